This is an optimization exercise on Yosys and OpenROAD, whose aim is small area, not a production implementation.
Only simulation tests tie the RTL to the original design; equivalence was not proved.
The runs stand in the order in which they began. Some may have run side by side, so a run need not build on the results above it, and the first need not be the original design.
Not every run is shown, and edits may drop behaviour that the tests do not exercise.
The clock cells of runs 7 to 15 come from the design's own scripts or RTL, not from TritonCTS.
The clock port is modelled as an ideal driver, which makes a skipped or thinned clock tree look cheaper than it is; a real chip needs a root buffer or a tree.

===== design/flow/config.mk =====
export PLATFORM = sky130hd
export DESIGN_NAME = uart
export DESIGN_NICKNAME = uart
export VERILOG_FILES = /design/flow/design.v
export SDC_FILE = /design/flow/constraint.sdc
export NUM_CORES = 4
export LEC_CHECK = 0
export CAP_MARGIN = 20
export CORE_MARGIN = 2
export CORE_UTILIZATION = 40
export SLEW_MARGIN = 20

===== design/flow/constraint.sdc =====
create_clock -name core_clock -period 20.0 [get_ports {clock}]
set_input_delay 4.0000 -clock core_clock [delete_from_list [all_inputs] [get_ports {clock}]]
set_output_delay 4.0000 -clock core_clock [all_outputs]
set_load 0.01 [all_outputs]

===== design/flow/design.v =====
module frequencyDivider #(
	parameter frequencyClock=50000000,
	parameter baudRate=115200
)(
	input clock,
	input reset,
	output txenable1,					 
	output rxenable1					 
);
localparam integer txCountMax=(frequencyClock/baudRate);
localparam integer rxCountMax=(txCountMax/8);
reg txDividedClock;		 
reg rxDividedClock;		 
assign txenable1=txDividedClock;
assign rxenable1=rxDividedClock;
integer txCount;
integer rxCount;
always @ (posedge clock) begin
	if(reset) begin
		txCount=0;
		rxCount=0;
		txDividedClock<=1'b0;
		rxDividedClock<=1'b0;
	end
	else begin
		if(txCount<=(txCountMax/2)) begin
			txDividedClock<=1'b1;
		end
		else if(txCount>(txCountMax/2)) begin
			txDividedClock<=1'b0;
		end
		txCount=txCount+1;
		if(txCount==txCountMax) begin
			txCount=0;
		end
		if(rxCount<=(rxCountMax/2)) begin
			rxDividedClock<=1'b1;
		end
		else if(rxCount>(rxCountMax/2)) begin
			rxDividedClock<=1'b0;
		end
		rxCount=rxCount+1;
		if(rxCount==rxCountMax) begin
			rxCount=0;
		end
	end
end
endmodule
module transmitter(
	input clock,
	input reset,
	input enable,
	input transmit, 			 
	input [7:0] txDataIn,	 
	output reg txDataOut,    
	output txOut				 
);
reg start;
integer count;
reg prevEnable;
assign txOut=txDataOut;
always @ (posedge clock) begin
	if(reset==1'b1) begin
		txDataOut<=1'b1;			 
		start=1'b0;
		count=0;
		prevEnable=1'b0;
	end
	else begin
		if(enable==1'b1 && prevEnable==1'b0) begin
			if(transmit==1'b1 && start==1'b0) begin
				txDataOut<=1'b0;		 
				count=0;
				start=1;	
			end	
			else if(start==1'b1 && count<8) begin
				txDataOut<=txDataIn[count];
				count=count+1;
			end
			else if(start==1'b1) begin
				txDataOut<=1'b1;
				start=1'b0;
				count=0;
			end
		end
		prevEnable=enable;
	end
end	
endmodule
module receiver(
	input clock,
	input reset,
	input enable,
	input rxDataIn,						 
	output reg [7:0] rxDataOut			 
);
integer count;
integer enableCount;
reg start;
reg startBit;
reg prevEnable;
always @ (posedge clock) begin
	if(reset==1'b1) begin
		start=1'b0;
		startBit=1'b0;
		count=0;
		enableCount=0;
		rxDataOut<=8'b00000000;
		prevEnable=1'b0;
	end
	else begin
		if(enable==1'b1 && prevEnable==1'b0) begin
			enableCount=enableCount+1;
			if(rxDataIn==1'b0 && start==1'b0) begin
				start=1'b1;
				enableCount=1;
			end
			else if(startBit==1'b0 && start==1'b1) begin
				if(enableCount==8) begin
					startBit=1'b1;
					enableCount=0;
				end
			end
			else if(start==1'b1 && startBit==1'b1) begin
				if(enableCount==4) begin
					if(count==8) begin
						start=1'b0;
						startBit=1'b0;
						count=0;
					end
					else begin
						rxDataOut[count]<=rxDataIn;
						count=count+1;
					end
				end
			end
			if(enableCount==8) begin
				enableCount=0;
			end
		end
		prevEnable=enable;
	end
end
endmodule
module uart # (
	parameter baudRate=115200,
	parameter clockFrequency=50000000
)(
	input clock,             
	input reset,             
	input transmit,			 
	input [7:0] dataIn,      
	output  txenable,			 
	output  rxenable,        
	output [7:0] dataOut,	 
	output txOutData         
);
wire txDataOut;
wire rxDataIn;
assign rxDataIn=txDataOut;
frequencyDivider #(
	.baudRate(baudRate),
	.frequencyClock(clockFrequency)
	)frequencyDivider1 (
	.clock(clock),
	.reset(reset),
	.txenable1(txenable),
	.rxenable1(rxenable)
	);
transmitter tx(
	.clock(clock),
	.enable(txenable),
	.reset(reset),
	.transmit(transmit),
	.txDataIn(dataIn),
	.txDataOut(txDataOut),
	.txOut(txOutData)
);
receiver rx(
	.clock(clock),
	.enable(rxenable),
	.reset(reset),
	.rxDataIn(rxDataIn),
	.rxDataOut(dataOut)
);
endmodule

===== design/flow/run.sh =====
#!/bin/bash
# synth_recipe.tcl (not shown) runs the flow's synth.tcl, then flattens the netlist and writes it again
# the make line also repeats each setting of config.mk as NAME=value (left out here)
make -C /OpenROAD-flow-scripts/flow DESIGN_CONFIG=/design/flow/config.mk WORK_HOME=/design/flow/orfs CLKGATE_MAP_FILE= SYNTH_SCRIPT=/design/flow/synth_recipe.tcl finish

==> metrics.cfg, run 1 <==
[run_status]
status = no timing/DRC/antenna violations

[setup_path]
worstPathRequired_ns = 20.34
end_kind = register
crit_chain = buf_4, buf_4, inv_1, o21ai_1, buf_4, nor3_1
criticalPathCategory = in -> reg
rr_endpoint = rx.count[21]
worstPathArrival_ns = 6.21
critPathSlowestCell = buf_4
cp_top_family = buffers and inverters
cp-start-kind = input pin
reg2reg_setup_slack_ns = 15.35
r2r_start = rx.enableCount[0]
crit_path_frequent_cell = buf_4
slowest_delay_ns = 0.67
crit_fanout = 79
reg2regPathDepth = 10
path_buf_inv = 4

[sta]
finalSetupTns_ns = 0
hold_ws_ns = 0.470
tightest_slew_ns = 0.977
clock_skew_ns = 0.0176
rsz0062_at_grt = no
max_freq_mhz = 170
setup_viol = 0
min_period_ns = 5.87
relSlewSlack_pct = 34.3
hold_viol = 0
drv_slew = 0
period_share_pct = 29.4

[global_routing]
antenna_found_initial = 1
grt_usage_pct = 19.0
overflow = 0
grt_max_degree = 80
first_global_vias = 9351
grt_pass1_wl_um = 46600

[hold_path]
min_to = tx.count[31]
min_path_type = reg -> reg
holdPathStages = 1
worstHoldStart = tx.count[31]

[drt]
wl_per_cell_um = 15.0
drcViolationCount = 0
antenna_left = 0
drt_wl_total_um = 27500
drt-pass1-iter-count = 5
via_per_inst = 5.69
num_vias = 10400
drtIter0Drc = 839

[synth]
syn_inst = 1498
ys_seq_area_share_pct = 31.5
ys_types = 83
synth_area_leader_cell = dfxtp_1
syn_area_um2 = 11200
yosys-top-cells-area = dfxtp_1 32%, nor2_1 6.9%, xnor2_1 4.3%
async_reset_ff_share_pct = 0
synth_top_area_share_pct = 31.5
synth.most_common_cell = nor2_1
ys_top_cells_by_count = 207 x nor2_1, 176 x dfxtp_1, 116 x nand2_1, 91 x nand3_1, 81 x clkbuf_1
synth-seq-cells = 176
synth_top_flop_cell = dfxtp_1
synth-edff-count = 0
syn_avg_cell_area_um2 = 7.46
ys_warn_count = 3
synth_fp_nets = 1518

[clocking]
cts_setup_buffers = 0
clk_latency_ns = 0.44
cts_hold_buf = 0
cts_root_buf = clkbuf_16
cts_max_level = 4
clk_pin_slew_ns = 0.09
clock-sinks = 176
clockBufferDepth = 2
cts_tree = built
ctsResizeCount = 0
numCtsBuffers = 17

[floorplanning]
coreArea_um2 = 27600
start_util_pct = 40.5
die_height_um = 171
io_pins = 22
die-area_um2 = 29300
row_count = 61
die_w_um = 171

[placement]
hpwl_um = 19000
place_congestion = 0.854
io_buffers = 21

[layout]
area_growth_pct = 8.75
layout-drive-gt1-share_pct = 5.51
diodes = 0
final_util_pct = 44.0
nets = 1459
nFillCells = 2797

[job]
drv_cap = 0

[cells in the final DEF (no fill, tap or decap), types with 6 or more instances in the layout]
cell type and n:
or4_1 16, clkdlybuf4s50_1 20, dfxtp_1 176, or2_2 10
nand2b_1 8, a31oi_1 18, xnor2_1 55, nor3_1 42
ha_1 9, o22ai_1 6, nor4_1 57, and4_1 15
a21oi_1 79, a22oi_1 10, o21ai_0 77, o31ai_1 17
nand3_1 91, nor2b_1 13, buf_4 10, mux2i_1 12
nand2_1 116, a22o_1 7, and3_1 31, nand4b_1 8
nand4_1 53, or3_1 36, clkinv_8 6, xor2_1 55
o31a_1 6, and2_1 8, inv_1 37, a211o_1 9
nor2_1 207, nor3b_1 7, clkbuf_16 17
[sequential cells by signal, summed over array words and instances (netlist names), 8 cells and up]
signal and cells:
rx.rxDataOut 8, tx.count 32, frequencyDivider1.txCount 32, frequencyDivider1.rxCount 32, rx.count 32, rx.enableCount 32
[logic make-up (layout without fill, tap and decap cells)]
group | Yosys count | after routing | share of synthesized area, %
buf+inv | 146 | 100 | 5.31
simple gates | 742 | 742 | 34.6
fa+ha+maj | 9 | 9 | 1.01
compound gates | 296 | 296 | 17.0
mux | 19 | 19 | 1.98
xor+xnor | 110 | 110 | 8.62
flops | 176 | 176 | 31.5
[cell type report]
cell class	instances	area [um^2]	share of cell area, %
timing repair buffer	31	290	2.39
clock buffer	17	425	3.50
inverter	37	139	1.14
clock inverter	15	213	1.75
multi-input combinational	1176	7100	58.4
sequential	176	3520	29.0
tap	378	473	3.89
[routing by layer]
layer / part of all wire [%] / vias up / GRT usage [%]
met2: 45 / 167 / 30.6
met1: 50 / 4882 / 27.2
met4: 0.76 / 0 / 3.46
met5: 0 / - / 0
li1: - / 5338 / -
met3: 3.5 / 18 / 2.85
[stage by stage]
| stage | cells | instance area (um^2) | worst slack (ns) |
|---|---|---|---|
| finish | 1830 | 12200 | 14.13 |
| global route | 1830 | 12200 | 13.86 |
| CTS | 1829 | 12100 | 14.04 |
| detailed placement | 1797 | 11500 | 13.59 |
| global placement | 1796 | 11500 | 13.47 |
| floorplan | 1498 | 11200 | 14.61 |
[how the worst max path moves through the flow]
stage / startpoint / to / slack (ns) / depth (start not counted)
finish: reset / tx.count[22] / 14.13 / 6
global route: reset / tx.count[22] / 13.86 / 6
CTS: reset / tx.count[22] / 14.04 / 6
detailed placement: reset / tx.count[22] / 13.59 / 6
global placement: reset / rx.count[7] / 13.47 / 5
floorplan: transmit / tx.count[19] / 14.61 / 8
Power of run 1 is not shown: the default activity estimate is doubtful for this run.
==> inputs of run 2 (changes only) <==
==> design/flow/design.v (replaced) <==
module frequencyDivider (
	input clock,
	input reset,
	output reg txenable1,
	output reg rxenable1,
	output txtick,
	output rxtick
);
reg [7:0] txCount;
reg [4:0] rxCount;
wire txWrap = &txCount;
wire rxWrap = &rxCount;
assign txtick = txenable1 & ~txCount[7] & ~txCount[6] & ~txCount[4] & ~txCount[3] & ~txCount[0];
assign rxtick = rxenable1 & ~rxCount[4] & ~rxCount[3] & ~rxCount[1] & ~rxCount[0];
always @(posedge clock) begin
	if (reset) begin
		txCount <= 8'hff;
		rxCount <= 5'h1f;
		txenable1 <= 1'b0;
		rxenable1 <= 1'b0;
	end else begin
		txenable1 <= txenable1 ^ txWrap;
		rxenable1 <= rxenable1 ^ rxWrap;
		txCount <= (txCount + 8'd1) | {2'b00, txWrap, 1'b0, txWrap & txenable1, txWrap & ~txenable1, txWrap & ~txenable1, 1'b0};
		rxCount <= (rxCount + 5'd1) | {2'b00, rxWrap, rxWrap & rxenable1, 1'b0};
	end
end
endmodule
module transmitter (
	input clock,
	input reset,
	input tick,
	input transmit,
	input [7:0] txDataIn,
	output reg txDataOut
);
reg [3:0] state;
wire idle = state[3] & state[0];
wire last = state[3] & ~state[0];
always @(posedge clock) begin
	if (reset) begin
		state <= 4'hf;
		txDataOut <= 1'b1;
	end else if (tick) begin
		if (idle) begin
			if (transmit) begin
				state <= 4'h0;
				txDataOut <= 1'b0;
			end
		end else if (last) begin
			state <= 4'hf;
			txDataOut <= 1'b1;
		end else begin
			state <= state + 4'd1;
			txDataOut <= txDataIn[state[2:0]];
		end
	end
end
endmodule
module receiver (
	input clock,
	input reset,
	input tick,
	input rxDataIn,
	output reg [7:0] rxDataOut
);
reg [6:0] q;
wire idle = ~q[6] & ~q[5];
wire [6:0] qn = q + 7'd1;
wire sample = qn[6] & ~qn[2] & ~qn[1] & ~qn[0];
always @(posedge clock) begin
	if (reset) begin
		q <= 7'd0;
		rxDataOut <= 8'd0;
	end else if (tick) begin
		if (idle) begin
			if (~rxDataIn)
				q <= 7'd53;
		end else begin
			q <= qn;
			if (sample)
				rxDataOut[qn[5:3]] <= rxDataIn;
		end
	end
end
endmodule
module uart (
	input clock,             
	input reset,             
	input transmit,          
	input [7:0] dataIn,      
	output txenable,         
	output rxenable,         
	output [7:0] dataOut,    
	output txOutData         
);
wire txtick, rxtick;
frequencyDivider frequencyDivider1 (
	.clock(clock),
	.reset(reset),
	.txenable1(txenable),
	.rxenable1(rxenable),
	.txtick(txtick),
	.rxtick(rxtick)
);
transmitter tx (
	.clock(clock),
	.reset(reset),
	.tick(txtick),
	.transmit(transmit),
	.txDataIn(dataIn),
	.txDataOut(txOutData)
);
receiver rx (
	.clock(clock),
	.reset(reset),
	.tick(rxtick),
	.rxDataIn(txOutData),
	.rxDataOut(dataOut)
);
endmodule
==> run 2 against run 1 <==
- worst hold slack got worse by 0.030 ns
- register-to-register slack improved by 2.1 ns
- global-route usage decreased by 3.7 points
- maximum frequency increased by 9.8%
- design area decreased by 82%
- routed wire length decreased by 87%
- critical path depth decreased by 5
- utilization increased by 5.3 points
- worst setup slack improved by 0.52 ns
==> metrics.cfg, run 2 <==
[sta]
min_period_ns = 5.35  ; -0.524 ns
fin_ws_ns = 14.65  ; +0.524 ns
period_share_pct = 26.7  ; -2.6 points
rsz0062_at_grt = no
max_freq_mhz = 187  ; +9.8%
hold_viol = 0  ; unchanged
setup_viol = 0  ; unchanged
tightest_slew_ns = 0.557  ; -0.421 ns
drv_slew = 0  ; unchanged
clock_skew_ns = 0.00634  ; -0.0113 ns
relSlewSlack_pct = 62.9  ; +29 points
finalSetupTns_ns = 0  ; unchanged

[layout]
final-seq-area_um2 = 701  ; -80%
nFillCells = 434  ; -84%
nets = 238  ; -84%
diodes = 0  ; unchanged
multi_input_area_um2 = 1080  ; -85%
layout-drive-gt1-share_pct = 9.22  ; +3.7 points
top_regs = frequencyDivider1.txCount: 8 flops, rx.rxDataOut: 8 flops, rx.q: 7 flops
layout_common_cells = 35 x dfxtp_1, 20 x clkdlybuf4s50_1, 14 x nand2_1
mostFrequentLayoutCell = dfxtp_1
area_growth_pct = 18.1
final_util_pct = 49.3  ; +5.3 points

[global_routing]
antenna_found_initial = 0  ; -1
first_global_vias = 1466  ; -84%
grt_pass1_wl_um = 6280  ; -87%
overflow = 0  ; unchanged
grt_usage_pct = 15.3  ; -3.7 points
grt_max_degree = 37  ; -54%

[synth]
syn_avg_cell_area_um2 = 9.48  ; +27%
ys_seq_area_share_pct = 38.3  ; +6.8 points
synth_fp_nets = 215  ; -86%
synth-edff-count = 0  ; unchanged
synth_top_flop_cell = dfxtp_1
synth_compound_area_share_pct = 16.3  ; -0.66 points
synth_mux_area_share_pct = 5.26  ; +3.3 points
ys_warn_count = 3  ; unchanged
synth_top_area_share_pct = 38.3  ; +6.8 points
synthSimpleGateAreaFrac_pct = 23.0  ; -12 points
synthXorXnorAreaFrac_pct = 6.70  ; -1.9 points
ys_types = 48  ; -42%
ys_top_cells_by_count = 35 x dfxtp_1, 14 x nand2_1, 12 x nor2_1, 11 x ha_1, 10 x nand2b_1
syn_area_um2 = 1830  ; -84%
synthAdderAreaFrac_pct = 7.52  ; +6.5 points
synth_area_leader_cell = dfxtp_1
async_reset_ff_share_pct = 0  ; unchanged
synth-seq-cells = 35  ; -80%
synth.most_common_cell = dfxtp_1
syn_inst = 193  ; -87%
synth_top_family_by_area = simple AND/OR/NAND/NOR gates
yosys-top-cells-area = dfxtp_1 38%, ha_1 7.5%, xor2_1 3.8%

[placement]
place_congestion = 0.808  ; -5.4%
hpwl_um = 2570  ; -87%
pre_cts_ws_ns = 13.95  ; +0.366 ns
io_buffers = 21  ; unchanged

[setup_path]
reg2reg_setup_slack_ns = 17.42  ; +2.07 ns
worstPathRequired_ns = 16.00  ; -4.34 ns
criticalPathCategory = reg -> out
rr_endpoint = rx.rxDataOut[2]
startpoint = tx.txDataOut
end_kind = output port
worstPathArrival_ns = 1.35  ; -4.86 ns
path_depth = 1  ; -5
reg2regPathDepth = 9  ; -1
critPathSlowestCell = clkdlybuf4s50_1
r2r_start = rx.q[0]
crit_chain = clkdlybuf4s50_1
path_buf_inv = 1  ; -3
cp_top_family = buffers and inverters
cp-start-kind = register
crit_fanout = 5  ; -94%
crit_end = txOutData
slowest_delay_ns = 0.59  ; -0.08 ns

[floorplanning]
die-area_um2 = 5130  ; -82%
row_count = 24  ; -61%
io_pins = 22  ; unchanged
die_w_um = 71.7  ; -58%
coreArea_um2 = 4380  ; -84%
start_util_pct = 41.8  ; +1.3 points
die_height_um = 71.7  ; -58%

[clocking]
ctsResizeCount = 0  ; unchanged
numCtsBuffers = 5  ; -12
clockBufferDepth = 2  ; unchanged
cts_setup_buffers = 0  ; unchanged
cts_hold_buf = 0  ; unchanged
clock-sinks = 35  ; -80%
clk_latency_ns = 0.28  ; -0.16 ns
cts_root_buf = clkbuf_8
cts_tree = built
cts_max_level = 2  ; -2
clk_pin_slew_ns = 0.07  ; -0.02 ns

[job]
drv_cap = 0  ; unchanged

[drt]
drtIter0Drc = 25  ; -97%
antenna_left = 0  ; unchanged
drt_wl_total_um = 3560  ; -87%
wl_per_cell_um = 13.2  ; -12%
via_per_inst = 5.43  ; -4.5%
num_vias = 1460  ; -86%
drt-pass1-iter-count = 4  ; -1
drcViolationCount = 0  ; unchanged

[run_status]
status = no timing/DRC/antenna violations

[hold_path]
worstHoldStart = frequencyDivider1.rxCount[0]
min_path_type = reg -> reg

==> run 2: cells by family after synthesis <==
logic type | after synthesis
adders and majority gates | 11
xor gates and xnor gates | 14
muxes | 7
buffers and inverters | 14
and+or+nand+nor | 74
DFF | 35
AOI/OAI and AO/OA | 38
==> run 2: layer usage <==
layer,share of wire [%],track usage [%],vias up
li1,-,-,747
met1,45,17.5,690
met2,50,27.1,17
met3,3.1,4.64,6
met4,1.4,5.03,0
met5,0,0,-
==> run 2: worst min-delay path by stage <==
stage,end,slack [ns],depth (start not counted)
6_report,frequencyDivider1.rxCount[0],0.44,1
5_1_grt,frequencyDivider1.rxCount[0],0.46,1
4_1_cts,frequencyDivider1.txCount[0],0.44,1
3_5_place_dp,frequencyDivider1.rxCount[0],0.43,1
3_3_place_gp,frequencyDivider1.txCount[0],0.41,1
2_1_floorplan,frequencyDivider1.txCount[0],0.40,1
==> run 2: final cells by class <==
type | instances | area share, %
Clock buffer | 7 | 3.53
Clock inverter | 1 | 0.231
Inverter | 9 | 1.56
Multi-Input combinational cell | 144 | 49.8
Sequential cell | 35 | 32.4
Tap cell | 52 | 3.01
Timing Repair Buffer | 21 | 9.49
==> run 2: through the flow <==
| stage | cell area, um^2 | hold slack [ns] | cells |
|---|---|---|---|
| after floorplan | 1830 | 0.396 | 193 |
| after global placement | 2090 | 0.413 | 261 |
| after detailed placement | 2090 | 0.428 | 261 |
| after CTS | 2170 | 0.443 | 269 |
| after global routing | 2160 | 0.464 | 269 |
| final | 2160 | 0.440 | 269 |
Power of run 2 is not shown: the default activity estimate is doubtful for this run.
==> inputs of run 3 (changes only) <==
--- a/design/flow/config.mk
+++ b/design/flow/config.mk
@@ -10,2 +10,3 @@
 export CORE_UTILIZATION = 40
+export CTS_BUF_LIST = sky130_fd_sc_hd__clkbuf_4
 export SLEW_MARGIN = 20
==> run 3 against run 2 <==
- clock skew is 0.0053 ns higher
- highest routed layer unchanged
- clock-buffer cell count stayed put
- worst hold slack better by 0.0063 ns
- routed wire length is 0.20% lower
- still clean on timing, DRC and antenna
- synthesized cell count stayed put
- non-clock buffer count stayed put
==> metrics.cfg, run 3 <==
[clocking]
cts_setup_buffers = 0  ; unchanged
cts_hold_buf = 0  ; unchanged
cts_root_buf = clkbuf_4
cts_max_level = 2  ; unchanged
numCtsBuffers = 5  ; unchanged
clock-sinks = 35  ; unchanged
cts_tree = built
clk_latency_ns = 0.35  ; +0.07 ns
clockBufferDepth = 2  ; unchanged
clk_pin_slew_ns = 0.10  ; +0.03 ns
ctsResizeCount = 0  ; unchanged

[global_routing]
first_global_vias = 1486  ; +1.4%
grt_usage_pct = 15.3  ; +0.029 points
antenna_found_initial = 0  ; unchanged
overflow = 0  ; unchanged
grt_max_degree = 37  ; unchanged
grt_pass1_wl_um = 6280  ; unchanged

[floorplanning]
die_height_um = 71.7  ; unchanged
row_count = 24  ; unchanged
start_util_pct = 41.8  ; unchanged
coreArea_um2 = 4380  ; unchanged
die-area_um2 = 5130  ; unchanged
die_w_um = 71.7  ; unchanged
io_pins = 22  ; unchanged

[sta]
setup_viol = 0  ; unchanged
max_freq_mhz = 185  ; -1.2%
min_period_ns = 5.42  ; +0.0664 ns
rsz0062_at_grt = no
clock_skew_ns = 0.0117  ; +0.00533 ns
drv_slew = 0  ; unchanged
finalSetupTns_ns = 0  ; unchanged
tightest_slew_ns = 0.549  ; -0.00786 ns
period_share_pct = 27.1  ; +0.33 points
relSlewSlack_pct = 63.4  ; +0.52 points
fin_ws_ns = 14.58  ; -0.0664 ns
hold_viol = 0  ; unchanged

[placement]
io_buffers = 21  ; unchanged
hpwl_um = 2570  ; unchanged
place_congestion = 0.808  ; unchanged
pre_cts_ws_ns = 13.95  ; unchanged

[synth]
synth.most_common_cell = dfxtp_1
ys_types = 48  ; unchanged
synth_fp_nets = 215  ; unchanged
synth_top_area_share_pct = 38.3  ; unchanged
async_reset_ff_share_pct = 0  ; unchanged
synth-edff-count = 0  ; unchanged
syn_inst = 193  ; unchanged
ys_seq_area_share_pct = 38.3  ; unchanged
syn_avg_cell_area_um2 = 9.48  ; unchanged
syn_area_um2 = 1830  ; unchanged
ys_top_cells_by_count = 35 x dfxtp_1, 14 x nand2_1, 12 x nor2_1, 11 x ha_1, 10 x nand2b_1
synth_area_leader_cell = dfxtp_1
ys_warn_count = 3  ; unchanged
yosys-top-cells-area = dfxtp_1 38%, ha_1 7.5%, xor2_1 3.8%
synth-seq-cells = 35  ; unchanged
synth_top_flop_cell = dfxtp_1

[layout]
area_growth_pct = 16.8
top_regs = frequencyDivider1.txCount: 8 flops, rx.rxDataOut: 8 flops, rx.q: 7 flops
layout_common_cells = 35 x dfxtp_1, 20 x clkdlybuf4s50_1, 14 x nand2_1
layout-drive-gt1-share_pct = 10.1  ; +0.92 points
nets = 238  ; unchanged
mostFrequentLayoutCell = dfxtp_1
diodes = 0  ; unchanged
nFillCells = 442  ; +1.8%

[setup_path]
path_buf_inv = 1  ; unchanged
criticalPathCategory = reg -> out
cp_top_family = buffers and inverters
cp-start-kind = register
end_kind = output port
worstPathRequired_ns = 16.00  ; about the same
slowest_delay_ns = 0.59  ; about the same
crit_fanout = 5  ; unchanged
crit_chain = clkdlybuf4s50_1
worstPathArrival_ns = 1.42  ; +0.07 ns
critPathSlowestCell = clkdlybuf4s50_1

[drt]
num_vias = 1461  ; +0.068%
drcViolationCount = 0  ; unchanged
via_per_inst = 5.43  ; about the same
wl_per_cell_um = 13.2  ; -0.20%
drt_wl_total_um = 3550  ; -0.20%
drt-pass1-iter-count = 6  ; +2
antenna_left = 0  ; unchanged
drtIter0Drc = 32  ; +28%

[run_status]
status = no timing/DRC/antenna violations

[hold_path]
min_path_type = reg -> reg

[job]
drv_cap = 0  ; unchanged

-- run 3: cell types whose count changed in the layout (fill, tap and decap cells not counted) --
cell / before / now
clkbuf_1: 2 / 0
clkbuf_8: 5 / 0
clkbuf_4: 0 / 7
-- run 3: layout make-up --
class | count | area, um^2 | share of cell area, %
tap | 52 | 65.1 | 3.04
clock buffer | 7 | 52.6 | 2.46
clock inverter | 1 | 5.00 | 0.234
inverter | 9 | 33.8 | 1.58
sequential | 35 | 701 | 32.8
timing repair buffer | 21 | 205 | 9.60
multi-input combinational | 144 | 1080 | 50.3
-- run 3: worst register-to-register path, delay by kind of cell (launching register included) --
family / cells / cell delay (ns)
XOR/XNOR: 3 / 0.71
adder cells (fa/ha/maj): 2 / 0.54
buffers and inverters: 1 / 0.12
flip-flops: 1 / 0.45
multiplexers: 1 / 0.21
AND/OR/NAND/NOR: 2 / 0.51
-- run 3: path summary, 6_finish.rpt --
kind | cells past startpoint | slack, ns | end | startpoint
setup reg to reg | 9 | 17.41 | rx.rxDataOut[4] | rx.q[0]
hold / removal | 1 | 0.45 | frequencyDivider1.rxCount[0] | frequencyDivider1.rxCount[0]
setup / recovery | 1 | 14.58 | txOutData | tx.txDataOut
hold reg to reg | 1 | 0.45 | frequencyDivider1.rxCount[0] | frequencyDivider1.rxCount[0]
-- run 3: kinds of logic after synthesis --
| family | count (synthesis) | share of synthesized area [%] |
|---|---|---|
| simple gates | 74 | 23.0 |
| compound gates | 38 | 16.3 |
| flops | 35 | 38.3 |
| xor+xnor | 14 | 6.70 |
| buf+inv | 14 | 2.94 |
| fa+ha+maj | 11 | 7.52 |
| mux | 7 | 5.26 |
-- run 3: through the flow --
| stage | hold slack, ns | cell area, um^2 | instances | util (%) |
|---|---|---|---|---|
| after CTS | 0.452 | 2140 | 269 | 48.9 |
| after floorplan | 0.396 | 1830 | 193 | - |
| after global routing | 0.474 | 2140 | 269 | 48.8 |
| after global placement | 0.413 | 2090 | 261 | 47.6 |
| after detailed placement | 0.428 | 2090 | 261 | 47.6 |
| final | 0.447 | 2140 | 269 | 48.8 |
-- run 3: metal layers --
layer  vias up  global-route usage (%)  part of all wire (%)  routed length [um]
li1        748                       -                     -                   -
met1       690                    17.2                    45                1610
met2        16                    27.2                    50                1760
met3         7                    3.38                   3.3                 118
met4         0                    7.55                   1.6                  58
met5         -                       0                     0                   0
Power of run 3 is not shown: the default activity estimate is doubtful for this run.
==> inputs of run 4 (changes only) <==
--- a/design/flow/design.v
+++ b/design/flow/design.v
@@ -8,7 +8,10 @@
 );
-reg [7:0] txCount;
+reg txMod2;
+reg [2:0] txMod7;
+reg [4:0] txMod31;
 reg [4:0] rxCount;
-wire txWrap = &txCount;
 wire rxWrap = &rxCount;
-assign txtick = txenable1 & ~txCount[7] & ~txCount[6] & ~txCount[4] & ~txCount[3] & ~txCount[0];
+wire txZero = ~txMod2 & ~|txMod7 & ~|txMod31;
+wire txOne = txMod7 == 3'b001 && txMod31 == 5'b00001;	 
+assign txtick = txMod2 & txOne;
 assign rxtick = rxenable1 & ~rxCount[4] & ~rxCount[3] & ~rxCount[1] & ~rxCount[0];
@@ -16,3 +19,5 @@
 	if (reset) begin
-		txCount <= 8'hff;
+		txMod2 <= 1'b0;
+		txMod7 <= 3'd0;
+		txMod31 <= 5'd0;
 		rxCount <= 5'h1f;
@@ -21,5 +26,7 @@
 	end else begin
-		txenable1 <= txenable1 ^ txWrap;
+		txMod2 <= ~txMod2;
+		txMod7 <= {txMod7[1:0], ~(txMod7[2] ^ txMod7[1])};
+		txMod31 <= {txMod31[3:0], ~(txMod31[4] ^ txMod31[2])};
+		txenable1 <= txZero | (txenable1 & ~(~txMod2 & txOne));
 		rxenable1 <= rxenable1 ^ rxWrap;
-		txCount <= (txCount + 8'd1) | {2'b00, txWrap, 1'b0, txWrap & txenable1, txWrap & ~txenable1, txWrap & ~txenable1, 1'b0};
 		rxCount <= (rxCount + 5'd1) | {2'b00, rxWrap, rxWrap & rxenable1, 1'b0};
==> design/flow/flow/run.sh (new file) <==
#!/bin/bash
# Own layout flow: the standard synthesis, then its combinational logic
# re-mapped for area by ABC (registers untouched), then the standard ORFS
# layout of that netlist with 1x port buffers.
set -euo pipefail
W=$PWD
F=$W/flow
bash standard.sh synth > $W/std_synth.log 2>&1
STD=$W/orfs/results/$FLOW_PLATFORM/uart/base/1_2_yosys.v
cp $STD $W/std_netlist.v
export LIBFILE=$FLOW_HOME/platforms/sky130hd/lib/sky130_fd_sc_hd__tt_025C_1v80.lib
export DONT_USE_CELLS="$(make -s -C $FLOW_HOME DESIGN_CONFIG=$W/config.mk print-DONT_USE_CELLS 2>/dev/null | sed -n 's/^DONT_USE_CELLS: //p')"
export STD_NETLIST=$W/std_netlist.v OUT_NETLIST=$W/resyn.v ABC_SCRIPT=$F/area.abc
yosys -c $F/resyn.tcl > $W/resyn.log 2>&1
rm -rf $W/orfs
export SYNTH_NETLIST_FILES=$W/resyn.v
export BUFFER_PORTS_ARGS="-buffer_cell sky130_fd_sc_hd__buf_1"
bash standard.sh > $W/layout.log 2>&1
==> design/flow/flow/area.abc (new file) <==
strash
dch -f
map -a
strash
dch -f
map -a
==> design/flow/flow/resyn.tcl (new file) <==
# Re-map the combinational logic of the standard synthesis netlist for area.
# The flip-flops are kept as they are (same instances, names and cell types).
yosys -import
set lib $::env(LIBFILE)
read_liberty -ignore_miss_func $lib
read_verilog -defer $::env(STD_NETLIST)
hierarchy -top $::env(FLOW_TOP)
foreach m [split [string trim [tee -q -s result.string select -list-mod =sky130_fd_sc_hd__*df* =sky130_fd_sc_hd__*dl*]] "\n"] {
  setattr -mod -set keep_hierarchy 1 $m
}
flatten
opt -purge
techmap
opt -fast
set du {}
foreach c $::env(DONT_USE_CELLS) { lappend du -dont_use $c }
abc -liberty $lib {*}$du -script $::env(ABC_SCRIPT)
opt_clean -purge
hilomap -singleton -hicell sky130_fd_sc_hd__conb_1 HI -locell sky130_fd_sc_hd__conb_1 LO
select $::env(FLOW_TOP)
tee -o resyn_stat.txt stat -liberty $lib
write_verilog -noattr -noexpr -nohex -nodec -selected $::env(OUT_NETLIST)
==> design/flow/standard.sh (new file) <==
#!/bin/bash
# synth_recipe.tcl (not shown) runs the flow's synth.tcl, then flattens the netlist and writes it again
# the make line also repeats each setting of config.mk as NAME=value (left out here)
make -C /OpenROAD-flow-scripts/flow DESIGN_CONFIG=/design/flow/config.mk WORK_HOME=/design/flow/orfs CLKGATE_MAP_FILE= SYNTH_SCRIPT=/design/flow/synth_recipe.tcl "${@:-finish}"
--- a/design/flow/config.mk
+++ b/design/flow/config.mk
@@ -10,3 +10,2 @@
 export CORE_UTILIZATION = 40
-export CTS_BUF_LIST = sky130_fd_sc_hd__clkbuf_4
 export SLEW_MARGIN = 20
removed: design/flow/run.sh
==> run 4 against run 3 <==
- non-clock buffer count unchanged
- critical endpoint is now rx.rxDataOut[1]
- flip-flop and latch count increased by 1
- clock skew decreased by 0.0073 ns
- register-to-register slack improved by 0.56 ns
- maximum frequency decreased by 2.5%
==> metrics.cfg, run 4 <==
[drt]
wl_per_cell_um = 10.3  ; -22%
drt-pass1-iter-count = 4  ; -2
drt_wl_total_um = 2850  ; -20%
antenna_left = 0  ; unchanged
drtIter0Drc = 68  ; +110%
via_per_inst = 4.72  ; -13%
drcViolationCount = 0  ; unchanged
num_vias = 1302  ; -11%

[sta]
finalSetupTns_ns = 0  ; unchanged
max_freq_mhz = 180  ; -2.5%
min_period_ns = 5.55  ; +0.139 ns
tightest_slew_ns = 0.742  ; +0.193 ns
drv_slew = 0  ; unchanged
clock_skew_ns = 0.00435  ; -0.00732 ns
hold_viol = 0  ; unchanged
relSlewSlack_pct = 50.5  ; -13 points
fin_ws_ns = 14.45  ; -0.139 ns
rsz0062_at_grt = no
setup_viol = 0  ; unchanged
period_share_pct = 27.8  ; +0.69 points

[layout]
final_util_pct = 47.2  ; -1.6 points
largest_reg_flops = 8
design_area_um2 = 1700  ; -20%
mostFrequentLayoutCell = dfxtp_1
nets = 238  ; unchanged
final-seq-area_um2 = 721  ; +2.9%
top_regs = rx.rxDataOut: 8 flops, rx.q: 7 flops
nFillCells = 367  ; -17%
diodes = 0  ; unchanged
area_growth_pct = 15.8
layout_common_cells = 36 x dfxtp_1, 35 x nor2_1, 32 x clkinv_1
multi_input_area_um2 = 628  ; -42%
layout-drive-gt1-share_pct = 5.70  ; -4.4 points
top_register = rx.rxDataOut

[floorplanning]
coreArea_um2 = 3610  ; -18%
die_w_um = 64.6  ; -9.8%
start_util_pct = 40.7  ; -1.0 points
io_pins = 22  ; unchanged
die_height_um = 64.6  ; -9.8%
die-area_um2 = 4170  ; -19%
row_count = 22  ; -8.3%

[setup_path]
end_kind = register
criticalPathCategory = in -> reg
cp-start-kind = input pin
slowest_delay_ns = 0.64  ; +0.05 ns
critPathSlowestCell = clkinv_1
worstPathArrival_ns = 5.73  ; +4.31 ns
crit_chain = buf_1, clkinv_1, nand2_1, o21ai_0
crit_fanout = 19  ; +14
worstPathRequired_ns = 20.17  ; +4.17 ns

[clocking]
clock-sinks = 36  ; +2.9%
clk_latency_ns = 0.29  ; -0.06 ns
cts_tree = built
cts_hold_buf = 0  ; unchanged
clk_pin_slew_ns = 0.08  ; -0.02 ns
cts_setup_buffers = 0  ; unchanged
cts_root_buf = clkbuf_8
ctsResizeCount = 0  ; unchanged
cts_max_level = 2  ; unchanged
numCtsBuffers = 5  ; unchanged
clockBufferDepth = 2  ; unchanged

[run_status]
status = no timing/DRC/antenna violations

[global_routing]
grt_usage_pct = 15.3  ; about the same
overflow = 0  ; unchanged
grt_max_degree = 20  ; -46%
antenna_found_initial = 0  ; unchanged
first_global_vias = 1164  ; -22%
grt_pass1_wl_um = 4860  ; -23%

[placement]
io_buffers = 21  ; unchanged
hpwl_um = 2060  ; -20%
post_dp_cell_area_um2 = 1610  ; -23%
pre_cts_ws_ns = 14.04  ; +0.0901 ns
place_congestion = 0.815  ; +0.89%

[synth]
syn_inst = 199  ; +3.1%
synth_fp_nets = 210  ; -2.3%
ys_warn_count = 0  ; -3
syn_avg_cell_area_um2 = 7.38  ; -22%
syn_area_um2 = 1470  ; -20%

[hold_path]
min_path_type = reg -> reg

[job]
drv_cap = 0  ; unchanged

==> run 4: layout make-up <==
class / instances / share of cell area (%)
Sequential cell: 36 / 42.4
Tap cell: 48 / 3.53
Timing Repair Buffer: 21 / 4.64
Multi-Input combinational cell: 131 / 36.9
Clock buffer: 5 / 4.05
Inverter: 32 / 7.06
Clock inverter: 3 / 1.40
==> run 4: critical path, delay by kind of cell <==
family | cells | cell delay, ns
AOI/OAI and AO/OA | 1 | 0.13
buffers and inverters | 2 | 1.19
and+or+nand+nor | 1 | 0.40
==> run 4: through the flow <==
stage / instances / hold slack, ns
floorplan: 199 / 0.375
global placement: 268 / 0.392
detailed placement: 268 / 0.392
CTS: 276 / 0.412
global route: 276 / 0.428
finish: 276 / 0.408
==> run 4: path summary, 6_finish.rpt <==
path / start / end / slack, ns / depth (start not counted)
setup / recovery: reset / rx.rxDataOut[1] / 14.45 / 4
hold / removal: frequencyDivider1.rxCount[0] / frequencyDivider1.rxCount[0] / 0.41 / 1
setup reg to reg: frequencyDivider1.txMod7[1] / tx.state[2] / 17.97 / 7
hold reg to reg: frequencyDivider1.rxCount[0] / frequencyDivider1.rxCount[0] / 0.41 / 1
==> run 4: per-layer routing <==
metal,vias up,global-route usage [%],routed length [um]
met3,9,4.86,130
li1,715,-,-
met1,550,18.5,1420
met2,28,23.2,1220
met4,0,10.4,85
met5,-,0,0
Power of run 4 is not shown: the default activity estimate is doubtful for this run.
==> inputs of run 5 (changes only) <==
--- a/design/flow/flow/run.sh
+++ b/design/flow/flow/run.sh
@@ -17,2 +17,3 @@
 export BUFFER_PORTS_ARGS="-buffer_cell sky130_fd_sc_hd__buf_1"
+if [[ -f $F/cts_args.txt ]]; then export CTS_ARGS="$(cat $F/cts_args.txt)"; fi
 bash standard.sh > $W/layout.log 2>&1
==> design/flow/flow/area.abc (replaced) <==
strash
&get -n
&deepsyn -I 4 -J 50
&put
dc2
dch -f
map -a
strash
dc2
dch -f
map -a
==> design/flow/flow/cts_args.txt (new file) <==
-buf_list sky130_fd_sc_hd__clkbuf_16 -root_buf sky130_fd_sc_hd__clkbuf_16 -dont_use_dummy_load -repair_clock_nets
==> run 5 against run 4 <==
- synthesized cell count is 15% lower
- final cell count decreased by 12%
- worst setup slack better by 0.75 ns
- critical path type unchanged
- critical endpoint is now tx.state[2]
- largest cell class unchanged
- highest routed layer unchanged
==> metrics.cfg, run 5 <==
[setup_path]
worstPathArrival_ns = 5.00  ; -0.73 ns
end_kind = register
worstPathRequired_ns = 20.20  ; +0.03 ns
reg2regPathDepth = 8  ; +1
crit_fanout = 25  ; +6
cp-start-kind = input pin
criticalPathCategory = in -> reg

[clocking]
clock-sinks = 36  ; unchanged
clk_pin_slew_ns = 0.05  ; -0.03 ns
cts_setup_buffers = 0  ; unchanged
clk_latency_ns = 0.27  ; -0.02 ns
cts_max_level = 2  ; unchanged
cts_root_buf = clkbuf_16
clockBufferDepth = 2  ; unchanged
cts_hold_buf = 0  ; unchanged
numCtsBuffers = 5  ; unchanged
ctsResizeCount = 0  ; unchanged
cts_tree = built

[drt]
wirelength_met1_um = 1280  ; -9.5%
drt-pass1-iter-count = 4  ; unchanged
wl_met2_um = 1220  ; +0.49%
wl_per_cell_um = 11.0  ; +6.1%
routed.top_layer = met4
antenna_left = 0  ; unchanged
drcViolationCount = 0  ; unchanged
num_vias = 1198  ; -8.0%
drt_wl_total_um = 2650  ; -7.0%
via_per_inst = 4.95  ; +4.9%
drtIter0Drc = 62  ; -8.8%
dr_wl_met3_um = 91  ; -30%

[sta]
setup_viol = 0  ; unchanged
max_freq_mhz = 208  ; +16%
min_period_ns = 4.80  ; -0.751 ns
rsz0062_at_grt = no
relSlewSlack_pct = 68.3  ; +18 points
clock_skew_ns = 0.0115  ; +0.00717 ns
drv_slew = 0  ; unchanged
hold_viol = 0  ; unchanged
tightest_slew_ns = 0.471  ; -0.271 ns
period_share_pct = 24.0  ; -3.8 points
finalSetupTns_ns = 0  ; unchanged

[global_routing]
grt_usage_pct = 14.9  ; -0.43 points
overflow = 0  ; unchanged
first_global_vias = 1133  ; -2.7%
grt_pass1_wl_um = 4630  ; -4.8%
grt_max_degree = 26  ; +30%
antenna_found_initial = 0  ; unchanged

[synth]
syn_inst = 169  ; -15%
syn_area_um2 = 1370  ; -6.8%
synth_fp_nets = 180  ; -14%
syn_avg_cell_area_um2 = 8.10  ; +9.7%
ys_warn_count = 0  ; unchanged

[floorplanning]
io_pins = 22  ; unchanged
die_height_um = 62.5  ; -3.3%
row_count = 21  ; -4.5%
start_util_pct = 41.3  ; +0.61 points
die_w_um = 62.5  ; -3.3%
die-area_um2 = 3910  ; -6.4%
coreArea_um2 = 3310  ; -8.2%

[layout]
top_register = rx.rxDataOut
largest_reg_flops = 8  ; unchanged
area_growth_pct = 19.7
layout_common_cells = 36 x dfxtp_1, 32 x nor2_1, 24 x clkinv_1
nFillCells = 326  ; -11%
top_regs = rx.rxDataOut: 8 flops, rx.q: 7 flops
layout-drive-gt1-share_pct = 5.61  ; -0.090 points
mostFrequentLayoutCell = dfxtp_1
diodes = 0  ; unchanged
nets = 209  ; -12%

[placement]
hpwl_um = 1980  ; -3.7%
io_buffers = 21  ; unchanged
place_congestion = 0.740  ; -9.1%

[hold_path]
min_path_type = reg -> reg
holdPathStages = 1  ; unchanged

[job]
drv_cap = 0  ; unchanged

[run_status]
status = no timing/DRC/antenna violations

[run 5: per-stage QoR]
step	cell area (um^2)	util (%)	hold WS, ns	std cells	setup slack, ns
2_1_floorplan	1370	-	0.375	169	15.38
3_3_place_gp	1510	45.7	0.390	237	15.01
3_5_place_dp	1510	45.7	0.394	237	14.92
4_1_cts	1640	49.5	0.407	242	15.19
5_1_grt	1640	49.5	0.422	242	15.04
6_report	1640	49.5	0.403	242	15.20
[run 5: final timing paths]
check                               start                            to  slack [ns]
max                                 reset                   tx.state[2]       15.20
max reg2reg  frequencyDivider1.txMod31[2]                   tx.state[2]       17.82
min          frequencyDivider1.rxCount[0]  frequencyDivider1.rxCount[0]        0.40
min reg2reg  frequencyDivider1.rxCount[0]  frequencyDivider1.rxCount[0]        0.40
[run 5: layout make-up]
cell class | instances | area (um^2) | share of cell area [%]
tap | 46 | 57.6 | 3.51
clock buffer | 5 | 125 | 7.64
sequential | 36 | 721 | 44.0
multi-input combinational | 109 | 558 | 34.1
inverter | 24 | 90.1 | 5.50
timing repair buffer | 22 | 86.3 | 5.27
[run 5: layer usage]
layer	up-vias	track usage (%)
met1	528	17.3
met2	23	25.1
met4	0	8.33
li1	642	-
met3	5	3.42
met5	-	0
[run 5: worst max-delay path, cell delays in order]
cell and delay, ns:
buf_1 0.07, buf_4 0.26, nor2_1 0.12, o21ai_0 0.31, o21ai_0 0.14, o21ai_0 0.08
Power of run 5 is not shown: the default activity estimate is doubtful for this run.
==> inputs of run 6 (changes only) <==
==> design/flow/flow/cts_args.txt (replaced) <==
-buf_list sky130_fd_sc_hd__clkbuf_8 -root_buf sky130_fd_sc_hd__clkbuf_8 -sink_clustering_enable -sink_clustering_size 40 -sink_clustering_max_diameter 500 -dont_use_dummy_load -repair_clock_nets
==> run 6 against run 5 <==
- still clean on timing, DRC and antenna
- flip-flop and latch count did not move
- design area fell by 3.4%
- clock skew rose by 0.0034 ns
- critical endpoint is now txOutData
- largest cell class unchanged
- highest routed layer unchanged
==> metrics.cfg, run 6 <==
[clocking]
ctsResizeCount = 0  ; unchanged
clk_latency_ns = 0.28  ; about the same
cts_hold_buf = 0  ; unchanged
cts_root_buf = clkbuf_8
clock-sinks = 36  ; unchanged
cts_setup_buffers = 0  ; unchanged
cts_max_level = 2  ; unchanged
numCtsBuffers = 5  ; unchanged
clk_pin_slew_ns = 0.06  ; about the same
clockBufferDepth = 2  ; unchanged
cts_tree = built

[setup_path]
worstPathArrival_ns = 0.81  ; -4.19 ns
worstPathRequired_ns = 16.00  ; -4.20 ns
cp-start-kind = register
crit_chain = buf_1
slowest_delay_ns = 0.37  ; +0.06 ns
criticalPathCategory = reg -> out
reg2regPathDepth = 8  ; unchanged
cp_top_family = flip-flops
critPathSlowestCell = dfxtp_1
r2r_start = frequencyDivider1.txMod31[2]
reg2reg_setup_slack_ns = 17.82  ; about the same
rr_endpoint = tx.state[2]
crit_fanout = 3  ; -88%
path_buf_inv = 1  ; -1
end_kind = output port

[floorplanning]
die-area_um2 = 3910  ; unchanged
io_pins = 22  ; unchanged
die_height_um = 62.5  ; unchanged
die_w_um = 62.5  ; unchanged
start_util_pct = 41.3  ; unchanged
coreArea_um2 = 3310  ; unchanged
row_count = 21  ; unchanged

[placement]
hpwl_um = 1980  ; unchanged
place_congestion = 0.740  ; unchanged
place_inst = 237  ; unchanged
io_buffers = 21  ; unchanged

[global_routing]
busiest_layer = met2
use_met1_pct = 17.3  ; unchanged
antenna_found_initial = 0  ; unchanged
first_global_vias = 1122  ; -0.97%
use_met2_pct = 24.9  ; -0.27 points
overflow = 0  ; unchanged
grt_pass1_wl_um = 4620  ; -0.28%
grt_usage_pct = 14.8  ; -0.077 points
grt_max_degree = 26  ; unchanged
grt_use_met3_pct = 3.42  ; unchanged

[drt]
num_vias = 1200  ; +0.17%
wl_per_cell_um = 11.1  ; +1.3%
drt_wl_total_um = 2690  ; +1.3%
drcViolationCount = 0  ; unchanged
drtIter0Drc = 66  ; +6.5%
drt-pass1-iter-count = 4  ; unchanged
via_per_inst = 4.96  ; +0.17%
antenna_left = 0  ; unchanged

[hold_path]
holdPathStages = 1  ; unchanged
min_path_type = reg -> reg
worstHoldStart = frequencyDivider1.rxCount[0]
min_to = frequencyDivider1.rxCount[0]

[layout]
layout-drive-gt1-share_pct = 5.61  ; unchanged
final_util_pct = 47.8  ; -1.7 points
fin_cells = 242  ; unchanged
layout_common_cells = 36 x dfxtp_1, 32 x nor2_1, 24 x clkinv_1
mostFrequentLayoutCell = dfxtp_1
nets = 209  ; unchanged
largest_reg_flops = 8  ; unchanged
top_regs = rx.rxDataOut: 8 flops, rx.q: 7 flops
area_growth_pct = 15.5
diodes = 0  ; unchanged
top_register = rx.rxDataOut

[sta]
tightest_slew_ns = 0.455  ; -0.0159 ns
relSlewSlack_pct = 69.4  ; +1.1 points
min_period_ns = 4.81  ; +0.00610 ns
hold_viol = 0  ; unchanged
drv_slew = 0  ; unchanged
max_freq_mhz = 208  ; -0.13%
setup_viol = 0  ; unchanged
period_share_pct = 24.0  ; +0.030 points
finalSetupTns_ns = 0  ; unchanged
clock_skew_ns = 0.0150  ; +0.00345 ns
rsz0062_at_grt = no
hold_ws_ns = 0.405  ; +0.00155 ns

[run_status]
status = no timing/DRC/antenna violations

[synth]
syn_area_um2 = 1370  ; unchanged
ys_warn_count = 0  ; unchanged
synth_fp_nets = 180  ; unchanged
syn_avg_cell_area_um2 = 8.10  ; unchanged
syn_inst = 169  ; unchanged

[job]
drv_cap = 0  ; unchanged

==> run 6: cell count changes in the layout (fill, tap and decap cells not counted) <==
| cell | delta |
|---|---|
| clkbuf_16 | -5 |
| clkbuf_8 | +5 |
==> run 6: how the worst max path moves through the flow <==
| stage | startpoint | slack [ns] | to | cells after the start |
|---|---|---|---|---|
| finish | tx.txDataOut | 15.19 | txOutData | 1 |
| floorplan | reset | 15.38 | tx.state[2] | 4 |
| global placement | reset | 15.01 | tx.state[2] | 6 |
| detailed placement | reset | 14.92 | tx.state[2] | 6 |
| CTS | tx.txDataOut | 15.17 | txOutData | 1 |
| global route | reset | 15.06 | tx.state[2] | 6 |
==> run 6: metal layers <==
layer | wire [um] | vias up
met5 | 0 | -
met1 | 1320 | 532
met4 | 50 | 0
met3 | 92 | 5
met2 | 1230 | 23
li1 | - | 640
==> run 6: worst register-to-register path: stages (launching register included) <==
cell	delay, ns
dfxtp_1	0.32
or2_2	0.31
nor4_1	0.26
clkinv_1	0.14
nor4_1	0.37
a21oi_1	0.17
o21ai_0	0.32
o21ai_0	0.15
o21ai_0	0.08
==> run 6: stage by stage <==
step	instance area (um^2)	setup slack, ns
floorplan	1370	15.38
global placement	1510	15.01
detailed placement	1510	14.92
CTS	1580	15.17
global route	1580	15.06
finish	1580	15.19
==> run 6: final cells by class <==
class / count / area, um^2
Clock buffer: 5 / 68.8
Tap cell: 46 / 57.6
Timing Repair Buffer: 22 / 86.3
Multi-Input combinational cell: 109 / 558
Inverter: 24 / 90.1
Fill cell: 334 / 1730
Sequential cell: 36 / 721
Power of run 6 is not shown: the default activity estimate is doubtful for this run.
==> inputs of run 7 (changes only) <==
--- a/design/flow/design.v
+++ b/design/flow/design.v
@@ -14,3 +14,3 @@
 wire txZero = ~txMod2 & ~|txMod7 & ~|txMod31;
-wire txOne = txMod7 == 3'b001 && txMod31 == 5'b00001;	 
+wire txOne = &txMod7 & &txMod31;	 
 assign txtick = txMod2 & txOne;
@@ -27,4 +27,4 @@
 		txMod2 <= ~txMod2;
-		txMod7 <= {txMod7[1:0], ~(txMod7[2] ^ txMod7[1])};
-		txMod31 <= {txMod31[3:0], ~(txMod31[4] ^ txMod31[2])};
+		txMod7 <= {~txMod7[1:0], ~(txMod7[2] ^ txMod7[1])};
+		txMod31 <= {~txMod31[3:0], ~(txMod31[4] ^ txMod31[2])};
 		txenable1 <= txZero | (txenable1 & ~(~txMod2 & txOne));
--- a/design/flow/flow/run.sh
+++ b/design/flow/flow/run.sh
@@ -17,3 +17,3 @@
 export BUFFER_PORTS_ARGS="-buffer_cell sky130_fd_sc_hd__buf_1"
-if [[ -f $F/cts_args.txt ]]; then export CTS_ARGS="$(cat $F/cts_args.txt)"; fi
+export PRE_CTS_TCL=$F/cts_pre.tcl CLOCK_BUF_CELL=sky130_fd_sc_hd__clkbuf_16 CLOCK_PORT_NAME=clock
 bash standard.sh > $W/layout.log 2>&1
==> design/flow/flow/cts_pre.tcl (new file) <==
# Clock distribution for a small design: one clock buffer, placed at the
# centre of the flip-flops it drives, feeds every clock pin from the clock
# port, in place of TritonCTS's tree (which builds a root and four leaves).
set block [ord::get_db_block]
set master [[ord::get_db] findMaster $::env(CLOCK_BUF_CELL)]
set clknet [$block findNet $::env(CLOCK_PORT_NAME)]
set bufnet [odb::dbNet_create $block clknet_root]
$bufnet setSigType CLOCK
set inst [odb::dbInst_create $block $master clkbuf_root]
set sx 0; set sy 0; set n 0
foreach iterm [$clknet getITerms] {
  set other [$iterm getInst]
  set bb [$other getBBox]
  set sx [expr {$sx + ([$bb xMin] + [$bb xMax]) / 2}]
  set sy [expr {$sy + ([$bb yMin] + [$bb yMax]) / 2}]
  incr n
  $iterm disconnect
  $iterm connect $bufnet
}
[$inst findITerm A] connect $clknet
[$inst findITerm X] connect $bufnet
$inst setLocation [expr {$sx / $n}] [expr {$sy / $n}]
$inst setPlacementStatus PLACED
puts "clock buffer $::env(CLOCK_BUF_CELL) drives $n clock pins"
rename clock_tree_synthesis tritoncts_clock_tree_synthesis
proc clock_tree_synthesis { args } { puts "TritonCTS skipped: the clock is buffered by cts_pre.tcl" }
removed: design/flow/flow/cts_args.txt
==> run 7 against run 6 <==
- still clean on timing, DRC and antenna
- flip-flop and latch count stayed put
- critical path depth is 3 higher
- die area up 0.67%
- clock skew decreased by 0.013 ns
- final cell count increased by 1.2%
- global-route usage is 1.1 points lower
==> metrics.cfg, run 7 <==
[run_status]
status = no timing/DRC/antenna violations

[placement]
hpwl_um = 2100  ; +5.8%
post_dp_cell_area_um2 = 1520  ; +0.17%
place_inst = 244  ; +3.0%
io_buffers = 21  ; unchanged
place_congestion = 0.856  ; +16%

[global_routing]
grt_pass1_wl_um = 4710  ; +2.1%
grt_usage_pct = 13.7  ; -1.1 points
overflow = 0  ; unchanged
antenna_found_initial = 0  ; unchanged
first_global_vias = 1145  ; +2.0%
grt_max_degree = 37  ; +42%

[synth]
syn_area_um2 = 1380  ; +0.73%
synth_fp_nets = 188  ; +4.4%
ys_warn_count = 0  ; unchanged
syn_avg_cell_area_um2 = 7.79  ; -3.8%
syn_inst = 177  ; +4.7%

[clocking]
cts_hold_buf = 0  ; unchanged
ctsResizeCount = 0  ; unchanged
clk_latency_ns = 0.18  ; -0.10 ns
cts_setup_buffers = 0  ; unchanged
clk_pin_slew_ns = 0.12  ; +0.06 ns

[sta]
rsz0062_at_grt = no
relSlewSlack_pct = 57.0  ; -12 points
clock_skew_ns = 0.00233  ; -0.0126 ns
period_share_pct = 27.5  ; +3.4 points
hold_viol = 0  ; unchanged
max_freq_mhz = 182  ; -12%
min_period_ns = 5.49  ; +0.681 ns
drv_slew = 0  ; unchanged
tightest_slew_ns = 0.646  ; +0.191 ns
finalSetupTns_ns = 0  ; unchanged
setup_viol = 0  ; unchanged

[setup_path]
worstPathRequired_ns = 20.07  ; +4.07 ns
end_kind = register
cp-start-kind = input pin
crit_chain = buf_1, clkinv_1, nand2_1, o21ai_0
critPathSlowestCell = clkinv_1
criticalPathCategory = in -> reg
worstPathArrival_ns = 5.56  ; +4.75 ns
crit_fanout = 19  ; +16
slowest_delay_ns = 0.63  ; +0.26 ns
reg2reg_setup_slack_ns = 18.18  ; +0.36 ns

[floorplanning]
start_util_pct = 41.6  ; +0.30 points
io_pins = 22  ; unchanged
coreArea_um2 = 3310  ; unchanged
die_w_um = 62.7  ; +0.34%
row_count = 21  ; unchanged
die-area_um2 = 3930  ; +0.67%
die_height_um = 62.7  ; +0.34%

[drt]
drcViolationCount = 0  ; unchanged
antenna_left = 0  ; unchanged
drt-pass1-iter-count = 4  ; unchanged
drt_wl_total_um = 2670  ; -0.74%
via_per_inst = 4.98  ; +0.34%
drtIter0Drc = 26  ; -61%
num_vias = 1219  ; +1.6%
wl_per_cell_um = 10.9  ; -2.0%

[job]
drv_cap = 0  ; unchanged

[layout]
layout-drive-gt1-share_pct = 1.51  ; -4.1 points
layout_common_cells = 36 x dfxtp_1, 26 x nor2_1, 23 x nand2_1
design_area_um2 = 1540  ; -2.6%
multi_input_area_um2 = 587  ; +5.2%
final_util_pct = 46.5  ; -1.2 points
final-seq-area_um2 = 721  ; unchanged
top_register = rx.rxDataOut
area_growth_pct = 11.7
nFillCells = 354  ; +6.0%
diodes = 0  ; unchanged
fin_cells = 245  ; +1.2%
top_regs = rx.rxDataOut: 8 flops, rx.q: 7 flops
largest_reg_flops = 8  ; unchanged
mostFrequentLayoutCell = dfxtp_1
nets = 212  ; +1.4%

[hold_path]
min_path_type = reg -> reg

==> run 7: cell types whose count changed in the layout (fill, tap and decap cells not counted), moves of 5 or more <==
cell | before | now
nand2_1 | 14 | 23
a311oi_1 | 8 | 0
nand3_1 | 8 | 14
nor2_1 | 32 | 26
clkbuf_8 | 5 | 0
clkinv_1 | 24 | 19
nor3_1 | 3 | 8
o21ai_0 | 12 | 17
==> run 7: per-stage QoR <==
step / hold slack (ns) / setup slack (ns)
finish: 0.421 / 14.51
floorplan: 0.375 / 15.30
CTS: 0.393 / 14.26
global placement: 0.390 / 14.38
global route: 0.434 / 14.20
detailed placement: 0.392 / 14.26
==> run 7: path summary, 6_finish.rpt <==
check,startpoint,to,cells after the start
setup reg to reg,frequencyDivider1.rxenable1,rx.q[4],8
hold reg to reg,frequencyDivider1.rxCount[0],frequencyDivider1.rxCount[0],1
setup / recovery,reset,rx.rxDataOut[1],4
hold / removal,frequencyDivider1.rxCount[0],frequencyDivider1.rxCount[0],1
==> run 7: layout make-up <==
cell class | count | area share (%)
Buffer | 1 | 1.62
Timing Repair Buffer | 21 | 5.12
Inverter | 19 | 4.63
Sequential cell | 36 | 46.8
Tap cell | 46 | 3.74
Multi-Input combinational cell | 122 | 38.1
==> run 7: per-layer routing <==
metal	vias to the layer above	wire, um	global-route usage (%)
met5	-	0	0
met4	0	31	1.67
met3	4	65	1.26
met2	12	1320	24.7
met1	553	1250	18.4
li1	650	-	-
==> run 7: worst max-delay path: cells and delay by family <==
family | cells | cell delay, ns
AOI/OAI and AO/OA | 1 | 0.12
and+or+nand+nor | 1 | 0.33
buffers and inverters | 2 | 1.11
Power of run 7 is not shown: the default activity estimate is doubtful for this run.
==> inputs of run 8 (changes only) <==
--- a/design/flow/flow/run.sh
+++ b/design/flow/flow/run.sh
@@ -17,3 +17,3 @@
 export BUFFER_PORTS_ARGS="-buffer_cell sky130_fd_sc_hd__buf_1"
-export PRE_CTS_TCL=$F/cts_pre.tcl CLOCK_BUF_CELL=sky130_fd_sc_hd__clkbuf_16 CLOCK_PORT_NAME=clock
+export PRE_CTS_TCL=$F/cts_pre.tcl CLOCK_BUF_CELL=${CLOCK_BUF_CELL:-sky130_fd_sc_hd__clkbuf_8} CLOCK_BUF_COUNT=${CLOCK_BUF_COUNT:-2} CLOCK_PORT_NAME=clock
 bash standard.sh > $W/layout.log 2>&1
==> design/flow/flow/cts_pre.tcl (replaced) <==
# Clock distribution for a small design, in place of TritonCTS's tree (which
# builds a root buffer and four leaf buffers): the flip-flops are split by
# position into CLOCK_BUF_COUNT groups of about equal size, and each group's
# clock pins are fed by one buffer placed at the group's centre. The clock
# port drives only these buffers, so every flip-flop is one buffer from it.
set block [ord::get_db_block]
set master [[ord::get_db] findMaster $::env(CLOCK_BUF_CELL)]
set clknet [$block findNet $::env(CLOCK_PORT_NAME)]
set k $::env(CLOCK_BUF_COUNT)
set sinks {}
foreach iterm [$clknet getITerms] {
  set bb [[$iterm getInst] getBBox]
  lappend sinks [list [expr {([$bb xMin] + [$bb xMax]) / 2}] [expr {([$bb yMin] + [$bb yMax]) / 2}] $iterm]
}
set n [llength $sinks]
# split along the longer side of the sinks' bounding box
set xs [lmap s $sinks {lindex $s 0}]
set ys [lmap s $sinks {lindex $s 1}]
set dx [expr {[tcl::mathfunc::max {*}$xs] - [tcl::mathfunc::min {*}$xs]}]
set dy [expr {[tcl::mathfunc::max {*}$ys] - [tcl::mathfunc::min {*}$ys]}]
set axis [expr {$dx >= $dy ? 0 : 1}]
set sinks [lsort -integer -index $axis $sinks]
for {set g 0} {$g < $k} {incr g} {
  set lo [expr {$g * $n / $k}]
  set hi [expr {($g + 1) * $n / $k - 1}]
  set group [lrange $sinks $lo $hi]
  set net [odb::dbNet_create $block clknet_$g]
  $net setSigType CLOCK
  set inst [odb::dbInst_create $block $master clkbuf_$g]
  set sx 0; set sy 0
  foreach s $group {
    set sx [expr {$sx + [lindex $s 0]}]
    set sy [expr {$sy + [lindex $s 1]}]
    set iterm [lindex $s 2]
    $iterm disconnect
    $iterm connect $net
  }
  [$inst findITerm A] connect $clknet
  [$inst findITerm X] connect $net
  set m [llength $group]
  $inst setLocation [expr {$sx / $m}] [expr {$sy / $m}]
  $inst setPlacementStatus PLACED
  puts "clock buffer clkbuf_$g ($::env(CLOCK_BUF_CELL)) drives $m clock pins"
}
rename clock_tree_synthesis tritoncts_clock_tree_synthesis
proc clock_tree_synthesis { args } { puts "TritonCTS skipped: the clock is buffered by cts_pre.tcl" }
==> run 8 against run 7 <==
- still clean on timing, DRC and antenna
- critical path depth unchanged
- routed wire length is 1.2% higher
- via count up 1.7%
- worst hold slack got worse by 0.0035 ns
- clock skew about the same
- register-to-register slack barely moved
- utilization up 0.076 points
==> metrics.cfg, run 8 <==
[run_status]
status = no timing/DRC/antenna violations

[drt]
drcViolationCount = 0  ; unchanged
drt-pass1-iter-count = 4  ; unchanged
via_per_inst = 5.04  ; +1.3%
wl_per_cell_um = 11.0  ; +0.75%
num_vias = 1240  ; +1.7%
drt_wl_total_um = 2700  ; +1.2%
drtIter0Drc = 30  ; +15%
antenna_left = 0  ; unchanged

[global_routing]
grt_pass1_wl_um = 4730  ; +0.45%
grt_usage_pct = 13.8  ; +0.12 points
antenna_found_initial = 0  ; unchanged
overflow = 0  ; unchanged
grt_max_degree = 20  ; -46%
first_global_vias = 1148  ; +0.26%

[layout]
multi_input_area_um2 = 587  ; unchanged
final-seq-area_um2 = 721  ; unchanged
diodes = 0  ; unchanged
area_growth_pct = 11.9
fin_cells = 246  ; +0.41%
largest_reg_flops = 8  ; unchanged
nFillCells = 356  ; +0.56%
nets = 213  ; +0.47%
layout-drive-gt1-share_pct = 2.00  ; +0.49 points
top_register = rx.rxDataOut
layout_common_cells = 36 x dfxtp_1, 26 x nor2_1, 23 x nand2_1
mostFrequentLayoutCell = dfxtp_1
top_regs = rx.rxDataOut: 8 flops, rx.q: 7 flops

[placement]
place_congestion = 0.856  ; unchanged
hpwl_um = 2100  ; unchanged
place_inst = 244  ; unchanged
io_buffers = 21  ; unchanged

[sta]
clock_skew_ns = 0.00244  ; +0.000112 ns
relSlewSlack_pct = 56.3  ; -0.69 points
hold_viol = 0  ; unchanged
max_freq_mhz = 180  ; -1.1%
finalSetupTns_ns = 0  ; unchanged
setup_viol = 0  ; unchanged
period_share_pct = 27.8  ; +0.30 points
hold_ws_ns = 0.417  ; -0.00350 ns
tightest_slew_ns = 0.656  ; +0.0103 ns
min_period_ns = 5.55  ; +0.0610 ns
drv_slew = 0  ; unchanged
rsz0062_at_grt = no

[setup_path]
criticalPathCategory = in -> reg
cp-start-kind = input pin
slowest_delay_ns = 0.64  ; about the same
crit_chain = buf_1, clkinv_1, nand2_1, o21ai_0
reg2regPathDepth = 8  ; unchanged
end_kind = register
crit_fanout = 19  ; unchanged
path_depth = 4  ; unchanged
critPathSlowestCell = clkinv_1
worstPathRequired_ns = 20.05  ; -0.02 ns
worstPathArrival_ns = 5.60  ; +0.04 ns
cp_top_family = buffers and inverters
path_buf_inv = 2  ; unchanged

[synth]
ys_warn_count = 0  ; unchanged
synth_fp_nets = 188  ; unchanged
syn_avg_cell_area_um2 = 7.79  ; unchanged
syn_area_um2 = 1380  ; unchanged
syn_inst = 177  ; unchanged

[floorplanning]
io_pins = 22  ; unchanged
start_util_pct = 41.6  ; unchanged
row_count = 21  ; unchanged
die_w_um = 62.7  ; unchanged
die-area_um2 = 3930  ; unchanged
die_height_um = 62.7  ; unchanged
coreArea_um2 = 3310  ; unchanged

[hold_path]
min_path_type = reg -> reg
holdPathStages = 1  ; unchanged

[clocking]
cts_setup_buffers = 0  ; unchanged
cts_hold_buf = 0  ; unchanged
clk_pin_slew_ns = 0.11  ; about the same
ctsResizeCount = 0  ; unchanged
clk_latency_ns = 0.16  ; -0.02 ns

[job]
drv_cap = 0  ; unchanged

-- run 8: routing by layer --
| metal | up-vias | global-route usage (%) | share of wire [%] |
|---|---|---|---|
| li1 | 654 | - | - |
| met1 | 567 | 18.6 | 47 |
| met2 | 13 | 24.6 | 48 |
| met3 | 6 | 1.26 | 2.5 |
| met4 | 0 | 2.22 | 1.6 |
| met5 | - | 0 | 0 |
-- run 8: area by class of cell --
class | count | share of cell area, %
flip-flops and latches | 36 | 46.7
multi-input cells | 122 | 38.0
inverters | 19 | 4.62
well taps | 46 | 3.73
plain buffers | 2 | 1.78
repair buffers | 21 | 5.11
-- run 8: through the flow --
step	cell area, um^2	setup WS [ns]	utilization, %
2_1_floorplan	1380	15.30	-
5_1_grt	1540	14.19	46.6
6_report	1540	14.45	46.6
4_1_cts	1540	14.26	46.6
3_3_place_gp	1520	14.38	45.8
3_5_place_dp	1520	14.26	45.8
-- run 8: worst reg2reg max path, delay by kind of cell, from the launching register on --
kind | cells | cell delay [ns]
compound gates | 3 | 0.45
buf+inv | 1 | 0.12
flops | 1 | 0.38
simple gates | 4 | 0.81
-- run 8: final timing paths --
check / startpoint / to / slack (ns)
min: frequencyDivider1.rxCount[0] / frequencyDivider1.rxCount[0] / 0.42
max: reset / rx.rxDataOut[1] / 14.45
min reg2reg: frequencyDivider1.rxCount[0] / frequencyDivider1.rxCount[0] / 0.42
max reg2reg: frequencyDivider1.rxenable1 / rx.q[4] / 18.18
Power of run 8 is not shown: the default activity estimate is doubtful for this run.
==> inputs of run 9 (changes only) <==
--- a/design/flow/design.v
+++ b/design/flow/design.v
@@ -11,8 +11,10 @@
 reg [4:0] txMod31;
-reg [4:0] rxCount;
-wire rxWrap = &rxCount;
-wire txZero = ~txMod2 & ~|txMod7 & ~|txMod31;
-wire txOne = &txMod7 & &txMod31;	 
+reg [4:0] rxMod27;
+localparam [15:0] FB = 16'd44115;
+wire txZero= ~txMod2 & ~|txMod7 & ~|txMod31;
+wire txOne = &txMod7 & &txMod31;
 assign txtick = txMod2 & txOne;
-assign rxtick = rxenable1 & ~rxCount[4] & ~rxCount[3] & ~rxCount[1] & ~rxCount[0];
+wire rxZero = ~txMod2 & (rxMod27 == 5'd0);
+wire rxOne = rxMod27 == 5'd31;
+assign rxtick = txMod2 & rxOne;
 always @(posedge clock) begin
@@ -22,3 +24,3 @@
 		txMod31 <= 5'd0;
-		rxCount <= 5'h1f;
+		rxMod27 <= 5'd0;
 		txenable1 <= 1'b0;
@@ -29,5 +31,5 @@
 		txMod31 <= {~txMod31[3:0], ~(txMod31[4] ^ txMod31[2])};
+		rxMod27 <= {~rxMod27[3:0], FB[{rxMod27[4], rxMod27[2], rxMod27[1], rxMod27[0]}]};
 		txenable1 <= txZero | (txenable1 & ~(~txMod2 & txOne));
-		rxenable1 <= rxenable1 ^ rxWrap;
-		rxCount <= (rxCount + 5'd1) | {2'b00, rxWrap, rxWrap & rxenable1, 1'b0};
+		rxenable1 <= rxZero | (rxenable1 & ~(~txMod2 & rxOne));
 	end
==> design/flow/flow/run.sh (replaced) <==
#!/bin/bash
# Own layout flow: the standard synthesis, then its combinational logic
# re-mapped for area by ABC (registers untouched), then the standard ORFS
# layout of that netlist with 1x port buffers and a two-buffer clock
# distribution (cts_pre.tcl). Each tool writes its own log here.
set -euo pipefail
W=$PWD
F=$W/flow
bash standard.sh synth > $W/std_synth.log 2>&1
STD=$W/orfs/results/$FLOW_PLATFORM/uart/base/1_2_yosys.v
cp $STD $W/std_netlist.v
export LIBFILE=$FLOW_HOME/platforms/sky130hd/lib/sky130_fd_sc_hd__tt_025C_1v80.lib
export DONT_USE_CELLS="$(make -s -C $FLOW_HOME DESIGN_CONFIG=$W/config.mk print-DONT_USE_CELLS 2>/dev/null | sed -n 's/^DONT_USE_CELLS: //p')"
# several ABC scripts, run side by side; the smallest netlist is kept
export STD_NETLIST=$W/std_netlist.v
mkdir -p $W/resyn
for s in $F/area_*.abc; do
  n=$(basename $s .abc)
  (cd $W/resyn && OUT_NETLIST=$W/resyn/$n.v ABC_SCRIPT=$s STAT_FILE=$W/resyn/$n.stat \
    yosys -c $F/resyn.tcl > $W/resyn_$n.log 2>&1) &
done
wait
best=$(for f in $W/resyn/*.stat; do echo "$(awk '/Chip area/{print $NF}' $f) $f"; done | sort -g | head -1 | cut -d' ' -f2)
for f in $W/resyn/*.stat; do echo "$(awk '/Chip area/{print $NF}' $f) $f"; done | sort -g > $W/resyn_choice.txt
cp ${best%.stat}.v $W/resyn.v
rm -rf $W/orfs
export SYNTH_NETLIST_FILES=$W/resyn.v
export BUFFER_PORTS_ARGS="-buffer_cell sky130_fd_sc_hd__buf_1"
export PRE_CTS_TCL=$F/cts_pre.tcl CLOCK_BUF_CELL=sky130_fd_sc_hd__clkbuf_8 CLOCK_BUF_COUNT=2 CLOCK_PORT_NAME=clock
bash standard.sh > $W/layout.log 2>&1
==> design/flow/flow/area_a7.abc (new file) <==
strash
dch -f
map -a
strash
dch -f
map -a
==> design/flow/flow/area_m1.abc (new file) <==
strash
&get -n
&deepsyn -I 4 -J 50
&put
dc2
dch -f
map -a
mfs2
strash
dc2
dch -f
map -a
==> design/flow/flow/area_m4.abc (new file) <==
strash
&get -n
&deepsyn -I 4 -J 50
&put
dc2
dch -f
map -a
strash
dc2
dch -f
map -a
strash
dc2
dch -f
map -a
==> design/flow/flow/area_s1.abc (new file) <==
strash
&get -n
&deepsyn -I 4 -J 50 -S 1
&put
dc2
dch -f
map -a
strash
dc2
dch -f
map -a
==> design/flow/flow/area_s2.abc (new file) <==
strash
&get -n
&deepsyn -I 4 -J 50 -S 2
&put
dc2
dch -f
map -a
strash
dc2
dch -f
map -a
==> design/flow/flow/area_s3.abc (new file) <==
strash
&get -n
&deepsyn -I 4 -J 50 -S 3
&put
dc2
dch -f
map -a
strash
dc2
dch -f
map -a
==> design/flow/flow/area_s4.abc (new file) <==
strash
&get -n
&deepsyn -I 4 -J 50 -S 4
&put
dc2
dch -f
map -a
strash
dc2
dch -f
map -a
==> design/flow/flow/area_s6.abc (new file) <==
strash
&get -n
&deepsyn -I 4 -J 50 -S 6
&put
dc2
dch -f
map -a
strash
dc2
dch -f
map -a
--- a/design/flow/flow/resyn.tcl
+++ b/design/flow/flow/resyn.tcl
@@ -20,3 +20,3 @@
 select $::env(FLOW_TOP)
-tee -o resyn_stat.txt stat -liberty $lib
+tee -o $::env(STAT_FILE) stat -liberty $lib
 write_verilog -noattr -noexpr -nohex -nodec -selected $::env(OUT_NETLIST)
removed: design/flow/flow/area.abc
==> run 9 against run 8 <==
- first-iteration DRC count rose by 10%
- final cell count fell by 1.2%
- routed wire length fell by 1.6%
- critical endpoint is now rx.rxDataOut[6]
==> metrics.cfg, run 9 <==
[global_routing]
grt_usage_pct = 14.3  ; +0.50 points
grt_pass1_wl_um = 4820  ; +1.9%
antenna_found_initial = 0  ; unchanged
first_global_vias = 1133  ; -1.3%
overflow = 0  ; unchanged
grt_max_degree = 23  ; +15%

[synth]
syn_inst = 173  ; -2.3%
syn_area_um2 = 1360  ; -1.6%
syn_avg_cell_area_um2 = 7.84  ; +0.64%
synth_fp_nets = 184  ; -2.1%
ys_warn_count = 0  ; unchanged

[floorplanning]
die_w_um = 62.2  ; -0.77%
die_height_um = 62.2  ; -0.77%
die-area_um2 = 3870  ; -1.5%
io_pins = 22  ; unchanged
start_util_pct = 41.3  ; -0.35 points
coreArea_um2 = 3280  ; -0.79%
row_count = 21  ; unchanged

[placement]
place_congestion = 0.827  ; -3.3%
hpwl_um = 2110  ; +0.80%
place_inst = 241  ; -1.2%
io_buffers = 21  ; unchanged

[drt]
num_vias = 1177  ; -5.1%
drt_wl_total_um = 2650  ; -1.6%
wl_per_cell_um = 10.9  ; -0.38%
drtIter0Drc = 33  ; +10%
drcViolationCount = 0  ; unchanged
via_per_inst = 4.84  ; -3.9%
antenna_left = 0  ; unchanged
drt-pass1-iter-count = 3  ; -1

[setup_path]
worstPathArrival_ns = 5.07  ; -0.53 ns
startpoint = reset
crit_fanout = 22  ; +3
r2r_start = frequencyDivider1.rxMod27[1]
cp-start-kind = input pin
reg2reg_setup_slack_ns = 17.82  ; -0.36 ns
criticalPathCategory = in -> reg
worstPathRequired_ns = 20.05  ; about the same
rr_endpoint = rx.rxDataOut[4]
reg2regPathDepth = 8  ; unchanged
crit_end = rx.rxDataOut[6]
end_kind = register

[sta]
drv_slew = 0  ; unchanged
clock_skew_ns = 0.00795  ; +0.00551 ns
finalSetupTns_ns = 0  ; unchanged
tightest_slew_ns = 0.542  ; -0.114 ns
period_share_pct = 25.1  ; -2.7 points
rsz0062_at_grt = no
setup_viol = 0  ; unchanged
max_freq_mhz = 199  ; +11%
hold_viol = 0  ; unchanged
relSlewSlack_pct = 63.6  ; +7.3 points
min_period_ns = 5.02  ; -0.531 ns

[layout]
largest_reg_flops = 8  ; unchanged
multi_input_area_um2 = 564  ; -3.8%
mostFrequentLayoutCell = dfxtp_1
layout-drive-gt1-share_pct = 2.54  ; +0.54 points
final-seq-area_um2 = 721  ; unchanged
nFillCells = 343  ; -3.7%
top_register = rx.rxDataOut
nets = 210  ; -1.4%
area_growth_pct = 12.6
fin_cells = 243  ; -1.2%
top_regs = rx.rxDataOut: 8 flops, rx.q: 7 flops, frequencyDivider1.txMod31: 5 flops
layout_common_cells = 36 x dfxtp_1, 34 x nor2_1, 21 x buf_1
diodes = 0  ; unchanged

[clocking]
clk_pin_slew_ns = 0.11  ; about the same
cts_hold_buf = 0  ; unchanged
clk_latency_ns = 0.16  ; about the same
cts_setup_buffers = 0  ; unchanged
ctsResizeCount = 0  ; unchanged

[job]
drv_cap = 0  ; unchanged

[run_status]
status = no timing/DRC/antenna violations

[hold_path]
min_path_type = reg -> reg

run 9: cell types whose count changed in the layout (fill, tap and decap cells not counted), sizes merged, moves of 2 or more:
cell	before	now
a211oi	0	3
a22oi	0	2
a31oi	3	0
nand2	23	19
nor2	26	34
nor3	8	14
nor3b	2	0
o21ai	17	6
run 9: critical path, stage by stage:
cell and delay, ns:
buf_1 0.07, buf_4 0.23, clkinv_1 0.35, nand2_1 0.30, a21oi_1 0.11
run 9: layout make-up:
cell class              count  area share, %
inverters                  19           4.67
flip-flops and latches     36           47.2
repair buffers             22           5.65
well taps                  46           3.77
multi-input cells         118           36.9
plain buffers               2           1.80
run 9: through the flow:
stage	util (%)	setup WS, ns	hold slack [ns]	area, um^2
5_1_grt	46.5	14.87	0.440	1530
2_1_floorplan	-	15.30	0.389	1360
6_report	46.5	14.98	0.430	1530
3_5_place_dp	45.7	14.82	0.413	1500
3_3_place_gp	45.7	14.87	0.403	1500
4_1_cts	46.5	14.81	0.413	1530
run 9: how the worst min path moves through the flow:
stage | from | end | slack [ns] | cells past startpoint
after global routing | frequencyDivider1.txMod7[0] | frequencyDivider1.txMod7[1] | 0.44 | 1
final | frequencyDivider1.txMod7[0] | frequencyDivider1.txMod7[1] | 0.43 | 1
after global placement | frequencyDivider1.txMod7[1] | frequencyDivider1.txMod7[2] | 0.40 | 1
after detailed placement | frequencyDivider1.txMod7[0] | frequencyDivider1.txMod7[1] | 0.41 | 1
after floorplan | register | frequencyDivider1.rxMod27[1] | 0.39 | 1
after CTS | frequencyDivider1.txMod7[0] | frequencyDivider1.txMod7[1] | 0.41 | 1
run 9: layer usage:
metal  up-vias  global-route usage [%]  routed length, um
met2        18                    28.0               1300
li1        640                       -                  -
met1       517                    18.1               1250
met5         -                       0                  0
met3         2                   0.906                 77
met4         0                   0.833                 16
Power of run 9 is not shown: the default activity estimate is doubtful for this run.
==> inputs of run 10 (changes only) <==
--- a/design/flow/design.v
+++ b/design/flow/design.v
@@ -52,15 +52,5 @@
 		txDataOut <= 1'b1;
-	end else if (tick) begin
-		if (idle) begin
-			if (transmit) begin
-				state <= 4'h0;
-				txDataOut <= 1'b0;
-			end
-		end else if (last) begin
-			state <= 4'hf;
-			txDataOut <= 1'b1;
-		end else begin
-			state <= state + 4'd1;
-			txDataOut <= txDataIn[state[2:0]];
-		end
+	end else if (tick & (~idle | transmit)) begin
+		state <= (state + 4'd1) | {4{last}};
+		txDataOut <= state[3] ? ~idle : txDataIn[state[2:0]];
 	end
@@ -77,4 +67,7 @@
 wire idle = ~q[6] & ~q[5];
+wire step = tick & ~idle;
+wire load = tick & idle & ~rxDataIn;
 wire [6:0] qn = q + 7'd1;
-wire sample = qn[6] & ~qn[2] & ~qn[1] & ~qn[0];
+wire [6:0] qstep = q + {6'd0, step};
+wire sample = step & qn[6] & ~qn[2] & ~qn[1] & ~qn[0];
 always @(posedge clock) begin
@@ -83,11 +76,6 @@
 		rxDataOut <= 8'd0;
-	end else if (tick) begin
-		if (idle) begin
-			if (~rxDataIn)
-				q <= 7'd53;
-		end else begin
-			q <= qn;
-			if (sample)
-				rxDataOut[qn[5:3]] <= rxDataIn;
-		end
+	end else begin
+		q <= qstep | ({7{load}} & 7'd53);
+		if (sample)
+			rxDataOut[qn[5:3]] <= rxDataIn;
 	end
==> run 10 against run 9 <==
- utilization down 0.30 points
- worst setup slack improved by 0.099 ns
- critical path depth up 1
- sequential share of layout area increased by 0.31 points
- synthesized area shrank 0.74%
==> metrics.cfg, run 10 <==
[setup_path]
startpoint = reset
worstPathRequired_ns = 20.06  ; about the same
end_kind = register
crit_fanout = 29  ; +32%
reg2reg_setup_slack_ns = 17.49  ; -0.33 ns
rr_endpoint = rx.rxDataOut[4]
criticalPathCategory = in -> reg
worstPathArrival_ns = 4.98  ; -0.09 ns
cp-start-kind = input pin
reg2regPathDepth = 15  ; +7
r2r_start = frequencyDivider1.rxMod27[2]

[clocking]
cts_setup_buffers = 0  ; unchanged
clk_latency_ns = 0.16  ; about the same
ctsResizeCount = 0  ; unchanged
cts_hold_buf = 0  ; unchanged
clk_pin_slew_ns = 0.10  ; about the same

[drt]
wl_per_cell_um = 10.8  ; -0.69%
antenna_left = 0  ; unchanged
num_vias = 1171  ; -0.51%
drt_wl_total_um = 2540  ; -4.4%
drcViolationCount = 0  ; unchanged
drt-pass1-iter-count = 4  ; +1
drtIter0Drc = 72  ; +120%
via_per_inst = 5.00  ; +3.3%

[layout]
layout-drive-gt1-share_pct = 2.13  ; -0.41 points
fin_cells = 234  ; -3.7%
area_growth_pct = 12.7  ; about the same
multi_input_area_um2 = 543  ; -3.8%
nets = 201  ; -4.3%
top_register = rx.rxDataOut
largest_reg_flops = 8  ; unchanged
top_regs = rx.rxDataOut: 8 flops, rx.q: 7 flops, frequencyDivider1.txMod31: 5 flops
mostFrequentLayoutCell = dfxtp_1
final-seq-area_um2 = 721  ; unchanged
layout_common_cells = 36 x dfxtp_1, 34 x nor2_1, 22 x clkinv_1
diodes = 0  ; unchanged
nFillCells = 343  ; unchanged

[sta]
drv_slew = 0  ; unchanged
hold_viol = 0  ; unchanged
finalSetupTns_ns = 0  ; unchanged
period_share_pct = 24.6  ; -0.50 points
tightest_slew_ns = 0.584  ; +0.0415 ns
clock_skew_ns = 0.0108  ; +0.00290 ns
min_period_ns = 4.92  ; -0.0993 ns
max_freq_mhz = 203  ; +2.0%
setup_viol = 0  ; unchanged
fin_ws_ns = 15.08  ; +0.0993 ns
relSlewSlack_pct = 60.7  ; -2.9 points
rsz0062_at_grt = no

[synth]
ys_warn_count = 0  ; unchanged
syn_inst = 164  ; -5.2%
syn_area_um2 = 1350  ; -0.74%
syn_avg_cell_area_um2 = 8.21  ; +4.7%
synth_fp_nets = 175  ; -4.9%

[global_routing]
antenna_found_initial = 0  ; unchanged
grt_usage_pct = 13.0  ; -1.3 points
grt_max_degree = 30  ; +30%
first_global_vias = 982  ; -13%
overflow = 0  ; unchanged
grt_pass1_wl_um = 3970  ; -18%

[placement]
io_buffers = 21  ; unchanged
place_inst = 232  ; -3.7%
hpwl_um = 1900  ; -10%
pre_cts_ws_ns = 14.89  ; +0.0754 ns
place_congestion = 0.803  ; -2.9%

[floorplanning]
start_util_pct = 41.0  ; -0.30 points
die-area_um2 = 3850  ; -0.69%
row_count = 21  ; unchanged
die_height_um = 62.0  ; -0.35%
die_w_um = 62.0  ; -0.35%
io_pins = 22  ; unchanged
coreArea_um2 = 3280  ; unchanged

[hold_path]
holdPathStages = 1  ; unchanged
min_path_type = reg -> reg
min_to = frequencyDivider1.rxMod27[1]

[run_status]
status = no timing/DRC/antenna violations

[job]
drv_cap = 0  ; unchanged

-- run 10: final cells by class --
class                   count  area share (%)
well taps                  46            3.79
inverters                  22            5.44
flip-flops and latches     36            47.5
plain buffers               2            1.81
repair buffers             22            5.69
multi-input cells         106            35.8
-- run 10: worst max path at each step --
stage                                   to  slack, ns  cells after the start
2_1_floorplan                  tx.state[3]      15.25                      6
3_3_place_gp   frequencyDivider1.txenable1      14.93                      6
3_5_place_dp   frequencyDivider1.txenable1      14.89                      6
4_1_cts        frequencyDivider1.txenable1      14.89                      6
5_1_grt        frequencyDivider1.txenable1      15.00                      6
6_report       frequencyDivider1.txenable1      15.08                      6
-- run 10: stage by stage --
stage / util, % / hold WS, ns / cell area, um^2
3_5_place_dp: 45.4 / 0.407 / 1490
3_3_place_gp: 45.4 / 0.404 / 1490
2_1_floorplan: - / 0.389 / 1350
5_1_grt: 46.2 / 0.430 / 1520
4_1_cts: 46.2 / 0.408 / 1520
6_report: 46.2 / 0.418 / 1520
-- run 10: routing by layer --
metal | part of all wire, % | routed length (um) | GRT usage (%) | vias up
li1 | - | - | - | 611
met3 | 3.5 | 90 | 1.66 | 3
met1 | 43 | 1080 | 14.9 | 542
met5 | 0 | 0 | 0 | -
met2 | 53 | 1330 | 26.0 | 15
met4 | 1.1 | 29 | 1.52 | 0
-- run 10: worst max-delay path: stages --
cell and delay [ns]:
buf_1 0.06, buf_4 0.29, clkinv_1 0.24, nand2_1 0.10, a21oi_1 0.04, a41o_2 0.24
Power of run 10 is not shown: the default activity estimate is doubtful for this run.
==> inputs of run 11 (changes only) <==
--- a/design/flow/config.mk
+++ b/design/flow/config.mk
@@ -7,5 +7,5 @@
 export LEC_CHECK = 0
-export CAP_MARGIN = 20
+export CAP_MARGIN = 0
 export CORE_MARGIN = 2
 export CORE_UTILIZATION = 40
-export SLEW_MARGIN = 20
+export SLEW_MARGIN = 0
==> run 11 against run 10 <==
- synthesized area stayed put
- flip-flop and latch count stayed put
- critical path depth stayed put
- routed wire length stayed put
- maximum frequency stayed put
- synthesized cell count stayed put
- clock skew stayed put
- final cell count stayed put
==> metrics.cfg, run 11 <==
[sta]
finalSetupTns_ns = 0  ; unchanged
setup_viol = 0  ; unchanged
hold_viol = 0  ; unchanged
tightest_slew_ns = 0.584  ; unchanged
min_period_ns = 4.92  ; unchanged
rsz0062_at_grt = no
relSlewSlack_pct = 60.7  ; unchanged
clock_skew_ns = 0.0108  ; unchanged
period_share_pct = 24.6  ; unchanged
max_freq_mhz = 203  ; unchanged
drv_slew = 0  ; unchanged

[setup_path]
criticalPathCategory = in -> reg
end_kind = register
crit_fanout = 29  ; unchanged
worstPathRequired_ns = 20.06  ; about the same
worstPathArrival_ns = 4.98  ; about the same
cp-start-kind = input pin

[placement]
hpwl_um = 1900  ; unchanged
io_buffers = 21  ; unchanged
place_congestion = 0.803  ; unchanged

[floorplanning]
die-area_um2 = 3850  ; unchanged
row_count = 21  ; unchanged
die_height_um = 62.0  ; unchanged
io_pins = 22  ; unchanged
coreArea_um2 = 3280  ; unchanged
die_w_um = 62.0  ; unchanged
start_util_pct = 41.0  ; unchanged

[clocking]
clk_latency_ns = 0.16  ; about the same
cts_setup_buffers = 0  ; unchanged
clk_pin_slew_ns = 0.10  ; about the same
ctsResizeCount = 0  ; unchanged
cts_hold_buf = 0  ; unchanged

[layout]
layout_common_cells = 36 x dfxtp_1, 34 x nor2_1, 22 x clkinv_1
diodes = 0  ; unchanged
area_growth_pct = 12.7  ; unchanged
nFillCells = 343  ; unchanged
layout-drive-gt1-share_pct = 2.13  ; unchanged
nets = 201  ; unchanged
top_regs = rx.rxDataOut: 8 flops, rx.q: 7 flops, frequencyDivider1.txMod31: 5 flops
mostFrequentLayoutCell = dfxtp_1
largest_reg_flops = 8  ; unchanged
top_register = rx.rxDataOut

[drt]
drt_wl_total_um = 2540  ; unchanged
via_per_inst = 5.00  ; unchanged
drcViolationCount = 0  ; unchanged
wl_per_cell_um = 10.8  ; unchanged
drt-pass1-iter-count = 4  ; unchanged
num_vias = 1171  ; unchanged
antenna_left = 0  ; unchanged
drtIter0Drc = 72  ; unchanged

[synth]
ys_warn_count = 0  ; unchanged
syn_avg_cell_area_um2 = 8.21  ; unchanged
syn_area_um2 = 1350  ; unchanged
syn_inst = 164  ; unchanged
synth_fp_nets = 175  ; unchanged

[hold_path]
min_path_type = reg -> reg

[global_routing]
overflow = 0  ; unchanged
grt_pass1_wl_um = 3970  ; unchanged
grt_usage_pct = 13.0  ; unchanged
busiest_layer = met2
use_met2_pct = 26.0  ; unchanged
first_global_vias = 982  ; unchanged
antenna_found_initial = 0  ; unchanged
grt_use_met3_pct = 1.66  ; unchanged
grt_max_degree = 30  ; unchanged
use_met1_pct = 14.9  ; unchanged

[job]
drv_cap = 0  ; unchanged

[run_status]
status = no timing/DRC/antenna violations

run 11: cell counts in the layout (fill, tap and decap cells not counted):
Identical to the previous run, type by type.
run 11: area by class of cell:
| class | instances | area, um^2 | area share [%] |
|---|---|---|---|
| Buffer | 2 | 27.5 | 1.81 |
| Tap cell | 46 | 57.6 | 3.79 |
| Timing Repair Buffer | 22 | 86.3 | 5.69 |
| Multi-Input combinational cell | 106 | 543 | 35.8 |
| Sequential cell | 36 | 721 | 47.5 |
| Inverter | 22 | 82.6 | 5.44 |
run 11: final timing paths:
path,depth (start not counted),startpoint,slack [ns],endpoint
hold / removal,1,register,0.42,frequencyDivider1.rxMod27[1]
setup / recovery,6,reset,15.08,frequencyDivider1.txenable1
setup reg to reg,15,frequencyDivider1.rxMod27[2],17.49,rx.rxDataOut[4]
hold reg to reg,1,register,0.42,frequencyDivider1.rxMod27[1]
run 11: worst max-delay path, stage by stage:
cell and delay, ns:
buf_1 0.06, buf_4 0.29, clkinv_1 0.24, nand2_1 0.10, a21oi_1 0.04, a41o_2 0.24
run 11: through the flow:
stage	hold slack (ns)	instances	instance area, um^2	util [%]	worst slack [ns]
after global placement	0.404	232	1490	45.4	14.93
after global routing	0.430	234	1520	46.2	15.00
final	0.418	234	1520	46.2	15.08
after CTS	0.408	234	1520	46.2	14.89
after floorplan	0.389	164	1350	-	15.25
after detailed placement	0.407	232	1490	45.4	14.89
run 11: layer usage:
layer | vias to the layer above | routed length [um]
met4 | 0 | 29
li1 | 611 | -
met3 | 3 | 90
met5 | - | 0
met2 | 15 | 1330
met1 | 542 | 1080
Power of run 11 is not shown: the default activity estimate is doubtful for this run.
==> inputs of run 12 (changes only) <==
--- a/design/flow/flow/run.sh
+++ b/design/flow/flow/run.sh
@@ -3,3 +3,4 @@
 # re-mapped for area by ABC (registers untouched), then the standard ORFS
-# layout of that netlist with 1x port buffers and a two-buffer clock
+# layout of that netlist with 1x port buffers (2x on reset, gpl_pre.tcl)
+# and a two-buffer clock
 # distribution (cts_pre.tcl). Each tool writes its own log here.
@@ -27,3 +28,3 @@
 export SYNTH_NETLIST_FILES=$W/resyn.v
-export BUFFER_PORTS_ARGS="-buffer_cell sky130_fd_sc_hd__buf_1"
+export PRE_GLOBAL_PLACE_TCL=$F/gpl_pre.tcl DONT_BUFFER_PORTS=1 RESET_PORT_NAME=reset GPL_TIMING_DRIVEN=0
 export PRE_CTS_TCL=$F/cts_pre.tcl CLOCK_BUF_CELL=sky130_fd_sc_hd__clkbuf_8 CLOCK_BUF_COUNT=2 CLOCK_PORT_NAME=clock
==> design/flow/flow/gpl_pre.tcl (new file) <==
# Port buffers, as the standard flow makes them but with 1x buffers; the
# reset input, which fans out to most of the design, gets a 2x buffer.
buffer_ports -buffer_cell sky130_fd_sc_hd__buf_1
set block [ord::get_db_block]
set bt [$block findBTerm $::env(RESET_PORT_NAME)]
set net [$bt getNet]
foreach iterm [$net getITerms] {
  set inst [$iterm getInst]
  if { [[$inst getMaster] getName] == "sky130_fd_sc_hd__buf_1" } {
    $inst swapMaster [[ord::get_db] findMaster sky130_fd_sc_hd__buf_2]
    puts "reset port buffer [$inst getName] is sky130_fd_sc_hd__buf_2"
  }
}
--- a/design/flow/config.mk
+++ b/design/flow/config.mk
@@ -7,5 +7,6 @@
 export LEC_CHECK = 0
-export CAP_MARGIN = 0
+export CAP_MARGIN = 20
 export CORE_MARGIN = 2
 export CORE_UTILIZATION = 40
-export SLEW_MARGIN = 0
+export GPL_TIMING_DRIVEN = 0
+export SLEW_MARGIN = 20
==> run 12 against run 11 <==
- synthesized cell count did not move
- worst hold slack improved by 0.0093 ns
- critical path depth fell by 1
- worst setup slack got worse by 0.19 ns
- global-route usage rose by 0.18 points
- sequential share of layout area rose by 0.20 points
- register-to-register slack got worse by 0.04 ns
- die area did not move
- synthesized area did not move
- via count fell by 0.51%
- flip-flop and latch count did not move
- design area fell by 0.41%
==> metrics.cfg, run 12 <==
[run_status]
status = no timing/DRC/antenna violations

[global_routing]
grt_usage_pct = 13.2  ; +0.18 points
overflow = 0  ; unchanged
antenna_found_initial = 0  ; unchanged
first_global_vias = 942  ; -4.1%
grt_pass1_wl_um = 4040  ; +1.9%
grt_max_degree = 30  ; unchanged

[floorplanning]
die_height_um = 62.0  ; unchanged
start_util_pct = 41.0  ; unchanged
io_pins = 22  ; unchanged
die-area_um2 = 3850  ; unchanged
row_count = 21  ; unchanged
die_w_um = 62.0  ; unchanged
coreArea_um2 = 3280  ; unchanged

[setup_path]
reg2reg_setup_slack_ns = 17.45  ; -0.04 ns
rr_endpoint = rx.rxDataOut[4]
crit_chain = buf_2, clkinv_1, nand2_1, a21oi_1, a41o_2
cp-start-kind = input pin
slowest_delay_ns = 0.42  ; +0.13 ns
worstPathArrival_ns = 5.18  ; +0.20 ns
criticalPathCategory = in -> reg
critPathSlowestCell = buf_2
r2r_start = frequencyDivider1.rxMod27[2]
crit_fanout = 29  ; unchanged
end_kind = register
reg2regPathDepth = 15  ; unchanged
worstPathRequired_ns = 20.07  ; about the same

[layout]
layout_common_cells = 36 x dfxtp_1, 34 x nor2_1, 22 x clkinv_1
mostFrequentLayoutCell = dfxtp_1
area_growth_pct = 12.3
nets = 200  ; -0.50%
diodes = 0  ; unchanged
top_regs = rx.rxDataOut: 8 flops, rx.q: 7 flops, frequencyDivider1.txMod31: 5 flops
top_register = rx.rxDataOut
largest_reg_flops = 8  ; unchanged
nFillCells = 337  ; -1.7%
layout-drive-gt1-share_pct = 2.14  ; +0.011 points

[hold_path]
min_path_type = reg -> reg
holdPathStages = 1  ; unchanged
min_to = frequencyDivider1.rxMod27[1]

[drt]
wl_per_cell_um = 10.6  ; -2.3%
drt-pass1-iter-count = 4  ; unchanged
antenna_left = 0  ; unchanged
drcViolationCount = 0  ; unchanged
drt_wl_total_um = 2470  ; -2.7%
drtIter0Drc = 64  ; -11%
via_per_inst = 5.00  ; about the same
num_vias = 1165  ; -0.51%

[clocking]
ctsResizeCount = 0  ; unchanged
clk_latency_ns = 0.16  ; about the same
cts_hold_buf = 0  ; unchanged
cts_setup_buffers = 0  ; unchanged
clk_pin_slew_ns = 0.10  ; about the same

[sta]
relSlewSlack_pct = 57.7  ; -3.0 points
finalSetupTns_ns = 0  ; unchanged
max_freq_mhz = 196  ; -3.8%
rsz0062_at_grt = no
hold_viol = 0  ; unchanged
min_period_ns = 5.11  ; +0.192 ns
tightest_slew_ns = 0.628  ; +0.0445 ns
drv_slew = 0  ; unchanged
period_share_pct = 25.6  ; +0.96 points
clock_skew_ns = 0.00267  ; -0.00818 ns
setup_viol = 0  ; unchanged

[synth]
syn_inst = 164  ; unchanged
ys_warn_count = 0  ; unchanged
syn_avg_cell_area_um2 = 8.21  ; unchanged
syn_area_um2 = 1350  ; unchanged
synth_fp_nets = 175  ; unchanged

[job]
drv_cap = 0  ; unchanged

[placement]
place_congestion = 0.815  ; +1.5%
io_buffers = 21  ; unchanged
hpwl_um = 1840  ; -2.9%

run 12: worst max-delay path, delay by kind of cell:
kind	cells	cell delay [ns]
AO/OA/AOI/OAI	2	0.29
buffers and inverters	2	0.76
AND/OR/NAND/NOR	1	0.12
run 12: how the worst max path moves through the flow:
stage,startpoint,to,cells past startpoint
4_1_cts,reset,frequencyDivider1.txenable1,5
3_3_place_gp,reset,frequencyDivider1.txenable1,5
2_1_floorplan,transmit,tx.state[3],6
5_1_grt,reset,frequencyDivider1.txenable1,5
6_report,reset,frequencyDivider1.txenable1,5
3_5_place_dp,reset,frequencyDivider1.txenable1,5
run 12: final cells by class:
type	count	area [um^2]	share of cell area, %
well taps	46	57.6	3.81
multi-input cells	106	543	35.9
inverters	22	82.6	5.46
repair buffers	21	80.1	5.30
flip-flops and latches	36	721	47.7
plain buffers	2	27.5	1.82
run 12: stage by stage:
stage / std cells / util (%) / instance area [um^2] / setup WS [ns] / hold slack [ns]
final: 233 / 46.0 / 1510 / 14.89 / 0.427
after global placement: 231 / 45.2 / 1480 / 14.75 / 0.400
after floorplan: 164 / - / 1350 / 15.25 / 0.389
after CTS: 233 / 46.0 / 1510 / 14.70 / 0.408
after detailed placement: 231 / 45.2 / 1480 / 14.70 / 0.408
after global routing: 233 / 46.0 / 1510 / 14.78 / 0.456
run 12: layer usage:
metal | part of all wire [%] | global-route usage (%) | vias up
met5 | 0 | 0 | -
met4 | 1.3 | 1.82 | 0
met3 | 3.4 | 0.828 | 3
met2 | 49 | 23.7 | 15
met1 | 46 | 17.9 | 536
li1 | - | - | 611
Power of run 12 is not shown: the default activity estimate is doubtful for this run.
==> inputs of run 13 (changes only) <==
--- a/design/flow/design.v
+++ b/design/flow/design.v
@@ -47,9 +47,8 @@
 wire idle = state[3] & state[0];
-wire last = state[3] & ~state[0];
 always @(posedge clock) begin
 	if (reset) begin
-		state <= 4'hf;
+		state <= 4'd9;
 		txDataOut <= 1'b1;
 	end else if (tick & (~idle | transmit)) begin
-		state <= (state + 4'd1) | {4{last}};
+		state <= (state + 4'd1) & {4{~idle}};
 		txDataOut <= state[3] ? ~idle : txDataIn[state[2:0]];
==> run 13 against run 12 <==
- clock skew rose by 0.0075 ns
- critical endpoint is now rx.rxDataOut[3]
- first-iteration DRC count is 48% lower
- still clean on timing, DRC and antenna
- critical path depth decreased by 1
- synthesized cell count increased by 5.5%
- design area fell by 0.25%
- routed wire length grew 5.2%
==> metrics.cfg, run 13 <==
[run_status]
status = no timing/DRC/antenna violations

[global_routing]
grt_max_degree = 22  ; -27%
first_global_vias = 1035  ; +9.9%
antenna_found_initial = 0  ; unchanged
grt_usage_pct = 14.4  ; +1.2 points
grt_pass1_wl_um = 4380  ; +8.4%
overflow = 0  ; unchanged

[synth]
syn_area_um2 = 1340  ; -0.28%
syn_inst = 173  ; +5.5%
synth_fp_nets = 184  ; +5.1%
ys_warn_count = 0  ; unchanged
syn_avg_cell_area_um2 = 7.76  ; -5.5%

[floorplanning]
die-area_um2 = 3840  ; -0.26%
coreArea_um2 = 3280  ; unchanged
start_util_pct = 40.9  ; -0.11 points
die_w_um = 61.9  ; -0.13%
row_count = 21  ; unchanged
die_height_um = 61.9  ; -0.13%
io_pins = 22  ; unchanged

[layout]
design_area_um2 = 1510  ; -0.25%
diodes = 0  ; unchanged
nets = 209  ; +4.5%
final-seq-area_um2 = 721  ; unchanged
top_register = rx.rxDataOut
layout_common_cells = 36 x dfxtp_1, 32 x nor2_1, 20 x nand2_1, 20 x clkinv_1, 20 x buf_1
mostFrequentLayoutCell = dfxtp_1
multi_input_area_um2 = 547  ; +0.69%
area_growth_pct = 12.3  ; about the same
largest_reg_flops = 8  ; unchanged
top_regs = rx.rxDataOut: 8 flops, rx.q: 7 flops, frequencyDivider1.txMod31: 5 flops
nFillCells = 361  ; +7.1%
layout-drive-gt1-share_pct = 2.04  ; -0.098 points
fin_cells = 242  ; +3.9%

[job]
drv_cap = 0  ; unchanged

[placement]
hpwl_um = 2010  ; +9.2%
io_buffers = 21  ; unchanged
place_inst = 240  ; +3.9%
post_dp_cell_area_um2 = 1480  ; -0.25%
pre_cts_ws_ns = 14.59  ; -0.113 ns
place_congestion = 0.788  ; -3.3%

[drt]
drcViolationCount = 0  ; unchanged
via_per_inst = 4.99  ; -0.17%
drt-pass1-iter-count = 4  ; unchanged
drtIter0Drc = 33  ; -48%
wl_per_cell_um = 10.7  ; +1.3%
num_vias = 1208  ; +3.7%
antenna_left = 0  ; unchanged
drt_wl_total_um = 2600  ; +5.2%

[sta]
max_freq_mhz = 191  ; -2.1%
drv_slew = 0  ; unchanged
rsz0062_at_grt = no
finalSetupTns_ns = 0  ; unchanged
relSlewSlack_pct = 69.2  ; +11 points
setup_viol = 0  ; unchanged
tightest_slew_ns = 0.459  ; -0.169 ns
period_share_pct = 26.1  ; +0.56 points
min_period_ns = 5.23  ; +0.111 ns
fin_ws_ns = 14.77  ; -0.111 ns
clock_skew_ns = 0.0101  ; +0.00745 ns
hold_viol = 0  ; unchanged

[setup_path]
crit_fanout = 21  ; -28%
cp-start-kind = input pin
crit_chain = buf_2, clkinv_1, nand2_1, o21ai_0
slowest_delay_ns = 0.49  ; +0.07 ns
end_kind = register
worstPathRequired_ns = 20.05  ; -0.02 ns
path_depth = 4  ; -1
cp_top_family = buffers and inverters
criticalPathCategory = in -> reg
critPathSlowestCell = clkinv_1
path_buf_inv = 2  ; unchanged
reg2regPathDepth = 13  ; -2
worstPathArrival_ns = 5.28  ; +0.10 ns

[clocking]
cts_setup_buffers = 0  ; unchanged
clk_latency_ns = 0.16  ; about the same
ctsResizeCount = 0  ; unchanged
clk_pin_slew_ns = 0.11  ; about the same
cts_hold_buf = 0  ; unchanged

[hold_path]
min_path_type = reg -> reg
holdPathStages = 1  ; unchanged

run 13: final cells by class:
type	instances	area share, %
plain buffers	2	1.83
inverters	20	4.98
multi-input cells	117	36.3
flip-flops and latches	36	47.8
well taps	46	3.82
repair buffers	21	5.31
run 13: routing by layer:
metal / vias to the layer above / GRT usage, % / part of all wire (%)
li1: 638 / - / -
met5: - / 0 / 0
met3: 2 / 1.04 / 4.3
met4: 0 / 1.22 / 0.96
met2: 26 / 25.6 / 45
met1: 542 / 20.0 / 49
run 13: worst paths after layout:
path | slack [ns] | start | end
worst max-delay path | 14.77 | reset | rx.rxDataOut[3]
worst min register to register | 0.41 | register | frequencyDivider1.rxMod27[1]
worst max register to register | 17.90 | frequencyDivider1.rxMod27[2] | rx.rxDataOut[1]
worst min-delay path | 0.41 | register | frequencyDivider1.rxMod27[1]
run 13: per-stage QoR:
step / utilization, % / hold slack (ns)
finish: 45.9 / 0.413
global route: 45.9 / 0.459
detailed placement: 45.1 / 0.400
floorplan: - / 0.389
global placement: 45.1 / 0.398
CTS: 45.9 / 0.400
Power of run 13 is not shown: the default activity estimate is doubtful for this run.
==> inputs of run 14 (changes only) <==
--- a/design/flow/design.v
+++ b/design/flow/design.v
@@ -12,8 +12,10 @@
 reg [4:0] rxMod27;
-localparam [15:0] FB = 16'd44115;
-wire txZero= ~txMod2 & ~|txMod7 & ~|txMod31;
-wire txOne = &txMod7 & &txMod31;
+localparam [15:0] FB = 16'd39780;
+wire txPair = txMod7[2:1] == 2'b10 && txMod31[4:1] == 4'b0101;
+wire txZero = ~txMod2 & txPair & txMod7[0] & ~txMod31[0];
+wire txOne = txPair & ~txMod7[0] & txMod31[0];	 
 assign txtick = txMod2 & txOne;
-wire rxZero = ~txMod2 & (rxMod27 == 5'd0);
-wire rxOne = rxMod27 == 5'd31;
+wire rxPair = rxMod27[4:1] == 4'd5;
+wire rxZero = ~txMod2 & rxPair & (rxMod27[0] == 1'b0);
+wire rxOne = rxPair & (rxMod27[0] == 1'b1);	 
 assign rxtick = txMod2 & rxOne;
@@ -22,5 +24,5 @@
 		txMod2 <= 1'b0;
-		txMod7 <= 3'd0;
-		txMod31 <= 5'd0;
-		rxMod27 <= 5'd0;
+		txMod7 <= 3'b101;
+		txMod31 <= 5'b01010;
+		rxMod27 <= 5'd10;
 		txenable1 <= 1'b0;
==> design/flow/flow/run.sh (replaced) <==
#!/bin/bash
# Own layout flow. The standard synthesis, then the combinational logic
# mapped again for area by ABC, in two ways and with several ABC scripts
# each, keeping the smallest netlist:
#  - resyn.tcl: the standard netlist's logic re-mapped (registers untouched);
#  - hier.tcl: the design synthesized with each module mapped on its own, its
#    registers then given the standard netlist's names by rename_regs.py
#    (used only if the registers pair one to one with the same cell types).
# Then the standard ORFS layout of that netlist, with 1x port buffers (2x on
# reset, gpl_pre.tcl) and a two-buffer clock distribution (cts_pre.tcl).
# Each tool writes its own log in this folder.
set -euo pipefail
W=$PWD
F=$W/flow
bash standard.sh synth > $W/std_synth.log 2>&1
cp $W/orfs/results/$FLOW_PLATFORM/uart/base/1_2_yosys.v $W/std_netlist.v
export LIBFILE=$FLOW_HOME/platforms/sky130hd/lib/sky130_fd_sc_hd__tt_025C_1v80.lib
export DONT_USE_CELLS="$(make -s -C $FLOW_HOME DESIGN_CONFIG=$W/config.mk print-DONT_USE_CELLS 2>/dev/null | sed -n 's/^DONT_USE_CELLS: //p')"
export STD_NETLIST=$W/std_netlist.v DESIGN_FILE=$W/design.v
mkdir -p $W/resyn
for s in $F/area_*.abc; do
  n=$(basename $s .abc)
  (cd $W/resyn && OUT_NETLIST=$W/resyn/flat_$n.v ABC_SCRIPT=$s STAT_FILE=$W/resyn/flat_$n.stat \
    yosys -c $F/resyn.tcl > $W/resyn_flat_$n.log 2>&1) &
  (cd $W/resyn && OUT_NETLIST=$W/resyn/hier_raw_$n.v ABC_SCRIPT=$s STAT_FILE=$W/resyn/hier_$n.stat \
    yosys -c $F/hier.tcl > $W/resyn_hier_$n.log 2>&1 &&
    python3 $F/rename_regs.py $W/std_netlist.v $W/resyn/hier_raw_$n.v $W/resyn/hier_$n.v \
    > $W/rename_hier_$n.log 2>&1 || rm -f $W/resyn/hier_$n.stat) &
done
wait
for f in $W/resyn/*.stat; do
  if [[ -f ${f%.stat}.v ]]; then echo "$(awk '/Chip area/{print $NF}' $f) ${f%.stat}.v"; fi
done | sort -g > $W/resyn_choice.txt
cp "$(head -1 $W/resyn_choice.txt | cut -d' ' -f2)" $W/resyn.v
rm -rf $W/orfs
export SYNTH_NETLIST_FILES=$W/resyn.v
export PRE_GLOBAL_PLACE_TCL=$F/gpl_pre.tcl DONT_BUFFER_PORTS=1 RESET_PORT_NAME=reset GPL_TIMING_DRIVEN=0
export PRE_CTS_TCL=$F/cts_pre.tcl CLOCK_BUF_CELL=sky130_fd_sc_hd__clkbuf_8 CLOCK_BUF_COUNT=2 CLOCK_PORT_NAME=clock
bash standard.sh > $W/layout.log 2>&1
==> design/flow/flow/hier.tcl (new file) <==
# Synthesis of the design with its module hierarchy kept while ABC maps each
# module's logic on its own, then flattened. rename_regs.py then gives its
# registers the standard synthesis's names (and checks their cell types).
yosys -import
set lib $::env(LIBFILE)
set top $::env(FLOW_TOP)
read_verilog -defer $::env(DESIGN_FILE)
hierarchy -top $top
synth -nofsm -noshare -top $top
set du {}
foreach c $::env(DONT_USE_CELLS) { lappend du -dont_use $c }
dfflibmap -liberty $lib {*}$du
opt
setundef -zero
abc -liberty $lib {*}$du -script $::env(ABC_SCRIPT)
opt_clean -purge
flatten
opt_clean -purge
hilomap -singleton -hicell sky130_fd_sc_hd__conb_1 HI -locell sky130_fd_sc_hd__conb_1 LO
select $top
tee -o $::env(STAT_FILE) stat -liberty $lib
write_verilog -noattr -noexpr -nohex -nodec -selected $::env(OUT_NETLIST)
==> design/flow/flow/rename_regs.py (new file) <==
#!/usr/bin/env python3
"""Give the registers of a netlist the instance names of the standard
synthesis's registers, pairing them by the net on their Q pin. Fails (exit 1)
unless both netlists hold the same registers, one to one, of the same cell
types. Usage: rename_regs.py standard.v netlist.v out.v"""
import re, sys
SEQ = re.compile(r'sky130_fd_sc_hd__(?:df|edf|sdf|sedf|dl)\w*')
INST = re.compile(r'^(\s*)(sky130_fd_sc_hd__\w+)\s+(\\\S+\s|\S+)\s*\((.*?)\);', re.S | re.M)
def regs(text):
    out = {}
    for m in INST.finditer(text):
        typ, name, pins = m.group(2), m.group(3).strip(), m.group(4)
        if not SEQ.fullmatch(typ):
            continue
        q = re.search(r'\.Q\(([^()]*)\)', pins)
        if not q:
            sys.exit('register %s has no Q' % name)
        key = re.sub(r'[\\\s]', '', q.group(1))
        if key in out:
            sys.exit('two registers drive %s' % key)
        out[key] = (typ, name, m.start(3), m.end(3))
    return out
std = regs(open(sys.argv[1]).read())
text = open(sys.argv[2]).read()
new = regs(text)
if set(std) != set(new):
    sys.exit('registers differ: %s' % sorted(set(std) ^ set(new)))
for k in std:
    if std[k][0].rsplit('_', 1)[0] != new[k][0].rsplit('_', 1)[0]:
        sys.exit('register on %s is %s, not %s' % (k, new[k][0], std[k][0]))
taken = set(n for _, n, _, _ in std.values())
for m in INST.finditer(text):
    if m.group(3).strip() in taken and not SEQ.fullmatch(m.group(2)):
        sys.exit('name %s already used' % m.group(3))
parts, last = [], 0
for k, (typ, name, s, e) in sorted(new.items(), key=lambda kv: kv[1][2]):
    parts.append(text[last:s])
    nm = std[k][1]
    parts.append(nm + ' ' if nm.startswith('\\') else nm + ' ')
    last = e
parts.append(text[last:])
open(sys.argv[3], 'w').write(''.join(parts))
print('renamed %d registers' % len(new))
--- a/design/flow/flow/resyn.tcl
+++ b/design/flow/flow/resyn.tcl
@@ -4,5 +4,6 @@
 set lib $::env(LIBFILE)
+set top $::env(FLOW_TOP)
 read_liberty -ignore_miss_func $lib
 read_verilog -defer $::env(STD_NETLIST)
-hierarchy -top $::env(FLOW_TOP)
+hierarchy -top $top
 foreach m [split [string trim [tee -q -s result.string select -list-mod =sky130_fd_sc_hd__*df* =sky130_fd_sc_hd__*dl*]] "\n"] {
@@ -19,3 +20,3 @@
 hilomap -singleton -hicell sky130_fd_sc_hd__conb_1 HI -locell sky130_fd_sc_hd__conb_1 LO
-select $::env(FLOW_TOP)
+select $top
 tee -o $::env(STAT_FILE) stat -liberty $lib
==> run 14 against run 13 <==
- still clean on timing, DRC and antenna
- routed wire length is 7.4% lower
- critical path depth unchanged
- clock skew down 0.0082 ns
- synthesized area decreased by 1.3%
- via count is 5.5% lower
- design area is 1.3% lower
- sequential share of layout area up 0.64 points
- critical path type unchanged
==> metrics.cfg, run 14 <==
[drt]
via_per_inst = 4.77  ; -4.4%
wl_per_cell_um = 10.1  ; -6.3%
drcViolationCount = 0  ; unchanged
antenna_left = 0  ; unchanged
num_vias = 1141  ; -5.5%
drtIter0Drc = 60  ; +82%
drt-pass1-iter-count = 4  ; unchanged
drt_wl_total_um = 2400  ; -7.4%

[layout]
layout-drive-gt1-share_pct = 2.05  ; +0.010 points
largest_reg_flops = 8  ; unchanged
layout_common_cells = 36 x dfxtp_1, 32 x nand2_1, 26 x nor2_1
final-seq-area_um2 = 721  ; unchanged
top_register = rx.rxDataOut
nFillCells = 338  ; -6.4%
area_growth_pct = 12.3  ; about the same
diodes = 0  ; unchanged
mostFrequentLayoutCell = dfxtp_1
multi_input_area_um2 = 533  ; -2.5%
top_regs = rx.rxDataOut: 8 flops, rx.q: 7 flops
nets = 208  ; -0.48%

[global_routing]
use_met1_pct = 18.1  ; -1.9 points
grt_max_degree = 19  ; -14%
first_global_vias = 1033  ; -0.19%
antenna_found_initial = 0  ; unchanged
use_met2_pct = 25.4  ; -0.15 points
grt_use_met3_pct = 0.840  ; -0.19 points
grt_pass1_wl_um = 4170  ; -4.7%
overflow = 0  ; unchanged
busiest_layer = met2
grt_usage_pct = 13.7  ; -0.67 points

[floorplanning]
io_pins = 22  ; unchanged
die-area_um2 = 3790  ; -1.2%
coreArea_um2 = 3100  ; -5.5%
die_height_um = 61.6  ; -0.61%
start_util_pct = 42.7  ; +1.8 points
row_count = 20  ; -4.8%
die_w_um = 61.6  ; -0.61%

[setup_path]
end_kind = register
crit_fanout = 18  ; -14%
cp-start-kind = input pin
crit_end = rx.rxDataOut[1]
reg2reg_setup_slack_ns = 17.61  ; -0.29 ns
reg2regPathDepth = 15  ; +2
startpoint = reset
criticalPathCategory = in -> reg
r2r_start = frequencyDivider1.rxMod27[1]
worstPathRequired_ns = 20.05  ; about the same
worstPathArrival_ns = 4.99  ; -0.29 ns
rr_endpoint = rx.rxDataOut[0]

[synth]
synth_fp_nets = 183  ; -0.54%
syn_inst = 172  ; -0.58%
syn_avg_cell_area_um2 = 7.70  ; -0.73%
syn_area_um2 = 1330  ; -1.3%
ys_warn_count = 0  ; unchanged

[job]
drv_cap = 0  ; unchanged

[clocking]
ctsResizeCount = 0  ; unchanged
cts_setup_buffers = 0  ; unchanged
cts_hold_buf = 0  ; unchanged
clk_latency_ns = 0.16  ; about the same
clk_pin_slew_ns = 0.10  ; about the same

[placement]
place_congestion = 0.738  ; -6.3%
hpwl_um = 1860  ; -7.6%
io_buffers = 21  ; unchanged

[run_status]
status = no timing/DRC/antenna violations

[sta]
finalSetupTns_ns = 0  ; unchanged
clock_skew_ns = 0.00196  ; -0.00816 ns
hold_viol = 0  ; unchanged
relSlewSlack_pct = 70.4  ; +1.3 points
period_share_pct = 24.7  ; -1.4 points
min_period_ns = 4.94  ; -0.283 ns
rsz0062_at_grt = no
max_freq_mhz = 202  ; +5.7%
tightest_slew_ns = 0.439  ; -0.0201 ns
setup_viol = 0  ; unchanged
drv_slew = 0  ; unchanged

[hold_path]
min_path_type = reg -> reg
holdPathStages = 1  ; unchanged

## run 14: worst min-delay path by stage
stage,from,end,slack (ns)
after floorplan,frequencyDivider1.txMod31[0],frequencyDivider1.txMod31[1],0.37
after global placement,frequencyDivider1.txMod7[1],frequencyDivider1.txMod7[2],0.37
after detailed placement,frequencyDivider1.txMod7[1],frequencyDivider1.txMod7[2],0.38
after CTS,frequencyDivider1.txMod7[1],frequencyDivider1.txMod7[2],0.38
after global routing,frequencyDivider1.txMod7[1],frequencyDivider1.txMod7[2],0.42
final,frequencyDivider1.txMod7[1],frequencyDivider1.txMod7[2],0.40
## run 14: worst max-delay path, stage by stage
cell and delay, ns:
buf_2 0.30, clkinv_1 0.33, nand2_1 0.25, o21ai_0 0.12
## run 14: area by class of cell
type	instances	share of cell area [%]
sequential	36	48.4
multi-input combinational	117	35.8
timing repair buffer	21	5.38
inverter	19	4.79
tap	44	3.70
buffer	2	1.85
## run 14: per-stage QoR
step	hold WS (ns)	worst slack (ns)	area (um^2)	cells	utilization (%)
finish	0.401	15.06	1490	239	47.9
global route	0.420	14.89	1490	239	47.9
CTS	0.380	14.86	1490	239	47.9
detailed placement	0.380	14.85	1460	237	47.1
global placement	0.374	14.89	1460	237	47.1
floorplan	0.370	15.16	1330	172	-
## run 14: layer usage
layer,vias up,wire (um)
met2,16,1140
met1,507,1160
li1,616,-
met3,2,66
met4,0,35
met5,-,0
Power of run 14 is not shown: the default activity estimate is doubtful for this run.
==> inputs of run 15 (changes only) <==
--- a/design/flow/design.v
+++ b/design/flow/design.v
@@ -49,8 +49,9 @@
 wire idle = state[3] & state[0];
+wire last = state[3] & ~state[0];
 always @(posedge clock) begin
 	if (reset) begin
-		state <= 4'd9;
+		state <= 4'hf;
 		txDataOut <= 1'b1;
 	end else if (tick & (~idle | transmit)) begin
-		state <= (state + 4'd1) & {4{~idle}};
+		state <= (state + 4'd1) | {4{last}};
 		txDataOut <= state[3] ? ~idle : txDataIn[state[2:0]];
@@ -66,3 +67,5 @@
 );
-reg [6:0] q;
+localparam [6:0] INV = 7'b0010101;
+reg [6:0] qr;
+wire [6:0] q = qr ^ INV;
 wire idle = ~q[6] & ~q[5];
@@ -75,6 +78,6 @@
 	if (reset) begin
-		q <= 7'd0;
+		qr <= INV;
 		rxDataOut <= 8'd0;
 	end else begin
-		q <= qstep | ({7{load}} & 7'd53);
+		qr <= (qstep | ({7{load}} & 7'd53)) ^ INV;
 		if (sample)
==> run 15 against run 14 <==
- sequential share of layout area increased by 0.49 points
- highest routed layer unchanged
- critical path depth unchanged
- worst setup slack got worse by 0.11 ns
- design area decreased by 1.0%
- routed wire length decreased by 2.0%
- via count increased by 0.70%
- synthesized area decreased by 1.1%
- clock skew increased by 0.0055 ns
- maximum frequency decreased by 2.1%
- utilization decreased by 0.098 points
- flip-flop and latch count unchanged
==> metrics.cfg, run 15 <==
[sta]
hold_viol = 0  ; unchanged
clock_skew_ns = 0.00744  ; +0.00548 ns
hold_ws_ns = 0.400  ; -0.00124 ns
fin_ws_ns = 14.95  ; -0.107 ns
min_period_ns = 5.05  ; +0.107 ns
rsz0062_at_grt = no
period_share_pct = 25.2  ; +0.53 points
setup_viol = 0  ; unchanged
finalSetupTns_ns = 0  ; unchanged
drv_slew = 0  ; unchanged
relSlewSlack_pct = 53.8  ; -17 points
tightest_slew_ns = 0.687  ; +0.248 ns
max_freq_mhz = 198  ; -2.1%

[placement]
place_congestion = 0.752  ; +1.9%
hpwl_um = 1840  ; -1.2%
io_buffers = 21  ; unchanged
pre_cts_ws_ns = 14.74  ; -0.116 ns

[layout]
layout-drive-gt1-share_pct = 1.58  ; -0.47 points
nets = 203  ; -2.4%
layout_common_cells = 36 x dfxtp_1, 29 x nor2_1, 25 x o21ai_0
diodes = 0  ; unchanged
top_regs = rx.rxDataOut: 8 flops, rx.qr: 7 flops
area_growth_pct = 12.4
final_util_pct = 47.8  ; -0.098 points
mostFrequentLayoutCell = dfxtp_1
largest_reg_flops = 8  ; unchanged
top_register = rx.rxDataOut

[setup_path]
crit_fanout = 14  ; -4
reg2reg_setup_slack_ns = 17.78  ; +0.17 ns
worstPathArrival_ns = 5.09  ; +0.10 ns
criticalPathCategory = in -> reg
reg2regPathDepth = 13  ; -2
worstPathRequired_ns = 20.04  ; about the same
rr_endpoint = rx.rxDataOut[4]
cp-start-kind = input pin
r2r_start = frequencyDivider1.rxMod27[1]
end_kind = register

[drt]
drt-pass1-iter-count = 4  ; unchanged
wl_per_cell_um = 10.1  ; +0.14%
antenna_left = 0  ; unchanged
drcViolationCount = 0  ; unchanged
drtIter0Drc = 23  ; -62%
via_per_inst = 4.91  ; +2.9%
num_vias = 1149  ; +0.70%
drt_wl_total_um = 2360  ; -2.0%

[global_routing]
grt_pass1_wl_um = 4130  ; -1.1%
overflow = 0  ; unchanged
grt_max_degree = 19  ; unchanged
grt_usage_pct = 13.8  ; +0.082 points
first_global_vias = 985  ; -4.6%
antenna_found_initial = 0  ; unchanged

[floorplanning]
row_count = 20  ; unchanged
die-area_um2 = 3750  ; -1.1%
die_height_um = 61.2  ; -0.54%
coreArea_um2 = 3080  ; -0.81%
io_pins = 22  ; unchanged
start_util_pct = 42.6  ; -0.14 points
die_w_um = 61.2  ; -0.54%

[clocking]
clk_latency_ns = 0.16  ; about the same
cts_hold_buf = 0  ; unchanged
clk_pin_slew_ns = 0.11  ; about the same
cts_setup_buffers = 0  ; unchanged
ctsResizeCount = 0  ; unchanged

[job]
drv_cap = 0  ; unchanged

[hold_path]
min_to = frequencyDivider1.txMod7[2]
worstHoldStart = frequencyDivider1.txMod7[1]
holdPathStages = 1  ; unchanged
min_path_type = reg -> reg

[run_status]
status = no timing/DRC/antenna violations

[synth]
syn_avg_cell_area_um2 = 7.84  ; +1.8%
synth_fp_nets = 178  ; -2.7%
syn_inst = 167  ; -2.9%
syn_area_um2 = 1310  ; -1.1%
ys_warn_count = 0  ; unchanged

==> run 15: how the worst max path moves through the flow <==
stage / endpoint / from / slack, ns
floorplan: tx.state[3] / transmit / 15.31
global placement: rx.rxDataOut[5] / reset / 14.77
detailed placement: rx.rxDataOut[2] / reset / 14.74
CTS: rx.rxDataOut[2] / reset / 14.74
global route: rx.rxDataOut[4] / reset / 14.78
finish: rx.rxDataOut[2] / reset / 14.95
==> run 15: area by class of cell <==
class | count | area (um^2)
Buffer | 2 | 27.5
Fill cell | 317 | 1610
Inverter | 18 | 67.6
Multi-Input combinational cell | 113 | 522
Sequential cell | 36 | 721
Tap cell | 44 | 55.1
Timing Repair Buffer | 21 | 80.1
==> run 15: worst max-delay path, cell delays in order <==
cell,delay [ns]
buf_2,0.26
clkinv_1,0.38
nand2_1,0.32
o21ai_0,0.13
==> run 15: metrics by stage <==
stage	area [um^2]	std cells
after global placement	1450	232
final	1470	234
after floorplan	1310	167
after detailed placement	1450	232
after CTS	1470	234
after global routing	1470	234
==> run 15: metal layers <==
layer | wire, um | share of wire [%] | global-route usage [%] | vias to the layer above
met1 | 1200 | 51 | 19.8 | 520
met3 | 72 | 3.1 | 0.840 | 2
met5 | 0 | 0 | 0 | -
met2 | 1070 | 46 | 23.9 | 15
met4 | 12 | 0.51 | 1.24 | 0
li1 | - | - | - | 612
Power of run 15 is not shown: the default activity estimate is doubtful for this run.

[port drivers added, routing unchanged]
How much do the figures lean on ideal ports? The routed layouts below were timed once more, with nothing changed but the port constraints.
Step 1 sets driving cells, clkbuf_16 on the clock port and buf_2 on the other inputs (assumed; they add their load-dependent delay and slew).
Step 2 adds t to the input delays and takes it off the output delays; t is the mean of the earliest and latest rising clock arrival at the registers after step 1. Input paths then give back, and output paths get back, about the clock's delay inside the block.
a / b / c = no drivers / after step 1 / after step 2; a / b = the first two.
| run | shift t [ns] | setup slack, ns | worst setup path at the end | latest minus earliest clock arrival (ns) | slew at the worst register clock pin (ns) |
|---|---|---|---|---|---|
| run 1 | 0.481 | 14.127 / 14.110 / 13.628 | input to register | 0.021 / 0.021 | 0.09 / 0.09 |
| run 2 | 0.307 | 14.651 / 14.625 / 14.515 | input to register | 0.006 / 0.006 | 0.07 / 0.07 |
| run 3 | 0.370 | 14.585 / 14.562 / 14.518 | input to register | 0.012 / 0.011 | 0.11 / 0.11 |
| run 4 | 0.320 | 14.446 / 14.448 / 14.128 | input to register | 0.004 / 0.005 | 0.08 / 0.08 |
| run 5 | 0.296 | 15.197 / 15.172 / 14.908 | input to register | 0.012 / 0.011 | 0.05 / 0.05 |
| run 6 | 0.299 | 15.191 / 15.167 / 14.901 | input to register | 0.015 / 0.015 | 0.07 / 0.07 |
| run 7 | 0.208 | 14.509 / 14.513 / 14.305 | input to register | 0.003 / 0.003 | 0.12 / 0.12 |
| run 8 | 0.194 | 14.448 / 14.456 / 14.263 | input to register | 0.003 / 0.003 | 0.11 / 0.11 |
| run 9 | 0.192 | 14.979 / 14.983 / 14.791 | input to register | 0.008 / 0.008 | 0.11 / 0.11 |
| run 10 | 0.194 | 15.079 / 15.091 / 14.898 | input to register | 0.011 / 0.011 | 0.11 / 0.11 |
| run 11 | 0.194 | 15.079 / 15.091 / 14.898 | input to register | 0.011 / 0.011 | 0.11 / 0.11 |
| run 12 | 0.192 | 14.886 / 14.897 / 14.706 | input to register | 0.004 / 0.003 | 0.10 / 0.10 |
| run 13 | 0.193 | 14.775 / 14.789 / 14.596 | input to register | 0.010 / 0.010 | 0.11 / 0.11 |
| run 14 | 0.192 | 15.058 / 15.071 / 14.879 | input to register | 0.002 / 0.002 | 0.10 / 0.10 |
| run 15 | 0.190 | 14.951 / 14.962 / 14.772 | input to register | 0.008 / 0.007 | 0.11 / 0.11 |
After both steps every run listed still meets setup and hold. For run 1, which loses most, drivers alone change the setup slack by -0.017 ns; drivers and shift together by -0.499 ns.
